Source: an optimization exercise on an open RTL-to-GDS flow (aim: small area). Production flows keep margins and buffers that such runs may drop.
Where RTL was checked, it was by simulation tests only, not by an equivalence proof against the original.
Order is by start time. A run may have started before the one above it ended, and the first run may already hold edits.
The series may have gaps, and a smaller design here may also do less where the tests do not look.
Function not checked in run 1: the RTL went through the layout flow alone.
In runs 10 to 15 the design's own scripts or RTL, not TritonCTS, make the clock network.
The clock port is modelled as an ideal driver, which makes a skipped or thinned clock tree look cheaper than it is; a real chip needs a root buffer or a tree.

<file path="design/flow/design.v">
module PWM_Generator_Verilog(clk,reset,rise,fall,clk_out);
input wire clk;
input wire reset;
output wire clk_out;
input wire [31:0] rise; 
input wire [31:0] fall;
reg [31:0] count, count_on, count_off;
reg  pos_or_neg;
always @(posedge clk, posedge reset) begin
    if(reset) begin
		count<= 0;
		count <= 0;
        pos_or_neg <=1;
		end 
	else  if ( (pos_or_neg ==1) )
	begin
	if ((count >= count_on-1) )
		begin 
		count <=0;
		pos_or_neg <=0;  	  
		end
	else 
	count <= count+1;
	end
	else  if ( (pos_or_neg ==0) )
	begin
	if ((count >= count_off-1) )
		begin 
		count <=0;
		pos_or_neg <=1;  	  
		end
	else 
	count <= count+1;
	end
end	
always @(rise, fall)
begin
count_on <= rise;
count_off <= fall;	
end	
assign clk_out = pos_or_neg;
endmodule
module robot_arm_controller (
  input        CLOCK_50,
  input        RESET_N,
  input [3:0] 	KEY,
  output	[35:0] GPIO_0
);
wire clk;
wire reset;
wire key0_triggered;
wire key1_triggered;
wire key2_triggered;
wire key3_triggered;
reg key0_reg;
reg key1_reg;
reg key2_reg;
reg key3_reg;
assign key0_triggered = ~KEY[0] && ~key0_reg;
assign key1_triggered = ~KEY[1] && ~key1_reg;
assign key2_triggered = ~KEY[2] && ~key2_reg;
assign key3_triggered = ~KEY[3] && ~key3_reg;
wire out20;
wire out19;
wire out18;
wire out17;
wire out16;
wire out15;
wire out14;
wire out13;
wire out12;
wire out11;
wire out10;
wire outTest;
wire outKEY;
wire outGrip;
assign clk = CLOCK_50;
assign reset = !RESET_N;
wire [31:0] rise20 = 100000;
wire [31:0] fall20 = 900000;
wire [31:0] rise19 = 95000;
wire [31:0] fall19 = 905000;
wire [31:0] rise18 = 90000;
wire [31:0] fall18 = 910000;
wire [31:0] rise17 = 85000;
wire [31:0] fall17 = 915000;
wire [31:0] rise16 = 80000;
wire [31:0] fall16 = 920000;
wire [31:0] rise15 = 75000;
wire [31:0] fall15 = 925000;
wire [31:0] rise14 = 70000;
wire [31:0] fall14 = 930000;
wire [31:0] rise13 = 65000;
wire [31:0] fall13 = 935000;
wire [31:0] rise12 = 60000;
wire [31:0] fall12 = 940000;
wire [31:0] rise11 = 55000;
wire [31:0] fall11 = 945000;
wire [31:0] rise10 = 50000;
wire [31:0] fall10 = 950000;
wire [31:0] riseTest = 125000;
wire [31:0] fallTest = 875000;
assign GPIO_0[0] = out20;
assign GPIO_0[1] = out19;
assign GPIO_0[2] = out18;
assign GPIO_0[3] = out17;
assign GPIO_0[4] = out16;
assign GPIO_0[5] = out15;
assign GPIO_0[6] = out14;
assign GPIO_0[7] = out13;
assign GPIO_0[8] = out12;
assign GPIO_0[9] = out11;
assign GPIO_0[10] = out10;
assign GPIO_0[11] = outTest;
assign GPIO_0[12] = 1'b0;
assign GPIO_0[13] = outKEY;
assign GPIO_0[14] = 1'b0;
assign GPIO_0[15] = outGrip;
assign GPIO_0[35:16] = 20'b0;
reg [31:0] riseKey;
reg [31:0] fallKey;
reg [31:0] riseGrip;
reg [31:0] fallGrip;
PWM_Generator_Verilog generator20(clk, reset, rise20, fall20, out20);
PWM_Generator_Verilog generator19(clk, reset, rise19, fall19, out19);
PWM_Generator_Verilog generator18(clk, reset, rise18, fall18, out18);
PWM_Generator_Verilog generator17(clk, reset, rise17, fall17, out17);
PWM_Generator_Verilog generator16(clk, reset, rise16, fall16, out16);
PWM_Generator_Verilog generator15(clk, reset, rise15, fall15, out15);
PWM_Generator_Verilog generator14(clk, reset, rise14, fall14, out14);
PWM_Generator_Verilog generator13(clk, reset, rise13, fall13, out13);
PWM_Generator_Verilog generator12(clk, reset, rise12, fall12, out12);
PWM_Generator_Verilog generator11(clk, reset, rise11, fall11, out11);
PWM_Generator_Verilog generator10(clk, reset, rise10, fall10, out10);
PWM_Generator_Verilog generatorTest(clk, reset, riseTest, fallTest, outTest);
PWM_Generator_Verilog generatorKey(clk, reset, riseKey, fallKey, outKEY);
PWM_Generator_Verilog generatorGrip(clk, reset, riseGrip, fallGrip, outGrip);
always@(posedge clk) begin
		key0_reg <= ~KEY[0];
		key1_reg <= ~KEY[1];
		key2_reg <= ~KEY[2];
		key3_reg <= ~KEY[3];
end
always@(posedge clk)begin
		if (reset) begin
			riseKey <= 75000;
			fallKey <= 925000;
			riseGrip = 75000;
			fallGrip = 925000;
		end
		else if (key0_triggered && riseKey < 125000) begin
			riseKey <= riseKey + 25000;
			fallKey <= fallKey - 25000;
		end
		else if (key1_triggered && riseKey > 25000) begin
			riseKey <= riseKey - 25000;
			fallKey <= fallKey + 25000;
		end
		else if (key2_triggered && riseGrip < 125000) begin
			riseGrip <= riseGrip + 25000;
			fallGrip <= fallGrip - 25000;
		end
		else if (key3_triggered && riseGrip > 25000) begin
			riseGrip <= riseGrip - 25000;
			fallGrip <= fallGrip + 25000;
		end
end
endmodule
</file>
<file path="design/flow/run.sh">
#!/bin/bash
# synth_recipe.tcl (not shown) runs the flow's synth.tcl, then flattens the netlist and writes it again
# the make line also repeats each setting of config.mk as NAME=value (left out here)
make -C /OpenROAD-flow-scripts/flow DESIGN_CONFIG=/design/flow/config.mk WORK_HOME=/design/flow/orfs CLKGATE_MAP_FILE= SYNTH_SCRIPT=/design/flow/synth_recipe.tcl finish
</file>
<file path="design/flow/config.mk">
export PLATFORM = sky130hd
export DESIGN_NAME = robot_arm_controller
export DESIGN_NICKNAME = robot_arm_controller
export VERILOG_FILES = /design/flow/design.v
export SDC_FILE = /design/flow/constraint.sdc
export NUM_CORES = 4
export LEC_CHECK = 0
export CAP_MARGIN = 20
export CORE_MARGIN = 2
export CORE_UTILIZATION = 40
export SLEW_MARGIN = 20
</file>
<file path="design/flow/constraint.sdc">
create_clock -name core_clock -period 10.0 [get_ports {CLOCK_50}]
set_input_delay 2.0000 -clock core_clock [delete_from_list [all_inputs] [get_ports {CLOCK_50}]]
set_output_delay 2.0000 -clock core_clock [all_outputs]
set_load 0.01 [all_outputs]
</file>
==> results.cfg, run 1 <==
[status]
run_status = timing/DRC/antenna clean

[yosys]
yosys_warnings = 2
area_share_of_fa_ha_maj_cells_after_synthesis = 0.0768
yosys_register_bits = 582
commonest_cells_in_the_synthesized_netlist = sky130_fd_sc_hd__nor2_1 (564), sky130_fd_sc_hd__dfrtp_1 (448), sky130_fd_sc_hd__nand2_1 (269)
post_synth_mux_area_share = 0.00287
post_synth_and_or_nand_nor_area_fraction = 0.220
post-synth-top-area-fraction = 0.352
synth_top_family_by_area = simple AND/OR/NAND/NOR gates
post_synthesis_instance_area_sq_mm = 0.0318
synth_area_leader_cell = sky130_fd_sc_hd__dfrtp_1
synth.top_cells.by_area = sky130_fd_sc_hd__dfrtp_1 (35%), sky130_fd_sc_hd__dfxtp_1 (7.6%), sky130_fd_sc_hd__ha_1 (7.6%)
synthDistinctLibCells = 82
yosys_most_used_dff = sky130_fd_sc_hd__dfrtp_1
postSynth.asyncResetShare = 0.794
post-synth-top-count-cell = sky130_fd_sc_hd__nor2_1
synth_xor_xnor_area_share = 0.129
synth_sequential_area_ratio = 0.440
syn-mean-instance-area_sq_um = 9.26
synth-compound-area-share = 0.101
postSynthCellCount = 3436
post_synth_edffs = 0

[die]
fp-row-count = 103
pin_count = 42
floorplan.die.height_microns = 286
core_sq_mm = 0.0789
dieArea_sq_mm = 0.0818
initial_cell_density_of_the_core = 0.403
die_width_microns = 286

[placement]
portBuffers = 19
place.detailed.hpwl_mm = 42.4
gp_routability_congestion = 0.842

[clock_tree]
tritoncts_clock_tree = yes
clk-insertion-delay-late_ps = 600
cts_made_buffers = 70
holdBufCountCts = 0
clock_path_buffers = 3
tritoncts_sink_count = 582
post_cts_resized = 0
ctsRootBufferMaster = sky130_fd_sc_hd__clkbuf_16
path_clk_slew_ps = 60
clock_tree.htree_level_count = 3
post-cts-setup-buffer-count = 0

[critical_path]
cp_data_arrival_time_ps = 7110
cp_slowest_cell = sky130_fd_sc_hd__a311oi_1
worst_setup_path_end_kind = flop
timing.critical_path.buf_inv = 2
crit-reg2reg-capture = fallGrip[31]
r2r_start = riseGrip[24]
critPathMaxFanout = 37
ff2ff_setup_slack_ps = 4300
path_common_cell = sky130_fd_sc_hd__nor3_1
crit_path_cell_trace = clkdlybuf4s50_1 > or4_1 > or4_4 > clkinv_4 > ha_1 > a2111oi_0 > o2111ai_1 > nor3_1 > nor3_1 > a311oi_1 > o32ai_1 > mux2_2 > o21a_1 > nor3_1
cp_top_family = compound AO/OA/AOI/OAI gates
worst-endpoint-required_ps = 10530
start_kind = input port
rr_worst_depth = 15
critPathMaxStageDelay_ps = 790
criticalPathCategory = in -> reg

[global_route]
grt_start_max_net_pins = 154
initial_antenna_violation_count = 0
grt-ovfl-total = 0
grt_pass1_vias = 22500
grt_pass1_wl_mm = 109
grt_util_all_layers = 0.156

[sta]
grt_setup_unrepaired = no
tightest_slew_ps = 971
post-route-min-period_ps = 6580
setup_total_negative_slack_ps = 0
final_min_period_over_clock_period = 0.658
finalClockSkew_ps = 26.5
setup_viol = 0
maxClockFrequency_mhz = 152
finalMaxSlewViolations = 0
hold_ws_ps = 459
finalHoldViolCount = 0
max-slew-margin-rel = 0.352

[min_path]
whs_endpoint = generatorKey.count[0]
worstHoldStart = generatorKey.count[0]
timing.hold.worst_path_depth = 1
worst_hold_path_type = reg -> reg

[detailed_routing]
via_count = 23400
drt_first_pass_iters = 5
final_antenna_net_count = 0
number_of_violations_reported_at_the_end_of_detailed_routing_iteration_0 = 1265
finalWirelength_mm = 62.3
vias_per_cell = 5.01
routed_wire_length_per_instance_microns = 13.4
drcViolationCount = 0

[layout]
num-fill-cells = 7630
antennaDiodeCount = 0
multiInputGateArea_sq_mm = 0.0175
share_of_layout_cells_above_drive_strength_1 = 0.0525
postLayoutCoreUtil = 0.455
ff_latch_area_sq_mm = 0.0140
layout.nets = 3763
syn2layout_area_growth_pct = 12.8

[run]
maxCapViolCount = 0
## logic make-up after synthesis
group                      Yosys count
AOI/OAI and AO/OA                  497
xor gates and xnor gates           470
adders and majority gates          194
buffers and inverters              207
DFF                                582
muxes                                9
other                                1
and+or+nand+nor                   1476
## worst max-delay path by stage
stage | depth (start not counted) | startpoint | slack (ps) | endpoint
after global routing | 14 | KEY[2] | 3290 | fallGrip[31]
after CTS | 14 | KEY[2] | 3560 | fallGrip[31]
after global placement | 14 | KEY[2] | 2960 | fallGrip[31]
after floorplan | 15 | KEY[2] | 3550 | fallGrip[28]
final | 14 | KEY[2] | 3420 | fallGrip[31]
after detailed placement | 14 | KEY[2] | 3040 | fallGrip[31]
## cells in the final DEF, fill, tap and decap left out, drive strengths merged, types with 49 or more instances in the layout
cell type  instances
a21o              60
a21oi            152
and3              49
clkbuf            91
conb             166
dfrtp            448
dfxtp            120
ha               192
inv               64
nand2            270
nand3            172
nand4             64
nor2             564
nor3              89
nor4              81
o21ai             89
xnor2            237
xor2             233
## per-layer routing
metal,part of all wire,global-route usage,vias to the layer above
met2,0.45,0.247,247
li1,-,-,12100
met4,0.019,0.0463,0
met3,0.032,0.0236,84
met1,0.50,0.221,11000
met5,0,0,-
## through the flow
step	worst slack [ps]	instance area, sq um	cells
after floorplan	3550	32400	3601
after global placement	2960	33400	4541
after detailed placement	3040	33400	4541
after CTS	3560	35900	4668
after global routing	3290	35900	4668
final	3420	35900	4668
## layout make-up
cell class | count | share of cell area
multi-input cells | 2812 | 0.489
clock inverters | 36 | 0.0142
repair buffers | 35 | 0.00914
clock buffers | 91 | 0.0550
flip-flops and latches | 582 | 0.390
well taps | 1050 | 0.0366
inverters | 62 | 0.00663
Power of run 1 is not shown: the default activity estimate is doubtful for this run.
==> run 2, diff against run 1 <==
==> design/flow/design.v (replaced) <==
module PWM_Generator_Verilog (
  input  wire       clk,
  input  wire       rst_n,
  input  wire [2:0] level,
  output reg        clk_out
);
  localparam [14:0] R = 15'b100110000100000;
  localparam [14:0] S = 15'b010011000010000;
  reg [14:0] r;
  reg [5:0]  q;
  wire det = ~r[0] & ~r[2] & ~r[3] & r[4] & ~r[5] & ~r[6] & ~r[7] & ~r[8] &
             r[9] & r[10] & ~r[12] & r[13] & ~r[14];
  wire [5:0] qn  = q + {5'd0, det};
  wire [5:0] lim = clk_out ? {3'd0, level} : (6'd40 - {3'd0, level});
  wire       done = (qn >= lim);
  always @(posedge clk or negedge rst_n) begin
    if (!rst_n) begin
      r <= R;
      q <= 6'd0;
      clk_out <= 1'b1;
    end else begin
      if (done) begin
        r <= R;
        q <= 6'd0;
        clk_out <= ~clk_out;
      end else begin
        r <= {r[13:0], ~(r[14] ^ r[6]) ^ det};
        q <= qn;
      end
    end
  end
endmodule
module robot_arm_controller (
  input         CLOCK_50,
  input         RESET_N,
  input  [3:0]  KEY,
  output [35:0] GPIO_0
);
  localparam [12:0] FR = 13'b0000111011111;
  localparam [12:0] FS = 13'b0000011101111;
  reg [12:0] a;
  reg [7:0]  b;
  wire adet = a[1] & a[2] & a[3] & ~a[4] & a[5] & a[6] & a[7] & ~a[8] &
              ~a[9] & ~a[11];
  always @(posedge CLOCK_50 or negedge RESET_N) begin
    if (!RESET_N) begin
      a <= FR;
      b <= 8'd0;
    end else begin
      a <= {a[11:0], ~(a[12] ^ a[2]) ^ adet};
      if (adet) b <= (b == 8'd199) ? 8'd0 : b + 8'd1;
    end
  end
  assign GPIO_0[0]  = b < 8'd20;
  assign GPIO_0[1]  = b < 8'd19;
  assign GPIO_0[2]  = b < 8'd18;
  assign GPIO_0[3]  = b < 8'd17;
  assign GPIO_0[4]  = b < 8'd16;
  assign GPIO_0[5]  = b < 8'd15;
  assign GPIO_0[6]  = b < 8'd14;
  assign GPIO_0[7]  = b < 8'd13;
  assign GPIO_0[8]  = b < 8'd12;
  assign GPIO_0[9]  = b < 8'd11;
  assign GPIO_0[10] = b < 8'd10;
  assign GPIO_0[11] = b < 8'd25;
  assign GPIO_0[12] = 1'b0;
  assign GPIO_0[14] = 1'b0;
  assign GPIO_0[35:16] = 20'd0;
  reg [3:0] kp;
  always @(posedge CLOCK_50) kp <= KEY;
  wire [3:0] pr = ~KEY & kp;
  reg [2:0] lk, lg;
  wire inc_k = pr[0] & (lk != 3'd5);
  wire dec_k = pr[1] & (lk != 3'd1);
  wire inc_g = pr[2] & (lg != 3'd5);
  wire dec_g = pr[3] & (lg != 3'd1);
  always @(posedge CLOCK_50) begin
    if (!RESET_N) begin
      lk <= 3'd3;
      lg <= 3'd3;
    end else if (inc_k) lk <= lk + 3'd1;
    else if (dec_k) lk <= lk - 3'd1;
    else if (inc_g) lg <= lg + 3'd1;
    else if (dec_g) lg <= lg - 3'd1;
  end
  PWM_Generator_Verilog gen_key  (.clk(CLOCK_50), .rst_n(RESET_N), .level(lk), .clk_out(GPIO_0[13]));
  PWM_Generator_Verilog gen_grip (.clk(CLOCK_50), .rst_n(RESET_N), .level(lg), .clk_out(GPIO_0[15]));
endmodule
==> run 2 against run 1 <==
Effect of this change:
- flip-flop and latch count decreased by 507
- sequential share of layout area grew 4.2 points
- global-route usage down 1.4 points
- synthesized area decreased by 88%
==> results.cfg, run 2 <==
[sta]
setup_total_negative_slack_ps = 0
grt_setup_unrepaired = no
setup_viol = 0
final_min_period_over_clock_period = 0.430
post-route-min-period_ps = 4300
finalMaxSlewViolations = 0
tightest_slew_ps = 864
max-slew-margin-rel = 0.424
finalHoldViolCount = 0
finalClockSkew_ps = 8.25
maxClockFrequency_mhz = 232

[detailed_routing]
finalWirelength_mm = 6.63
via_count = 2625
number_of_violations_reported_at_the_end_of_detailed_routing_iteration_0 = 56
final_antenna_net_count = 0
routed_wire_length_per_instance_microns = 12.7
drt_first_pass_iters = 4
drcViolationCount = 0
vias_per_cell = 5.04

[yosys]
synth.top_cells.by_area = sky130_fd_sc_hd__dfrtp_1 (31%), sky130_fd_sc_hd__dfstp_2 (12%), sky130_fd_sc_hd__ha_1 (7.1%)
post_synthesis_instance_area_sq_mm = 0.00385
yosys_register_bits = 75
postSynth.asyncResetShare = 0.867
yosys_most_used_dff = sky130_fd_sc_hd__dfrtp_1
postSynthCellCount = 374
yosys_warnings = 2
post-synth-top-area-fraction = 0.305
synth_sequential_area_ratio = 0.480
synthDistinctLibCells = 50
post_synth_edffs = 0
syn-mean-instance-area_sq_um = 10.3
synth_area_leader_cell = sky130_fd_sc_hd__dfrtp_1
commonest_cells_in_the_synthesized_netlist = sky130_fd_sc_hd__dfrtp_1 (47), sky130_fd_sc_hd__inv_1 (47), sky130_fd_sc_hd__a211oi_1 (35)

[die]
pin_count = 42
fp-row-count = 35
initial_cell_density_of_the_core = 0.415
die_width_microns = 102
dieArea_sq_mm = 0.0104
floorplan.die.height_microns = 102
core_sq_mm = 0.00928

[min_path]
worst_hold_path_type = reg -> reg
timing.hold.worst_path_depth = 0
whs_endpoint = a[11]
worstHoldStart = a[10]

[placement]
place.detailed.hpwl_mm = 4.14
gp_routability_congestion = 0.767
portBuffers = 19

[clock_tree]
path_clk_slew_ps = 80
post-cts-setup-buffer-count = 0
post_cts_resized = 0
cts_made_buffers = 9
clock_tree.htree_level_count = 3
tritoncts_clock_tree = yes
holdBufCountCts = 0
ctsRootBufferMaster = sky130_fd_sc_hd__clkbuf_8
clock_path_buffers = 2
tritoncts_sink_count = 75
clk-insertion-delay-late_ps = 360

[critical_path]
rr_worst_depth = 12
ff2ff_setup_slack_ps = 6680
crit_path_cell_trace = or3_1 > or2_2 > a31oi_1 > clkdlybuf4s50_1
worst-endpoint-required_ps = 8000
crit_cells = 4
timing.critical_path.buf_inv = 1
critPathMaxStageDelay_ps = 560
worst_setup_path_end_kind = primary output
start_kind = flop
crit-reg2reg-capture = gen_key.clk_out
cp_slowest_cell = sky130_fd_sc_hd__clkdlybuf4s50_1
critPathMaxFanout = 9
r2r_start = gen_key.r[10]
criticalPathCategory = reg -> out
cp_data_arrival_time_ps = 2300
cp_top_family = simple AND/OR/NAND/NOR gates

[layout]
syn2layout_area_growth_pct = 11.0
layout_common_cells = sky130_fd_sc_hd__inv_1 (47), sky130_fd_sc_hd__dfrtp_1 (47), sky130_fd_sc_hd__a211oi_1 (35)
layout.nets = 415
antennaDiodeCount = 0
layout_top_registers = gen_grip.r: 15 flops, gen_key.r: 15 flops, a: 13 flops
num-fill-cells = 885
share_of_layout_cells_above_drive_strength_1 = 0.107

[global_route]
initial_antenna_violation_count = 0
grt_pass1_wl_mm = 11.8
grt_start_max_net_pins = 71
grt_pass1_vias = 2529
grt-ovfl-total = 0
grt_util_all_layers = 0.142

[status]
run_status = timing/DRC/antenna clean

[run]
maxCapViolCount = 0
## run 2: cell count changes in the layout (fill, tap and decap cells not counted), moves of 75 or more
cell and delta:
sky130_fd_sc_hd__nand3_1 -162, sky130_fd_sc_hd__nor2_1 -552, sky130_fd_sc_hd__nand2_1 -261, sky130_fd_sc_hd__nor3_1 -85, sky130_fd_sc_hd__xnor2_1 -225, sky130_fd_sc_hd__dfxtp_1 -110, sky130_fd_sc_hd__nor4_1 -75, sky130_fd_sc_hd__ha_1 -170
sky130_fd_sc_hd__xor2_1 -227, sky130_fd_sc_hd__a21oi_1 -137, sky130_fd_sc_hd__conb_1 -144, sky130_fd_sc_hd__dfrtp_1 -401
## run 2: kinds of logic after synthesis
logic type / Yosys count / synth area share
AOI/OAI and AO/OA: 89 / 0.168
buffers and inverters: 89 / 0.110
DFF: 75 / 0.480
and+or+nand+nor: 74 / 0.112
adders and majority gates: 22 / 0.0714
xor gates and xnor gates: 18 / 0.0409
muxes: 6 / 0.0162
other: 1 / 0.000973
## run 2: how the worst max path moves through the flow
stage               from   endpoint  slack (ps)
detailed placement  b[5]  GPIO_0[6]        6080
global route        b[5]  GPIO_0[6]        5520
finish              b[5]  GPIO_0[6]        5700
CTS                 b[5]  GPIO_0[6]        5680
floorplan           b[5]  GPIO_0[5]        6510
global placement    b[5]  GPIO_0[7]        6120
## run 2: cell type report
type	count	area, sq um	area share
sequential	75	1850	0.432
tap	129	161	0.0377
clock inverter	6	90.1	0.0211
multi-input combinational	231	1660	0.388
inverter	47	176	0.0412
timing repair buffer	23	215	0.0503
clock buffer	10	128	0.0298
## run 2: metrics by stage
| stage | util | area [sq um] | worst slack (ps) | hold slack, ps | std cells |
|---|---|---|---|---|---|
| final | 0.461 | 4280 | 5700 | 349 | 521 |
| after global placement | 0.437 | 4060 | 6120 | 335 | 505 |
| after floorplan | - | 3930 | 6510 | 331 | 395 |
| after global routing | 0.461 | 4280 | 5520 | 362 | 521 |
| after detailed placement | 0.437 | 4060 | 6080 | 338 | 505 |
| after CTS | 0.461 | 4280 | 5680 | 347 | 521 |
## run 2: layer usage
metal | part of all wire | vias up | GRT usage
met5 | 0 | - | 0
met4 | 0.015 | 0 | 0.0462
met3 | 0.030 | 6 | 0.0431
met2 | 0.45 | 43 | 0.211
met1 | 0.50 | 1267 | 0.200
li1 | - | 1309 | -
Power of run 2 is not shown: the default activity estimate is doubtful for this run.
==> run 3, diff against run 2 <==
--- a/design/flow/config.mk
+++ b/design/flow/config.mk
@@ -8,4 +8,6 @@
 export CAP_MARGIN = 20
 export CORE_MARGIN = 2
 export CORE_UTILIZATION = 40
+export CTS_CLUSTER_DIAMETER = 100
+export CTS_CLUSTER_SIZE = 50
 export SLEW_MARGIN = 20
==> run 3 against run 2 <==
Effect of this change:
- still clean on timing, DRC and antenna
- synthesized cell count stayed put
- register-to-register slack hardly changed
- count of clock-buffer cells in the layout stayed put
- maximum frequency stayed put
- utilization stayed put
- flip-flop and latch count stayed put
- first-iteration DRC count stayed put
- global-route usage stayed put
- wire length stayed put
==> results.cfg, run 3 <==
[status]
run_status = timing/DRC/antenna clean

[clock_tree]
holdBufCountCts = 0
clk-insertion-delay-late_ps = 360
ctsRootBufferMaster = sky130_fd_sc_hd__clkbuf_8
path_clk_slew_ps = 80
clock_tree.htree_level_count = 3
post_cts_resized = 0
post-cts-setup-buffer-count = 0
tritoncts_clock_tree = yes
clock_path_buffers = 2
cts_made_buffers = 9
tritoncts_sink_count = 75

[yosys]
syn-mean-instance-area_sq_um = 10.3
synth_sequential_area_ratio = 0.480
post-synth-top-area-fraction = 0.305
synthDistinctLibCells = 50
post_synthesis_instance_area_sq_mm = 0.00385
postSynthCellCount = 374
synth_area_leader_cell = sky130_fd_sc_hd__dfrtp_1
yosys_most_used_dff = sky130_fd_sc_hd__dfrtp_1
postSynth.asyncResetShare = 0.867
yosys_register_bits = 75
yosys_warnings = 2
commonest_cells_in_the_synthesized_netlist = sky130_fd_sc_hd__dfrtp_1 (47), sky130_fd_sc_hd__inv_1 (47), sky130_fd_sc_hd__a211oi_1 (35)
synth.top_cells.by_area = sky130_fd_sc_hd__dfrtp_1 (31%), sky130_fd_sc_hd__dfstp_2 (12%), sky130_fd_sc_hd__ha_1 (7.1%)
post_synth_edffs = 0

[detailed_routing]
vias_per_cell = 5.04
routed_wire_length_per_instance_microns = 12.7
number_of_violations_reported_at_the_end_of_detailed_routing_iteration_0 = 56
drt_first_pass_iters = 4
final_antenna_net_count = 0
finalWirelength_mm = 6.63
via_count = 2625
drcViolationCount = 0

[critical_path]
ff2ff_setup_slack_ps = 6680
critPathMaxFanout = 9
rr_worst_depth = 12
crit_path_cell_trace = or3_1 > or2_2 > a31oi_1 > clkdlybuf4s50_1
crit_cells = 4
timing.critical_path.buf_inv = 1
cp_top_family = simple AND/OR/NAND/NOR gates
worst-endpoint-required_ps = 8000
endpoint = GPIO_0[6]
r2r_start = gen_key.r[10]
start_kind = flop
cp_data_arrival_time_ps = 2300
setup.worst_path.start = b[5]
cp_slowest_cell = sky130_fd_sc_hd__clkdlybuf4s50_1
crit-reg2reg-capture = gen_key.clk_out
critPathMaxStageDelay_ps = 560
worst_setup_path_end_kind = primary output
criticalPathCategory = reg -> out

[global_route]
initial_antenna_violation_count = 0
global_routing_s_busiest_layer = met2
grt_pass1_wl_mm = 11.8
grt_use_met1 = 0.200
grt_util_all_layers = 0.142
use_met3 = 0.0431
grt-ovfl-total = 0
globalRouteMet2Util = 0.211
grt_pass1_vias = 2529
grt_start_max_net_pins = 71

[layout]
layout_top_registers = gen_grip.r: 15 flops, gen_key.r: 15 flops, a: 13 flops
antennaDiodeCount = 0
postLayoutCoreUtil = 0.461
multiInputGateArea_sq_mm = 0.00166
share_of_layout_cells_above_drive_strength_1 = 0.107
num-fill-cells = 885
layout.nets = 415
layout_common_cells = sky130_fd_sc_hd__inv_1 (47), sky130_fd_sc_hd__dfrtp_1 (47), sky130_fd_sc_hd__a211oi_1 (35)
syn2layout_area_growth_pct = 11.0
ff_latch_area_sq_mm = 0.00185

[die]
pin_count = 42
fp-row-count = 35
dieArea_sq_mm = 0.0104
floorplan.die.height_microns = 102
initial_cell_density_of_the_core = 0.415
die_width_microns = 102
core_sq_mm = 0.00928

[sta]
finalClockSkew_ps = 8.25
tightest_slew_ps = 864
setup_total_negative_slack_ps = 0
max-slew-margin-rel = 0.424
finalHoldViolCount = 0
final_min_period_over_clock_period = 0.430
grt_setup_unrepaired = no
setup_viol = 0
post-route-min-period_ps = 4300
maxClockFrequency_mhz = 232
finalMaxSlewViolations = 0

[placement]
place.detailed.hpwl_mm = 4.14
portBuffers = 19
gp_routability_congestion = 0.767

[run]
maxCapViolCount = 0

[min_path]
worst_hold_path_type = reg -> reg
run 3: cells by family (layout without fill, tap and decap cells):
family / count (synthesis) / after routing / share of synthesized area
buf+inv: 89 / 86 / 0.110
xor+xnor: 18 / 18 / 0.0409
flops: 75 / 75 / 0.480
other cells: 1 / 22 / 0.000973
compound gates: 89 / 89 / 0.168
simple gates: 74 / 74 / 0.112
fa+ha+maj: 22 / 22 / 0.0714
mux: 6 / 6 / 0.0162
run 3: area by class of cell:
type / count / share of cell area
clock buffers: 10 / 0.0298
flip-flops and latches: 75 / 0.432
inverters: 47 / 0.0412
repair buffers: 23 / 0.0503
well taps: 129 / 0.0377
clock inverters: 6 / 0.0211
multi-input cells: 231 / 0.388
run 3: worst min path at each step:
stage,startpoint,end,slack [ps],cells after the start
6_report,a[10],a[11],350,0
5_1_grt,a[10],a[11],360,0
4_1_cts,a[10],a[11],350,0
3_5_place_dp,a[10],a[11],340,0
3_3_place_gp,a[10],a[11],340,0
2_1_floorplan,a[10],a[11],330,0
run 3: metrics by stage:
step	cells	setup slack (ps)	hold WS (ps)	instance area [sq um]
global placement	505	6120	335	4060
global route	521	5520	362	4280
finish	521	5700	349	4280
detailed placement	505	6080	338	4060
CTS	521	5680	347	4280
floorplan	395	6510	331	3930
run 3: routing by layer:
metal / vias up / wire length (microns)
li1: 1309 / -
met1: 1267 / 3320
met2: 43 / 3010
met3: 6 / 201
met4: 0 / 101
met5: - / 0
Power of run 3 is not shown: the default activity estimate is doubtful for this run.
==> run 4, diff against run 3 <==
==> design/flow/flow/run.sh (new file) <==
#!/bin/bash
# Own layout flow: the standard flow (standard.sh) with
#  - synthesis by flow/mysynth.tcl (area-oriented abc, see there),
#  - port buffers of the smallest buffer cell,
#  - clock tree synthesis without dummy loads.
set -euo pipefail
W=$(pwd)
export MY_ABC_SCRIPT=$W/flow/area.abc
export BUFFER_PORTS_ARGS="-buffer_cell sky130_fd_sc_hd__buf_1"
export CTS_ARGS="-sink_clustering_enable -repair_clock_nets -dont_use_dummy_load"
bash standard.sh SYNTH_SCRIPT=$W/flow/mysynth.tcl finish > $W/standard_flow.log 2>&1
==> design/flow/flow/area.abc (new file) <==
strash
&get -n
&deepsyn -T 20
&put
dch -f
amap
strash
dch -f
amap
topo
==> design/flow/flow/mysynth.tcl (new file) <==
# The standard synthesis (synth_recipe.tcl) with two changes to the
# combinational mapping only: Yosys's extract_fa is skipped (no ha/fa cells)
# and abc runs flow/area.abc, an area-oriented script, in place of ORFS's.
# Registers, their names and cell types are as in the standard synthesis.
proc synth {args} { yosys synth -nofsm -noshare {*}$args }
proc abc {args} {
  set i [lsearch -exact $args -script]
  if {$i >= 0} { set args [lreplace $args $i [expr {$i + 1}] -script $::env(MY_ABC_SCRIPT)] }
  yosys abc {*}$args
}
proc extract_fa {args} {}
source $::env(SCRIPTS_DIR)/synth.tcl
# left out here: clear keep_hierarchy, flatten, clean up, hide names made inside functions, write 1_2_yosys.v
==> design/flow/standard.sh (new file) <==
#!/bin/bash
# synth_recipe.tcl (not shown) runs the flow's synth.tcl, then flattens the netlist and writes it again
# the make line also repeats each setting of config.mk as NAME=value (left out here)
make -C /OpenROAD-flow-scripts/flow DESIGN_CONFIG=/design/flow/config.mk WORK_HOME=/design/flow/orfs CLKGATE_MAP_FILE= SYNTH_SCRIPT=/design/flow/synth_recipe.tcl "${@:-finish}"
--- a/design/flow/config.mk
+++ b/design/flow/config.mk
@@ -8,6 +8,4 @@
 export CAP_MARGIN = 20
 export CORE_MARGIN = 2
 export CORE_UTILIZATION = 40
-export CTS_CLUSTER_DIAMETER = 100
-export CTS_CLUSTER_SIZE = 50
 export SLEW_MARGIN = 20
removed: design/flow/run.sh
==> run 4 against run 3 <==
Effect of this change:
- sequential share of layout area grew 11 points
- largest cell class unchanged
- maximum frequency up 11%
- still clean on timing, DRC and antenna
- wire length is 24% lower
==> results.cfg, run 4 <==
[yosys]
synth.top_cells.by_area = sky130_fd_sc_hd__dfrtp_1 (37%), sky130_fd_sc_hd__dfstp_2 (15%), sky130_fd_sc_hd__nor2_1 (6.8%)
postSynthCellCount = 329
post-synth-top-count-cell = sky130_fd_sc_hd__nor2_1
post_synthesis_instance_area_sq_mm = 0.00315
post_synth_edffs = 0
yosys_warnings = 2
post-synth-top-area-fraction = 0.374
yosys_most_used_dff = sky130_fd_sc_hd__dfrtp_1
syn-mean-instance-area_sq_um = 9.56
synthDistinctLibCells = 34
yosys_register_bits = 75
commonest_cells_in_the_synthesized_netlist = sky130_fd_sc_hd__nor2_1 (57), sky130_fd_sc_hd__dfrtp_1 (47), sky130_fd_sc_hd__clkinv_1 (42)
postSynth.asyncResetShare = 0.867
synth_area_leader_cell = sky130_fd_sc_hd__dfrtp_1
synth_sequential_area_ratio = 0.588

[status]
run_status = timing/DRC/antenna clean

[clock_tree]
clock_path_buffers = 2
cts_made_buffers = 9
clock_tree.htree_level_count = 3
path_clk_slew_ps = 70
post_cts_resized = 0
tritoncts_sink_count = 75
post-cts-setup-buffer-count = 0
tritoncts_clock_tree = yes
holdBufCountCts = 0
ctsRootBufferMaster = sky130_fd_sc_hd__clkbuf_8
clk-insertion-delay-late_ps = 340

[sta]
worst_slack_ps = 6110
finalHoldViolCount = 0
setup_viol = 0
grt_setup_unrepaired = no
maxClockFrequency_mhz = 257
setup_total_negative_slack_ps = 0
finalClockSkew_ps = 16.3
finalMaxSlewViolations = 0
post-route-min-period_ps = 3890
tightest_slew_ps = 847
max-slew-margin-rel = 0.435
final_min_period_over_clock_period = 0.389

[global_route]
grt_util_all_layers = 0.132
grt_pass1_wl_mm = 8.87
grt_pass1_vias = 2031
grt_start_max_net_pins = 69
grt-ovfl-total = 0
initial_antenna_violation_count = 0

[detailed_routing]
vias_per_cell = 4.59
finalWirelength_mm = 5.03
final_antenna_net_count = 0
number_of_violations_reported_at_the_end_of_detailed_routing_iteration_0 = 80
drt_first_pass_iters = 4
via_count = 2104
drcViolationCount = 0
routed_wire_length_per_instance_microns = 11.0

[layout]
layout_commonest_cell = sky130_fd_sc_hd__nor2_1
postLayoutCoreUtil = 0.440
num-fill-cells = 741
syn2layout_area_growth_pct = 7.64
layout.nets = 364
layout_top_registers = gen_grip.r: 15 flops, gen_key.r: 15 flops, a: 13 flops
antennaDiodeCount = 0
multiInputGateArea_sq_mm = 0.00104
ff_latch_area_sq_mm = 0.00185
share_of_layout_cells_above_drive_strength_1 = 0.0871
layout_common_cells = sky130_fd_sc_hd__nor2_1 (56), sky130_fd_sc_hd__dfrtp_1 (47), sky130_fd_sc_hd__clkinv_1 (42)

[placement]
place.detailed.hpwl_mm = 3.45
portBuffers = 19
preCtsSetupSlack_ps = 6270
gp_routability_congestion = 0.813

[critical_path]
critPathMaxFanout = 4
criticalPathCategory = reg -> out
cp_data_arrival_time_ps = 1890
worst_setup_path_end_kind = primary output
start_kind = flop
worst-endpoint-required_ps = 8000

[die]
initial_cell_density_of_the_core = 0.409
dieArea_sq_mm = 0.00859
die_width_microns = 92.7
fp-row-count = 32
floorplan.die.height_microns = 92.7
pin_count = 42
core_sq_mm = 0.00769

[run]
maxCapViolCount = 0

[min_path]
worst_hold_path_type = reg -> reg
-- run 4: routing by layer --
layer  global-route usage  vias up  share of wire
met5                    0        -              0
met4               0.0490        0          0.013
met3               0.0513        7          0.047
met2                0.205       34           0.44
met1                0.168      971           0.50
li1                     -     1092              -
-- run 4: per-stage QoR --
stage | area, sq um | hold slack, ps | std cells
5_1_grt | 3390 | 367 | 458
2_1_floorplan | 3220 | 331 | 350
3_3_place_gp | 3260 | 336 | 449
3_5_place_dp | 3260 | 347 | 449
4_1_cts | 3380 | 357 | 458
6_report | 3390 | 359 | 458
-- run 4: final timing paths --
| kind | start | slack, ps | depth (start not counted) | end |
|---|---|---|---|---|
| setup / recovery | b[5] | 6110 | 5 | GPIO_0[9] |
| hold / removal | a[1] | 360 | 0 | a[2] |
| setup reg to reg | gen_grip.r[8] | 6770 | 17 | gen_grip.q[4] |
| hold reg to reg | a[1] | 360 | 0 | a[2] |
| max in group asynchronous | RESET_N | 7600 | 2 | gen_grip.q[1] |
| min in group asynchronous | RESET_N | 1840 | 2 | gen_grip.q[4] |
-- run 4: cell families (layout without fill, tap and decap cells) --
group	Yosys count	in the layout	synth area share
other	1	22	0.00119
flip-flops	75	75	0.588
AO/OA/AOI/OAI	61	61	0.116
AND/OR/NAND/NOR	126	126	0.187
buffers and inverters	66	72	0.107
-- run 4: layout make-up --
type / instances / area share
clock buffers: 9 / 0.0366
inverters: 42 / 0.0466
multi-input cells: 209 / 0.307
flip-flops and latches: 75 / 0.546
well taps: 102 / 0.0377
repair buffers: 21 / 0.0259
-- run 4: critical path, stage by stage (launching register included) --
cell,delay [ps]
sky130_fd_sc_hd__dfrtp_1,400
sky130_fd_sc_hd__or3_1,420
sky130_fd_sc_hd__nor2_1,190
sky130_fd_sc_hd__o21ai_0,190
sky130_fd_sc_hd__a31oi_1,190
sky130_fd_sc_hd__buf_1,170
Power of run 4 is not shown: the default activity estimate is doubtful for this run.
==> run 5, diff against run 4 <==
==> design/flow/design.v (replaced) <==
module PWM_Generator_Verilog (
  input  wire       clk,
  input  wire       rst_n,
  input  wire [2:0] level,    
  output reg        clk_out
);
  localparam [255:0] DONE = 256'b0100111101001111010011110100111101001111010011110100111100001111000011110000101100001011000000110000001100000001000000010000000001001111010011110100111101001110010011100100110001001100010001000100010001000000010000000000000000000000000000000000000000000000;
  reg [14:0] s;
  reg [5:0]  q;
  wire det  = s[0] & ~s[1] & ~s[3] & ~s[4] & ~s[5] & ~s[6] & s[7] & ~s[8] & ~s[9] & ~s[10] & ~s[11] & s[12] & s[13];
  wire done = (clk_out | q[5]) & DONE[{clk_out, q[2:0], det, level}];
  wire clr  = det | done;
  always @(posedge clk or negedge rst_n) begin
    if (!rst_n) begin
      s <= 15'd0;
      q <= 6'd0;
      clk_out <= 1'b1;
    end else begin
      s <= clr ? 15'd0 : {~s[13:0], ~(s[14] ^ s[7])};
      q <= done ? 6'd0 : q + {5'd0, det};
      if (done) clk_out <= ~clk_out;
    end
  end
endmodule
module robot_arm_controller (
  input         CLOCK_50,
  input         RESET_N,
  input  [3:0]  KEY,
  output [35:0] GPIO_0
);
  localparam [12:0] FR = 13'b0000111011111;
  reg [12:0] a;
  reg [4:0]  b1;
  reg [2:0]  b2;
  wire adet = a[1] & a[2] & a[3] & ~a[4] & a[5] & a[6] & a[7] & ~a[8] & ~a[9] & ~a[11];
  wire bw   = b1[4] & b1[3];    
  always @(posedge CLOCK_50 or negedge RESET_N) begin
    if (!RESET_N) begin
      a  <= FR;
      b1 <= 5'd0;
      b2 <= 3'd0;
    end else begin
      a <= {a[11:0], ~(a[12] ^ a[2]) ^ adet};
      if (adet) begin
        b1 <= bw ? 5'd0 : b1 + 5'd1;
        if (bw) b2 <= b2 + 3'd1;
      end
    end
  end
  localparam [31:0] LT10 = 32'b00000000000000000000001111111111;
  localparam [31:0] LT11 = 32'b00000000000000000000011111111111;
  localparam [31:0] LT12 = 32'b00000000000000000000111111111111;
  localparam [31:0] LT13 = 32'b00000000000000000001111111111111;
  localparam [31:0] LT14 = 32'b00000000000000000011111111111111;
  localparam [31:0] LT15 = 32'b00000000000000000111111111111111;
  localparam [31:0] LT16 = 32'b00000000000000001111111111111111;
  localparam [31:0] LT17 = 32'b00000000000000011111111111111111;
  localparam [31:0] LT18 = 32'b00000000000000111111111111111111;
  localparam [31:0] LT19 = 32'b00000000000001111111111111111111;
  localparam [31:0] LT20 = 32'b00000000000011111111111111111111;
  wire sb0 = (b2 == 3'd0);
  assign GPIO_0[0] = sb0 & LT20[b1];
  assign GPIO_0[1] = sb0 & LT19[b1];
  assign GPIO_0[2] = sb0 & LT18[b1];
  assign GPIO_0[3] = sb0 & LT17[b1];
  assign GPIO_0[4] = sb0 & LT16[b1];
  assign GPIO_0[5] = sb0 & LT15[b1];
  assign GPIO_0[6] = sb0 & LT14[b1];
  assign GPIO_0[7] = sb0 & LT13[b1];
  assign GPIO_0[8] = sb0 & LT12[b1];
  assign GPIO_0[9] = sb0 & LT11[b1];
  assign GPIO_0[10] = sb0 & LT10[b1];
  assign GPIO_0[11] = sb0;
  assign GPIO_0[12] = 1'b0;
  assign GPIO_0[14] = 1'b0;
  assign GPIO_0[35:16] = 20'd0;
  localparam [7:0] IS5 = 8'b01000000;
  localparam [7:0] IS1 = 8'b00000001;
  localparam [23:0] INC = {3'd0, 3'd6, 3'd0, 3'd0, 3'd2, 3'd6, 3'd3, 3'd1};
  localparam [23:0] DEC = {3'd0, 3'd2, 3'd0, 3'd0, 3'd1, 3'd3, 3'd0, 3'd0};
  reg [3:0] kp;
  always @(posedge CLOCK_50) kp <= KEY;
  wire [3:0] pr = ~KEY & kp;
  reg [2:0] lk, lg;
  wire inc_k = pr[0] & ~IS5[lk];
  wire dec_k = pr[1] & ~IS1[lk];
  wire inc_g = pr[2] & ~IS5[lg];
  wire dec_g = pr[3] & ~IS1[lg];
  always @(posedge CLOCK_50) begin
    if (!RESET_N) begin
      lk <= 3'd3;
      lg <= 3'd3;
    end else if (inc_k) lk <= INC[lk*3 +: 3];
    else if (dec_k) lk <= DEC[lk*3 +: 3];
    else if (inc_g) lg <= INC[lg*3 +: 3];
    else if (dec_g) lg <= DEC[lg*3 +: 3];
  end
  PWM_Generator_Verilog gen_key  (.clk(CLOCK_50), .rst_n(RESET_N), .level(lk), .clk_out(GPIO_0[13]));
  PWM_Generator_Verilog gen_grip (.clk(CLOCK_50), .rst_n(RESET_N), .level(lg), .clk_out(GPIO_0[15]));
endmodule
--- a/design/flow/flow/run.sh
+++ b/design/flow/flow/run.sh
@@ -7,5 +7,5 @@
 W=$(pwd)
 export MY_ABC_SCRIPT=$W/flow/area.abc
 export BUFFER_PORTS_ARGS="-buffer_cell sky130_fd_sc_hd__buf_1"
-export CTS_ARGS="-sink_clustering_enable -repair_clock_nets -dont_use_dummy_load"
+export CTS_ARGS="-sink_clustering_enable -repair_clock_nets -dont_use_dummy_load -buf_list sky130_fd_sc_hd__clkbuf_4"
 bash standard.sh SYNTH_SCRIPT=$W/flow/mysynth.tcl finish > $W/standard_flow.log 2>&1
==> run 5 against run 4 <==
Effect of this change:
- utilization shrank 0.13 points
- critical path depth rose by 2
- worst hold slack improved by 3.5 ps
- register-to-register slack lost 230 ps
- global-route usage down 0.47 points
- still clean on timing, DRC and antenna
- wire length decreased by 7.1%
- via count shrank 2.4%
- critical endpoint is now GPIO_0[3]
==> results.cfg, run 5 <==
[yosys]
synth_area_leader_cell = sky130_fd_sc_hd__dfrtp_1
synthDistinctLibCells = 29
post_synth_edffs = 0
post-synth-top-area-fraction = 0.453
commonest_cells_in_the_synthesized_netlist = sky130_fd_sc_hd__nor2_1 (78), sky130_fd_sc_hd__dfrtp_1 (55), sky130_fd_sc_hd__clkinv_1 (28)
synth_sequential_area_ratio = 0.605
yosys_most_used_dff = sky130_fd_sc_hd__dfrtp_1
postSynth.asyncResetShare = 0.867
syn-mean-instance-area_sq_um = 9.65
post-synth-top-count-cell = sky130_fd_sc_hd__nor2_1
yosys_warnings = 2
yosys_register_bits = 75
synth.top_cells.by_area = sky130_fd_sc_hd__dfrtp_1 (45%), sky130_fd_sc_hd__nor2_1 (9.6%), sky130_fd_sc_hd__dfstp_2 (8.6%)
post_synthesis_instance_area_sq_mm = 0.00304
postSynthCellCount = 315

[layout]
layout_top_registers = gen_grip.s: 15 flops, gen_key.s: 15 flops, a: 13 flops
num-fill-cells = 729
share_of_layout_cells_above_drive_strength_1 = 0.0618
layout.cell_area.non_filler_sq_mm = 0.00320
postLayoutCoreUtil = 0.439
syn2layout_area_growth_pct = 5.35
layout_common_cells = sky130_fd_sc_hd__nor2_1 (78), sky130_fd_sc_hd__dfrtp_1 (55), sky130_fd_sc_hd__clkinv_1 (28)
antennaDiodeCount = 0
layout.nets = 348
layout_commonest_cell = sky130_fd_sc_hd__nor2_1

[sta]
maxClockFrequency_mhz = 248
tightest_slew_ps = 823
setup_viol = 0
final_min_period_over_clock_period = 0.403
finalHoldViolCount = 0
setup_total_negative_slack_ps = 0
finalClockSkew_ps = 29.1
hold_ws_ps = 362
post-route-min-period_ps = 4030
finalMaxSlewViolations = 0
grt_setup_unrepaired = no
max-slew-margin-rel = 0.451

[critical_path]
worst-endpoint-required_ps = 8000
rr_worst_depth = 10
start_kind = flop
worst_setup_path_end_kind = primary output
criticalPathCategory = reg -> out
critPathMaxFanout = 8
cp_data_arrival_time_ps = 2030

[global_route]
grt_util_all_layers = 0.127
grt_pass1_vias = 1887
grt_start_max_net_pins = 70
grt_pass1_wl_mm = 8.41
grt-ovfl-total = 0
initial_antenna_violation_count = 0

[die]
initial_cell_density_of_the_core = 0.417
core_sq_mm = 0.00729
dieArea_sq_mm = 0.00831
pin_count = 42
die_width_microns = 91.2
fp-row-count = 31
floorplan.die.height_microns = 91.2

[placement]
gp_routability_congestion = 0.787
portBuffers = 19
place.detailed.hpwl_mm = 3.28
placement.cell_area_sq_mm = 0.00313

[clock_tree]
post-cts-setup-buffer-count = 0
ctsRootBufferMaster = sky130_fd_sc_hd__clkbuf_4
clock_path_buffers = 2
path_clk_slew_ps = 120
clk-insertion-delay-late_ps = 400
clock_tree.htree_level_count = 3
cts_made_buffers = 9
tritoncts_clock_tree = yes
tritoncts_sink_count = 75
post_cts_resized = 0
holdBufCountCts = 0

[status]
run_status = timing/DRC/antenna clean

[detailed_routing]
number_of_violations_reported_at_the_end_of_detailed_routing_iteration_0 = 90
finalWirelength_mm = 4.67
routed_wire_length_per_instance_microns = 10.6
drcViolationCount = 0
final_antenna_net_count = 0
drt_first_pass_iters = 4
vias_per_cell = 4.68
via_count = 2053

[run]
maxCapViolCount = 0

[min_path]
worst_hold_path_type = reg -> reg
timing.hold.worst_path_depth = 0
[run 5: cell count changes after synthesis, moves of 8 or more]
cell,before,now
sky130_fd_sc_hd__a21oi_1,21,11
sky130_fd_sc_hd__clkinv_1,42,28
sky130_fd_sc_hd__nor3_1,8,25
sky130_fd_sc_hd__dfstp_2,18,10
sky130_fd_sc_hd__nor2_1,57,78
sky130_fd_sc_hd__dfrtp_1,47,55
sky130_fd_sc_hd__o21ai_0,18,8
sky130_fd_sc_hd__nor2b_1,19,4
[run 5: metal layers]
layer	part of all wire	GRT usage	wire length, microns	vias to the layer above
met2	0.42	0.179	1940	58
li1	-	-	-	1058
met1	0.52	0.178	2410	935
met4	0.0069	0.0417	32	0
met5	0	0	0	-
met3	0.062	0.0531	289	2
[run 5: cell families (layout without fill, tap and decap cells)]
| logic type | Yosys count | after routing | synth area share |
|---|---|---|---|
| compound gates | 44 | 44 | 0.0947 |
| buf+inv | 53 | 57 | 0.0963 |
| flops | 75 | 75 | 0.605 |
| other cells | 1 | 22 | 0.00123 |
| simple gates | 142 | 142 | 0.203 |
[run 5: layout make-up]
class,count,area (sq um),share of cell area
inverters,28,105,0.0328
repair buffers,20,80.1,0.0250
well taps,99,124,0.0387
flip-flops and latches,75,1840,0.574
clock buffers,9,67.6,0.0211
multi-input cells,208,986,0.308
[run 5: metrics by stage]
step / setup slack, ps / cells
floorplan: 6480 / 336
global placement: 6450 / 430
detailed placement: 6360 / 430
CTS: 5900 / 439
global route: 5730 / 439
finish: 5970 / 439
[run 5: worst paths after layout]
| check | from | endpoint | slack, ps |
|---|---|---|---|
| min in group asynchronous | RESET_N | gen_grip.q[5] | 1760 |
| hold reg to reg | a[0] | a[1] | 360 |
| setup reg to reg | gen_key.s[9] | gen_key.s[0] | 6540 |
| max in group asynchronous | RESET_N | gen_key.q[4] | 7670 |
| setup / recovery | b2[2] | GPIO_0[3] | 5970 |
| hold / removal | a[0] | a[1] | 360 |
[run 5: worst max-delay path, stage by stage (launching register included)]
cell,delay [ps]
sky130_fd_sc_hd__dfrtp_1,410
sky130_fd_sc_hd__nor3_1,300
sky130_fd_sc_hd__nand2_1,240
sky130_fd_sc_hd__clkinv_1,120
sky130_fd_sc_hd__a31oi_1,70
sky130_fd_sc_hd__a21oi_1,200
sky130_fd_sc_hd__o21a_1,150
sky130_fd_sc_hd__buf_1,140
Power of run 5 is not shown: the default activity estimate is doubtful for this run.
==> run 6, diff against run 5 <==
--- a/design/flow/flow/run.sh
+++ b/design/flow/flow/run.sh
@@ -7,5 +7,6 @@
 W=$(pwd)
 export MY_ABC_SCRIPT=$W/flow/area.abc
 export BUFFER_PORTS_ARGS="-buffer_cell sky130_fd_sc_hd__buf_1"
-export CTS_ARGS="-sink_clustering_enable -repair_clock_nets -dont_use_dummy_load -buf_list sky130_fd_sc_hd__clkbuf_4"
+export CTS_ARGS="-sink_clustering_enable -repair_clock_nets -dont_use_dummy_load -buf_list sky130_fd_sc_hd__clkbuf_4 -root_buf sky130_fd_sc_hd__clkbuf_8 -sink_clustering_size 6 -sink_clustering_max_diameter 30"
+export SKIP_REPAIR_TIE_FANOUT=1
 bash standard.sh SYNTH_SCRIPT=$W/flow/mysynth.tcl finish > $W/standard_flow.log 2>&1
==> run 6 against run 5 <==
Effect of this change:
- still clean
- synthesized area unchanged
- sequential share of layout area up 0.41 points
- global-route usage up 0.11 points
- wire length down 1.1%
- final area down 0.70%
- maximum frequency up 0.77%
- clock skew down 3.9 ps
- non-clock buffer count unchanged
- utilization down 0.31 points
- first-iteration DRC count up 13%
==> results.cfg, run 6 <==
[status]
run_status = timing/DRC/antenna clean

[clock_tree]
post-cts-setup-buffer-count = 0
cts_made_buffers = 9
ctsRootBufferMaster = sky130_fd_sc_hd__clkbuf_8
clock_path_buffers = 2
holdBufCountCts = 0
path_clk_slew_ps = 80
clk-insertion-delay-late_ps = 340
tritoncts_sink_count = 75
post_cts_resized = 0
tritoncts_clock_tree = yes
clock_tree.htree_level_count = 3

[layout]
share_of_layout_cells_above_drive_strength_1 = 0.0658
layout_top_registers = gen_grip.s: 15 flops, gen_key.s: 15 flops, a: 13 flops
layout.nets = 327
multiInputGateArea_sq_um = 907
ff_latch_area_sq_mm = 0.00184
syn2layout_area_growth_pct = 4.61
layout_commonest_cell = sky130_fd_sc_hd__nor2_1
postLayoutCoreUtil = 0.436
layout_common_cells = sky130_fd_sc_hd__nor2_1 (78), sky130_fd_sc_hd__dfrtp_1 (55), sky130_fd_sc_hd__clkinv_1 (28)
layout.cell_area.non_filler_sq_mm = 0.00318
num-fill-cells = 732
antennaDiodeCount = 0

[sta]
setup_viol = 0
max-slew-margin-rel = 0.449
setup_total_negative_slack_ps = 0
tightest_slew_ps = 826
finalMaxSlewViolations = 0
grt_setup_unrepaired = no
final_min_period_over_clock_period = 0.400
maxClockFrequency_mhz = 250
finalClockSkew_ps = 25.2
post-route-min-period_ps = 4000
finalHoldViolCount = 0

[detailed_routing]
finalWirelength_mm = 4.62
drt_first_pass_iters = 4
via_count = 1984
drcViolationCount = 0
final_antenna_net_count = 0
vias_per_cell = 4.75
routed_wire_length_per_instance_microns = 11.0
number_of_violations_reported_at_the_end_of_detailed_routing_iteration_0 = 102

[critical_path]
worst-endpoint-required_ps = 8000
critPathMaxFanout = 8
cp_data_arrival_time_ps = 2000
start_kind = flop
criticalPathCategory = reg -> out
worst_setup_path_end_kind = primary output

[global_route]
grt_start_max_net_pins = 70
grt_pass1_vias = 1899
grt-ovfl-total = 0
grt_util_all_layers = 0.128
grt_pass1_wl_mm = 8.51
initial_antenna_violation_count = 0

[placement]
placement.cell_area_sq_mm = 0.00306
place.detailed.hpwl_mm = 3.15
portBuffers = 19
gp_routability_congestion = 0.782

[die]
initial_cell_density_of_the_core = 0.417
fp-row-count = 31
dieArea_sq_mm = 0.00831
pin_count = 42
core_sq_mm = 0.00729
floorplan.die.height_microns = 91.2
die_width_microns = 91.2

[yosys]
postSynthCellCount = 315
synthDistinctLibCells = 29
synth.top_cells.by_area = sky130_fd_sc_hd__dfrtp_1 (45%), sky130_fd_sc_hd__nor2_1 (9.6%), sky130_fd_sc_hd__dfstp_2 (8.6%)
synth_sequential_area_ratio = 0.605
yosys_warnings = 2
postSynth.asyncResetShare = 0.867
yosys_register_bits = 75
commonest_cells_in_the_synthesized_netlist = sky130_fd_sc_hd__nor2_1 (78), sky130_fd_sc_hd__dfrtp_1 (55), sky130_fd_sc_hd__clkinv_1 (28)
synth_area_leader_cell = sky130_fd_sc_hd__dfrtp_1
yosys_most_used_dff = sky130_fd_sc_hd__dfrtp_1
post-synth-top-count-cell = sky130_fd_sc_hd__nor2_1
post_synth_edffs = 0
syn-mean-instance-area_sq_um = 9.65
post_synthesis_instance_area_sq_mm = 0.00304
post-synth-top-area-fraction = 0.453

[min_path]
worst_hold_path_type = reg -> reg

[run]
maxCapViolCount = 0
run 6: changes by cell type in the layout (fill, tap and decap cells not counted), sizes merged:
cell  previous run  this run
conb            22         1
run 6: metal layers:
| metal | share of wire | routed length, microns | vias to the layer above | GRT usage |
|---|---|---|---|---|
| met1 | 0.52 | 2380 | 911 | 0.177 |
| li1 | - | - | 1029 | - |
| met5 | 0 | 0 | - | 0 |
| met2 | 0.42 | 1920 | 39 | 0.186 |
| met4 | 0.012 | 57 | 0 | 0.0492 |
| met3 | 0.056 | 259 | 5 | 0.0448 |
run 6: path summary, 6_finish.rpt:
check                               from       endpoint  slack, ps  depth (start not counted)
setup / recovery                   b2[0]      GPIO_0[3]       6000                          7
hold / removal                      a[7]           a[8]        350                          0
setup reg to reg           gen_key.s[11]   gen_key.s[0]       6590                         10
hold reg to reg                     a[7]           a[8]        350                          0
max in group asynchronous        RESET_N   gen_key.q[1]       7600                          2
min in group asynchronous        RESET_N  gen_grip.q[3]       1840                          2
run 6: cell families (layout without fill, tap and decap cells):
kind of cell	Yosys count	count (layout)	share of synthesized area
other	1	1	0.00123
flip-flops	75	75	0.605
AO/OA/AOI/OAI	44	44	0.0947
AND/OR/NAND/NOR	142	142	0.203
buffers and inverters	53	57	0.0963
run 6: through the flow:
step | instances | hold WS (ps) | worst slack [ps]
2_1_floorplan | 315 | 331 | 6480
3_3_place_gp | 409 | 333 | 6440
3_5_place_dp | 409 | 341 | 6380
4_1_cts | 418 | 349 | 5970
5_1_grt | 418 | 352 | 5810
6_report | 418 | 351 | 6000
run 6: cell type report:
| cell class | instances | area share |
|---|---|---|
| clock buffer | 9 | 0.0390 |
| multi-input combinational | 187 | 0.285 |
| timing repair buffer | 20 | 0.0252 |
| tap | 99 | 0.0390 |
| sequential | 75 | 0.579 |
| inverter | 28 | 0.0331 |
run 6: critical path, stage by stage, from the launching register on:
cell and delay [ps]:
sky130_fd_sc_hd__dfrtp_1 400, sky130_fd_sc_hd__nor3_1 330, sky130_fd_sc_hd__nand2_1 230, sky130_fd_sc_hd__clkinv_1 130
sky130_fd_sc_hd__a31oi_1 70, sky130_fd_sc_hd__a21oi_1 200, sky130_fd_sc_hd__o21a_1 150, sky130_fd_sc_hd__buf_1 140
Power of run 6 is not shown: the default activity estimate is doubtful for this run.
==> run 7, diff against run 6 <==
==> design/flow/flow/run.sh (replaced) <==
#!/bin/bash
# Own layout flow: the standard flow (standard.sh) with
#  - synthesis by flow/mysynth.tcl: the standard synthesis script with an
#    area-oriented abc script (flow/area.abc) and without Yosys's extract_fa;
#    registers are those of the standard synthesis, which also runs here
#    (refsyn/) so that flow/regnames.py can give every register the
#    standard synthesis's instance name;
#  - port buffers of the smallest buffer cell (buf_1);
#  - clock tree synthesis without dummy loads;
#  - no splitting of the constant-0 driver (one tie cell for the 0 outputs).
set -euo pipefail
W=$(pwd)
R=orfs/results/sky130hd/robot_arm_controller/base
export MY_ABC_SCRIPT=$W/flow/area.abc
export BUFFER_PORTS_ARGS="-buffer_cell sky130_fd_sc_hd__buf_1"
export CTS_ARGS="-sink_clustering_enable -repair_clock_nets -dont_use_dummy_load"
export SKIP_REPAIR_TIE_FANOUT=1
bash standard.sh WORK_HOME=$W/refsyn synth > $W/refsyn.log 2>&1
bash standard.sh SYNTH_SCRIPT=$W/flow/mysynth.tcl synth > $W/synth.log 2>&1
python3 flow/regnames.py refsyn/results/sky130hd/robot_arm_controller/base/1_2_yosys.v $R/1_2_yosys.v $W/renamed.v > $W/regnames.log 2>&1
mv $W/renamed.v $R/1_2_yosys.v
rm -f $R/1_synth.odb $R/1_synth.sdc
bash standard.sh SYNTH_SCRIPT=$W/flow/mysynth.tcl finish > $W/layout.log 2>&1
==> design/flow/flow/regnames.py (new file) <==
#!/usr/bin/env python3
"""Give the registers of a synthesized netlist the instance names that the
standard synthesis gave them, pairing each register with the standard one
that drives the same output net (Q). Registers Yosys could not name after
their Verilog register get numbered names (_123_) that depend on how many
cells synthesis made before them, so a different combinational mapping
renumbers them. The cell types and Q nets must match one to one.
usage: regnames.py REF.v MINE.v OUT.v"""
import re, sys

inst_re = re.compile(r'^\s*(sky130_fd_sc_hd__\w+)\s+(\\\S+|\S+)\s*\($')
pin_re = re.compile(r'^\s*\.(\w+)\((.*)\),?\s*$')

def parse(path):
    lines = open(path).read().split('\n')
    insts = []  # (line index, type, name, pins)
    i = 0
    while i < len(lines):
        m = inst_re.match(lines[i])
        if m:
            t, n = m.group(1), m.group(2)
            pins = {}
            j = i + 1
            while not lines[j].strip().startswith(');'):
                pm = pin_re.match(lines[j])
                if pm: pins[pm.group(1)] = pm.group(2).strip()
                j += 1
            insts.append((i, t, n, pins))
            i = j
        i += 1
    return lines, insts

def is_reg(t):
    return re.match(r'sky130_fd_sc_hd__(df|sdf|edf|sedf)', t) is not None

def base(t):
    return re.sub(r'_\d+$', '', t)

ref_lines, ref = parse(sys.argv[1])
lines, mine = parse(sys.argv[2])
ref_q = {r[3]['Q']: (r[1], r[2]) for r in ref if is_reg(r[1])}
my_regs = [r for r in mine if is_reg(r[1])]
assert len(ref_q) == len([r for r in ref if is_reg(r[1])]), "ref: Q nets not unique"
assert len(my_regs) == len(ref_q), f"register count {len(my_regs)} != {len(ref_q)}"
names = {r[2] for r in mine}
renames = {}
for (i, t, n, pins) in my_regs:
    q = pins.get('Q')
    assert q in ref_q, f"no standard register drives {q}"
    rt, rn = ref_q[q]
    assert base(rt) == base(t), f"{q}: cell {t} != {rt}"
    if rn != n: renames[i] = rn
targets = set(renames.values())
fresh = 0
for (i, t, n, pins) in mine:
    if n in targets and i not in renames:
        # a non-register cell holds a name a register needs: rename it
        while f"_rn{fresh}_" in names: fresh += 1
        renames[i] = f"_rn{fresh}_"; names.add(renames[i])
for i, new in renames.items():
    m = inst_re.match(lines[i])
    lines[i] = lines[i].replace(m.group(2), new, 1)
    print(f"renamed {m.group(2)} -> {new}")
open(sys.argv[3], 'w').write('\n'.join(lines))
==> run 7 against run 6 <==
Effect of this change:
- maximum frequency about the same
- register-to-register slack worse by 40 ps
- global-route usage down 0.16 points
- synthesized cell count unchanged
- largest cell class unchanged
==> results.cfg, run 7 <==
[critical_path]
critPathMaxStageDelay_ps = 390
ff2ff_setup_slack_ps = 6550
crit-reg2reg-capture = gen_key.s[0]
worst-endpoint-required_ps = 8000
timing.critical_path.buf_inv = 2
critPathMaxFanout = 8
cp_top_family = simple AND/OR/NAND/NOR gates
criticalPathCategory = reg -> out
cp_slowest_cell = sky130_fd_sc_hd__dfrtp_1
cp_data_arrival_time_ps = 2000
start_kind = flop
r2r_start = gen_key.s[11]
rr_worst_depth = 10
crit_path_cell_trace = nor3_1 > nand2_1 > clkinv_1 > a31oi_1 > a21oi_1 > o21a_1 > buf_1
worst_setup_path_end_kind = primary output

[global_route]
grt_pass1_vias = 1876
grt_pass1_wl_mm = 8.34
grt-ovfl-total = 0
grt_util_all_layers = 0.127
grt_start_max_net_pins = 70
initial_antenna_violation_count = 0

[clock_tree]
cts_made_buffers = 9
tritoncts_clock_tree = yes
post-cts-setup-buffer-count = 0
clk-insertion-delay-late_ps = 340
post_cts_resized = 0
clock_tree.htree_level_count = 3
ctsRootBufferMaster = sky130_fd_sc_hd__clkbuf_8
tritoncts_sink_count = 75
clock_path_buffers = 2
holdBufCountCts = 0
path_clk_slew_ps = 80

[die]
pin_count = 42
die_width_microns = 91.2
core_sq_mm = 0.00729
fp-row-count = 31
initial_cell_density_of_the_core = 0.417
dieArea_sq_mm = 0.00831
floorplan.die.height_microns = 91.2

[yosys]
postSynth.asyncResetShare = 0.867
commonest_cells_in_the_synthesized_netlist = sky130_fd_sc_hd__nor2_1 (78), sky130_fd_sc_hd__dfrtp_1 (55), sky130_fd_sc_hd__clkinv_1 (28)
yosys_warnings = 2
postSynthCellCount = 315
yosys_register_bits = 75
post_synth_edffs = 0
synth.top_cells.by_area = sky130_fd_sc_hd__dfrtp_1 (45%), sky130_fd_sc_hd__nor2_1 (9.6%), sky130_fd_sc_hd__dfstp_2 (8.6%)
syn-mean-instance-area_sq_um = 9.65
post_synthesis_instance_area_sq_mm = 0.00304
synth_sequential_area_ratio = 0.605
yosys_most_used_dff = sky130_fd_sc_hd__dfrtp_1
synth_area_leader_cell = sky130_fd_sc_hd__dfrtp_1
synthDistinctLibCells = 29
post-synth-top-area-fraction = 0.453
post-synth-top-count-cell = sky130_fd_sc_hd__nor2_1

[sta]
setup_total_negative_slack_ps = 0
finalHoldViolCount = 0
final_min_period_over_clock_period = 0.400
post-route-min-period_ps = 4000
maxClockFrequency_mhz = 250
setup_viol = 0
finalClockSkew_ps = 20.6
finalMaxSlewViolations = 0
max-slew-margin-rel = 0.448
tightest_slew_ps = 828
grt_setup_unrepaired = no

[placement]
place.detailed.hpwl_mm = 3.23
gp_routability_congestion = 0.784
portBuffers = 19

[detailed_routing]
routed_wire_length_per_instance_microns = 11.2
drcViolationCount = 0
drt_first_pass_iters = 4
vias_per_cell = 4.81
via_count = 2012
final_antenna_net_count = 0
finalWirelength_mm = 4.67
number_of_violations_reported_at_the_end_of_detailed_routing_iteration_0 = 86

[layout]
layout_common_cells = sky130_fd_sc_hd__nor2_1 (78), sky130_fd_sc_hd__dfrtp_1 (55), sky130_fd_sc_hd__clkinv_1 (28)
syn2layout_area_growth_pct = 4.61
antennaDiodeCount = 0
share_of_layout_cells_above_drive_strength_1 = 0.0658
layout_commonest_cell = sky130_fd_sc_hd__nor2_1
layout.nets = 327
layout_top_registers = gen_grip.s: 15 flops, gen_key.s: 15 flops, a: 13 flops

[min_path]
worst_hold_path_type = reg -> reg
whs_endpoint = a[1]
worstHoldStart = a[0]
timing.hold.worst_path_depth = 0

[status]
run_status = timing/DRC/antenna clean

[run]
maxCapViolCount = 0
-- run 7: cell counts after synthesis --
No cell type changed its count.
-- run 7: worst max-delay path by stage --
stage               startpoint        end  cells past startpoint
finish                   b2[0]  GPIO_0[3]                      7
global route             b2[0]  GPIO_0[3]                      7
CTS                      b2[0]  GPIO_0[3]                      7
detailed placement      KEY[0]      lg[0]                     11
global placement        KEY[0]      lg[0]                     11
floorplan                b2[0]  GPIO_0[3]                      6
-- run 7: final cells by class --
cell class                 count  area [sq um]
clock buffer                   9           124
fill                         729          4110
inverter                      28           105
multi-input combinational    187           907
sequential                    75          1840
tap                           99           124
timing repair buffer          20          80.1
-- run 7: worst reg2reg max path: stages (launching register included) --
cell	delay, ps
sky130_fd_sc_hd__dfrtp_1	390
sky130_fd_sc_hd__nor4_1	260
sky130_fd_sc_hd__nand2_1	90
sky130_fd_sc_hd__nor3_1	310
sky130_fd_sc_hd__nor3_1	110
sky130_fd_sc_hd__or2_0	240
sky130_fd_sc_hd__o32ai_1	410
sky130_fd_sc_hd__clkinv_1	100
sky130_fd_sc_hd__o21ai_0	580
sky130_fd_sc_hd__or2_0	670
sky130_fd_sc_hd__nor2_1	130
-- run 7: cell families (layout without fill, tap and decap cells) --
family / after synthesis / in the layout / synth area share
AOI/OAI and AO/OA: 44 / 44 / 0.0947
buffers and inverters: 53 / 57 / 0.0963
DFF: 75 / 75 / 0.605
other: 1 / 1 / 0.00123
and+or+nand+nor: 142 / 142 / 0.203
-- run 7: routing by layer --
layer	share of wire	track usage	wire [microns]	up-vias
li1	-	-	-	1036
met1	0.51	0.168	2380	928
met2	0.42	0.186	1940	42
met3	0.061	0.0523	283	6
met4	0.013	0.0455	61	0
met5	0	0	0	-
-- run 7: through the flow --
step / instance area, sq um / std cells / worst slack, ps / hold WS, ps / utilization
5_1_grt: 3180 / 418 / 5810 / 361 / 0.436
3_3_place_gp: 3060 / 409 / 6440 / 335 / 0.419
2_1_floorplan: 3040 / 315 / 6480 / 331 / -
6_report: 3180 / 418 / 6000 / 359 / 0.436
4_1_cts: 3180 / 418 / 6010 / 360 / 0.436
3_5_place_dp: 3060 / 409 / 6360 / 348 / 0.419
Power of run 7 is not shown: the default activity estimate is doubtful for this run.
==> run 8, diff against run 7 <==
--- a/design/flow/flow/run.sh
+++ b/design/flow/flow/run.sh
@@ -13,7 +13,7 @@
 R=orfs/results/sky130hd/robot_arm_controller/base
 export MY_ABC_SCRIPT=$W/flow/area.abc
 export BUFFER_PORTS_ARGS="-buffer_cell sky130_fd_sc_hd__buf_1"
-export CTS_ARGS="-sink_clustering_enable -repair_clock_nets -dont_use_dummy_load"
+export CTS_ARGS="-sink_clustering_enable -repair_clock_nets -dont_use_dummy_load -buf_list sky130_fd_sc_hd__clkbuf_16 -root_buf sky130_fd_sc_hd__clkbuf_16"
 export SKIP_REPAIR_TIE_FANOUT=1
 bash standard.sh WORK_HOME=$W/refsyn synth > $W/refsyn.log 2>&1
 bash standard.sh SYNTH_SCRIPT=$W/flow/mysynth.tcl synth > $W/synth.log 2>&1
==> run 8 against run 7 <==
Effect of this change:
- non-clock buffer count unchanged
- first-iteration DRC count up 15%
- sequential share of layout area down 1.8 points
- critical path depth unchanged
==> results.cfg, run 8 <==
[status]
run_status = timing/DRC/antenna clean

[sta]
finalClockSkew_ps = 13.8
max-slew-margin-rel = 0.443
post-route-min-period_ps = 3970
grt_setup_unrepaired = no
setup_viol = 0
maxClockFrequency_mhz = 252
setup_total_negative_slack_ps = 0
tightest_slew_ps = 836
final_min_period_over_clock_period = 0.397
finalHoldViolCount = 0
finalMaxSlewViolations = 0

[yosys]
synth_sequential_area_ratio = 0.605
synth_area_leader_cell = sky130_fd_sc_hd__dfrtp_1
synth.top_cells.by_area = sky130_fd_sc_hd__dfrtp_1 (45%), sky130_fd_sc_hd__nor2_1 (9.6%), sky130_fd_sc_hd__dfstp_2 (8.6%)
post_synth_edffs = 0
postSynth.asyncResetShare = 0.867
synthDistinctLibCells = 29
syn-mean-instance-area_sq_um = 9.65
post_synthesis_instance_area_sq_mm = 0.00304
yosys_most_used_dff = sky130_fd_sc_hd__dfrtp_1
commonest_cells_in_the_synthesized_netlist = sky130_fd_sc_hd__nor2_1 (78), sky130_fd_sc_hd__dfrtp_1 (55), sky130_fd_sc_hd__clkinv_1 (28)
yosys_register_bits = 75
postSynthCellCount = 315
post-synth-top-count-cell = sky130_fd_sc_hd__nor2_1
post-synth-top-area-fraction = 0.453
yosys_warnings = 2

[clock_tree]
ctsRootBufferMaster = sky130_fd_sc_hd__clkbuf_16
holdBufCountCts = 0
path_clk_slew_ps = 50
cts_made_buffers = 9
clock_tree.htree_level_count = 3
clock_path_buffers = 2
post_cts_resized = 0
clk-insertion-delay-late_ps = 330
tritoncts_sink_count = 75
post-cts-setup-buffer-count = 0
tritoncts_clock_tree = yes

[run]
maxCapViolCount = 0

[critical_path]
crit_path_cell_trace = nor3_1 > nand2_1 > clkinv_1 > a31oi_1 > a21oi_1 > o21a_1 > buf_1
worst-endpoint-required_ps = 8000
critPathMaxStageDelay_ps = 380
worst_setup_path_end_kind = primary output
critPathMaxFanout = 8
cp_data_arrival_time_ps = 1970
criticalPathCategory = reg -> out
cp_top_family = simple AND/OR/NAND/NOR gates
start_kind = flop
cp_slowest_cell = sky130_fd_sc_hd__dfrtp_1
timing.critical_path.buf_inv = 2

[layout]
layout_common_cells = sky130_fd_sc_hd__nor2_1 (78), sky130_fd_sc_hd__dfrtp_1 (55), sky130_fd_sc_hd__clkinv_1 (28)
syn2layout_area_growth_pct = 7.95
num-fill-cells = 720
ff_latch_area_sq_mm = 0.00184
layout_commonest_cell = sky130_fd_sc_hd__nor2_1
layout.nets = 327
antennaDiodeCount = 0
share_of_layout_cells_above_drive_strength_1 = 0.0658
layout_top_registers = gen_grip.s: 15 flops, gen_key.s: 15 flops, a: 13 flops
multiInputGateArea_sq_um = 907

[detailed_routing]
routed_wire_length_per_instance_microns = 11.3
drt_first_pass_iters = 4
drcViolationCount = 0
number_of_violations_reported_at_the_end_of_detailed_routing_iteration_0 = 99
final_antenna_net_count = 0
via_count = 2020
finalWirelength_mm = 4.74
vias_per_cell = 4.83

[global_route]
grt_start_max_net_pins = 70
grt_pass1_vias = 1887
grt_util_all_layers = 0.129
grt-ovfl-total = 0
initial_antenna_violation_count = 0
grt_pass1_wl_mm = 8.42

[die]
die_width_microns = 91.2
core_sq_mm = 0.00729
fp-row-count = 31
initial_cell_density_of_the_core = 0.417
floorplan.die.height_microns = 91.2
pin_count = 42
dieArea_sq_mm = 0.00831

[placement]
place.detailed.hpwl_mm = 3.23
gp_routability_congestion = 0.784
portBuffers = 19

[min_path]
worst_hold_path_type = reg -> reg
## run 8: cell counts after synthesis
No cell type changed its count.
## run 8: path summary, 6_finish.rpt
| kind | from | to | slack [ps] | cells after the start |
|---|---|---|---|---|
| hold reg to reg | a[0] | a[1] | 360 | 0 |
| max in group asynchronous | RESET_N | gen_key.s[9] | 7580 | 2 |
| hold / removal | a[0] | a[1] | 360 | 0 |
| setup / recovery | b2[0] | GPIO_0[3] | 6030 | 7 |
| setup reg to reg | gen_key.s[11] | gen_key.s[0] | 6550 | 10 |
| min in group asynchronous | RESET_N | gen_key.q[5] | 1860 | 2 |
## run 8: cell families (layout without fill, tap and decap cells)
| group | Yosys count | count (layout) | synth area share |
|---|---|---|---|
| buffers and inverters | 53 | 57 | 0.0963 |
| AOI/OAI and AO/OA | 44 | 44 | 0.0947 |
| and+or+nand+nor | 142 | 142 | 0.203 |
| other | 1 | 1 | 0.00123 |
| DFF | 75 | 75 | 0.605 |
## run 8: layout make-up
| cell class | count | share of cell area |
|---|---|---|
| flip-flops and latches | 75 | 0.561 |
| multi-input cells | 187 | 0.277 |
| clock buffers | 9 | 0.0686 |
| well taps | 99 | 0.0378 |
| inverters | 28 | 0.0320 |
| repair buffers | 20 | 0.0244 |
## run 8: layer usage
layer,vias to the layer above,share of wire,global-route usage
li1,1036,-,-
met1,929,0.50,0.168
met2,48,0.43,0.190
met3,7,0.058,0.0573
met4,0,0.013,0.0492
met5,-,0,0
## run 8: per-stage QoR
| stage | hold slack [ps] | worst slack (ps) | cells | cell area, sq um | utilization |
|---|---|---|---|---|---|
| after floorplan | 331 | 6480 | 315 | 3040 | - |
| after global placement | 335 | 6440 | 409 | 3060 | 0.419 |
| after detailed placement | 348 | 6360 | 409 | 3060 | 0.419 |
| after CTS | 357 | 6030 | 418 | 3280 | 0.450 |
| after global routing | 358 | 5840 | 418 | 3280 | 0.450 |
| final | 355 | 6030 | 418 | 3280 | 0.450 |
Power of run 8 is not shown: the default activity estimate is doubtful for this run.
==> run 9, diff against run 8 <==
--- a/design/flow/design.v
+++ b/design/flow/design.v
@@ -4,7 +4,7 @@
   input  wire [2:0] level,    
   output reg        clk_out
 );
-  localparam [255:0] DONE = 256'b0100111101001111010011110100111101001111010011110100111100001111000011110000101100001011000000110000001100000001000000010000000001001111010011110100111101001110010011100100110001001100010001000100010001000000010000000000000000000000000000000000000000000000;
+  localparam [255:0] DONE = 256'b1111111111111111111111111111111111111111111111111111111100001111000011110000101100001011000000110000001100000001000000010000000011111111111111111111111111111110111111101111110011111100111101001111010011110000111100000000000000000000000000000000000000000000;
   reg [14:0] s;
   reg [5:0]  q;
   wire det  = s[0] & ~s[1] & ~s[3] & ~s[4] & ~s[5] & ~s[6] & s[7] & ~s[8] & ~s[9] & ~s[10] & ~s[11] & s[12] & s[13];
--- a/design/flow/flow/run.sh
+++ b/design/flow/flow/run.sh
@@ -13,7 +13,7 @@
 R=orfs/results/sky130hd/robot_arm_controller/base
 export MY_ABC_SCRIPT=$W/flow/area.abc
 export BUFFER_PORTS_ARGS="-buffer_cell sky130_fd_sc_hd__buf_1"
-export CTS_ARGS="-sink_clustering_enable -repair_clock_nets -dont_use_dummy_load -buf_list sky130_fd_sc_hd__clkbuf_16 -root_buf sky130_fd_sc_hd__clkbuf_16"
+export CTS_ARGS="-sink_clustering_enable -repair_clock_nets -dont_use_dummy_load"
 export SKIP_REPAIR_TIE_FANOUT=1
 bash standard.sh WORK_HOME=$W/refsyn synth > $W/refsyn.log 2>&1
 bash standard.sh SYNTH_SCRIPT=$W/flow/mysynth.tcl synth > $W/synth.log 2>&1
==> design/flow/flow/area.abc (replaced) <==
strash
&get -n
&deepsyn -T 20
&put
dch -f
amap
strash
&get -n
&dch -f
&nf -a -R 1000
&put
topo
==> run 9 against run 8 <==
Effect of this change:
- cell count down 5.5%
- via count down 4.3%
- still clean on timing, DRC and antenna
- maximum frequency up 6.8%
- final area down 3.4%
- critical path type unchanged
- worst hold slack worse by 3.4 ps
- clock skew up 7.4 ps
- synthesized area down 0.82%
- count of clock-buffer cells in the layout unchanged
- first-iteration DRC count down 33%
- highest routed layer unchanged
==> results.cfg, run 9 <==
[sta]
maxClockFrequency_mhz = 269
grt_setup_unrepaired = no
post-route-min-period_ps = 3710
final_min_period_over_clock_period = 0.371
finalMaxSlewViolations = 0
max-slew-margin-rel = 0.433
tightest_slew_ps = 851
finalHoldViolCount = 0
finalClockSkew_ps = 21.2
setup_viol = 0
setup_total_negative_slack_ps = 0

[die]
die_width_microns = 90.8
core_sq_mm = 0.00729
initial_cell_density_of_the_core = 0.413
fp-row-count = 31
pin_count = 42
dieArea_sq_mm = 0.00825
floorplan.die.height_microns = 90.8

[min_path]
worst_hold_path_type = reg -> reg

[critical_path]
cp_top_family = simple AND/OR/NAND/NOR gates
critPathMaxStageDelay_ps = 420
crit_path_cell_trace = nor3_1 > nand2_1 > a21oi_1 > a21boi_0 > buf_1
worst_setup_path_end_kind = primary output
worst-endpoint-required_ps = 8000
critPathMaxFanout = 4
cp_slowest_cell = sky130_fd_sc_hd__dfrtp_1
cp_data_arrival_time_ps = 1710
criticalPathCategory = reg -> out
timing.critical_path.buf_inv = 1
start_kind = flop

[status]
run_status = timing/DRC/antenna clean

[global_route]
grt_util_all_layers = 0.130
grt_pass1_wl_mm = 8.49
grt_pass1_vias = 1884
initial_antenna_violation_count = 0
grt-ovfl-total = 0
grt_start_max_net_pins = 72

[layout]
share_of_layout_cells_above_drive_strength_1 = 0.0777
layout_common_cells = sky130_fd_sc_hd__dfrtp_1 (55), sky130_fd_sc_hd__nor2_1 (53), sky130_fd_sc_hd__nand2_1 (18), sky130_fd_sc_hd__buf_1 (18), sky130_fd_sc_hd__a21oi_1 (14)
final-instance-count-excl-fill = 395
antennaDiodeCount = 0
syn2layout_area_growth_pct = 5.15
layout_top_registers = gen_grip.s: 15 flops, gen_key.s: 15 flops, a: 13 flops
layout_commonest_cell = sky130_fd_sc_hd__dfrtp_1
layout.nets = 304
num-fill-cells = 742

[detailed_routing]
drt_first_pass_iters = 4
finalWirelength_mm = 4.70
via_count = 1934
vias_per_cell = 4.90
number_of_violations_reported_at_the_end_of_detailed_routing_iteration_0 = 66
drcViolationCount = 0
routed_wire_length_per_instance_microns = 11.9
final_antenna_net_count = 0

[yosys]
yosys_warnings = 2
post-synth-top-area-fraction = 0.457
commonest_cells_in_the_synthesized_netlist = sky130_fd_sc_hd__dfrtp_1 (55), sky130_fd_sc_hd__nor2_1 (53), sky130_fd_sc_hd__buf_4 (25)
postSynth.asyncResetShare = 0.867
synthDistinctLibCells = 38
yosys_most_used_dff = sky130_fd_sc_hd__dfrtp_1
syn-mean-instance-area_sq_um = 10.4
post_synthesis_instance_area_sq_mm = 0.00301
synth.top_cells.by_area = sky130_fd_sc_hd__dfrtp_1 (46%), sky130_fd_sc_hd__dfstp_2 (8.7%), sky130_fd_sc_hd__dfxtp_1 (6.6%)
postSynthCellCount = 290
yosys_register_bits = 75
synth_sequential_area_ratio = 0.610
post_synth_edffs = 0
post-synth-top-count-cell = sky130_fd_sc_hd__dfrtp_1
synth_area_leader_cell = sky130_fd_sc_hd__dfrtp_1

[clock_tree]
cts_made_buffers = 9
clk-insertion-delay-late_ps = 340
path_clk_slew_ps = 70
clock_tree.htree_level_count = 3
ctsRootBufferMaster = sky130_fd_sc_hd__clkbuf_8
holdBufCountCts = 0
post-cts-setup-buffer-count = 0
post_cts_resized = 0
tritoncts_clock_tree = yes
clock_path_buffers = 2
tritoncts_sink_count = 75

[placement]
place.detailed.hpwl_mm = 3.08
gp_routability_congestion = 0.742
dp.cells = 386
portBuffers = 19

[run]
maxCapViolCount = 0
[run 9: changes by cell type after synthesis, sizes merged, moves of 4 or more]
cell / previous run / this run
nor2: 78 / 53
clkinv: 28 / 12
nor3: 25 / 13
a211oi: 7 / 0
and2: 1 / 6
o221ai: 5 / 0
nand2b: 0 / 4
nand4: 0 / 4
xnor2: 0 / 4
xor2: 0 / 4
[run 9: metrics by stage]
step	hold slack (ps)	util	instance area (sq um)	setup WS, ps
6_report	352	0.435	3170	6290
5_1_grt	361	0.435	3170	5970
4_1_cts	354	0.435	3170	6240
3_5_place_dp	337	0.418	3050	6440
3_3_place_gp	337	0.418	3050	6610
2_1_floorplan	331	-	3010	6600
[run 9: cell type report]
| type | instances | area (sq um) | share of cell area |
|---|---|---|---|
| multi-input cells | 178 | 942 | 0.297 |
| clock buffers | 9 | 124 | 0.0391 |
| repair buffers | 22 | 95.1 | 0.0300 |
| well taps | 99 | 124 | 0.0391 |
| flip-flops and latches | 75 | 1840 | 0.580 |
| inverters | 12 | 45.0 | 0.0142 |
[run 9: routing by layer]
layer	wire (microns)	GRT usage	part of all wire
met2	2120	0.192	0.45
met3	187	0.0601	0.040
met4	37	0.0417	0.0079
met5	0	0	0
met1	2360	0.169	0.50
[run 9: path summary, 6_finish.rpt]
kind	start	end	slack [ps]	cells after the start
worst max-delay path	b2[0]	GPIO_0[3]	6290	5
worst max register to register	gen_key.s[7]	gen_key.s[0]	6870	11
max in group asynchronous	RESET_N	gen_key.s[10]	7590	2
min in group asynchronous	RESET_N	gen_key.q[5]	1860	2
worst min-delay path	a[10]	a[11]	350	0
worst min register to register	a[10]	a[11]	350	0
[run 9: logic make-up (layout without fill, tap and decap cells)]
group,count (synthesis),after routing,share of synthesized area
compound gates,43,43,0.0876
xor+xnor,8,8,0.0232
buf+inv,37,43,0.0772
other cells,1,1,0.00124
flops,75,75,0.610
simple gates,126,126,0.200
Power of run 9 is not shown: the default activity estimate is doubtful for this run.
==> run 10, diff against run 9 <==
--- a/design/flow/flow/run.sh
+++ b/design/flow/flow/run.sh
@@ -13,7 +13,10 @@
 R=orfs/results/sky130hd/robot_arm_controller/base
 export MY_ABC_SCRIPT=$W/flow/area.abc
 export BUFFER_PORTS_ARGS="-buffer_cell sky130_fd_sc_hd__buf_1"
-export CTS_ARGS="-sink_clustering_enable -repair_clock_nets -dont_use_dummy_load"
+export PRE_CTS_TCL=$W/flow/manual_cts.tcl
+export MANUAL_CTS_GROUPS=4
+export MANUAL_CTS_BUF=sky130_fd_sc_hd__clkbuf_8
+export MANUAL_CTS_PORT=CLOCK_50
 export SKIP_REPAIR_TIE_FANOUT=1
 bash standard.sh WORK_HOME=$W/refsyn synth > $W/refsyn.log 2>&1
 bash standard.sh SYNTH_SCRIPT=$W/flow/mysynth.tcl synth > $W/synth.log 2>&1
==> design/flow/flow/manual_cts.tcl (new file) <==
# Sourced before ORFS's CTS step (PRE_CTS_TCL). Builds the clock tree by hand:
# the registers are split into NGROUPS regions by placement (halves by x, then
# by y), and one clock buffer placed at each region's centre drives the clock
# pins of that region; the clock port drives only these buffers. Then ORFS's
# clock_tree_synthesis call becomes a no-op; the rest of the CTS step
# (legalization, timing repair) runs as usual.
set ngroups $::env(MANUAL_CTS_GROUPS)
set bufcell $::env(MANUAL_CTS_BUF)
set block [ord::get_db_block]
set db [ord::get_db]
set clk_net [$block findNet $::env(MANUAL_CTS_PORT)]
set master [$db findMaster $bufcell]

set sinks {}
foreach it [$clk_net getITerms] {
  set inst [$it getInst]
  set loc [$inst getLocation]
  lappend sinks [list $it [lindex $loc 0] [lindex $loc 1]]
}
proc split_groups {items n axis} {
  if {$n <= 1} { return [list $items] }
  set sorted [lsort -integer -index $axis $items]
  set n1 [expr {$n / 2}]
  set k [expr {int(round(double([llength $sorted]) * $n1 / $n))}]
  set a [lrange $sorted 0 [expr {$k - 1}]]
  set b [lrange $sorted $k end]
  set next [expr {$axis == 1 ? 2 : 1}]
  return [concat [split_groups $a $n1 $next] [split_groups $b [expr {$n - $n1}] $next]]
}
set groups [split_groups $sinks $ngroups 1]
set g 0
foreach grp $groups {
  set sx 0; set sy 0
  foreach s $grp { incr sx [lindex $s 1]; incr sy [lindex $s 2] }
  set cx [expr {$sx / [llength $grp]}]
  set cy [expr {$sy / [llength $grp]}]
  set buf [odb::dbInst_create $block $master "clkbuf_manual_$g"]
  set net [odb::dbNet_create $block "clknet_manual_$g"]
  $net setSigType CLOCK
  [$buf findITerm A] connect $clk_net
  [$buf findITerm X] connect $net
  foreach s $grp {
    set it [lindex $s 0]
    $it disconnect
    $it connect $net
  }
  $buf setLocation $cx $cy
  $buf setPlacementStatus PLACED
  puts "manual CTS: buffer $g at ($cx, $cy) drives [llength $grp] clock pins"
  incr g
}
set_propagated_clock [all_clocks]
proc clock_tree_synthesis {args} { puts "clock_tree_synthesis skipped: manual clock tree built by flow/manual_cts.tcl" }
==> run 10 against run 9 <==
Effect of this change:
- critical endpoint unchanged
- final area fell by 2.2%
- largest cell class unchanged
- still clean
- critical path depth unchanged
- utilization down 0.94 points
==> results.cfg, run 10 <==
[clock_tree]
post_cts_resized = 0
path_clk_slew_ps = 110
clk-insertion-delay-late_ps = 170
holdBufCountCts = 0
post-cts-setup-buffer-count = 0

[critical_path]
crit-reg2reg-capture = gen_grip.s[0]
worst-endpoint-required_ps = 8000
ff2ff_setup_slack_ps = 6880
critPathMaxFanout = 4
start_kind = flop
cp_data_arrival_time_ps = 1550
crit_path_cell_trace = nor3_1 > nand2_1 > a21oi_1 > a21boi_0 > buf_1
worst_setup_path_end_kind = primary output
critPathMaxStageDelay_ps = 430
criticalPathCategory = reg -> out
rr_worst_depth = 13
cp_slowest_cell = sky130_fd_sc_hd__dfrtp_1
setup.worst_path.start = b2[0]
r2r_start = gen_grip.s[5]

[yosys]
yosys_most_used_dff = sky130_fd_sc_hd__dfrtp_1
post-synth-top-count-cell = sky130_fd_sc_hd__dfrtp_1
post-synth-top-area-fraction = 0.457
synth_sequential_area_ratio = 0.610
synthDistinctLibCells = 38
post_synthesis_instance_area_sq_mm = 0.00301
postSynthCellCount = 290
yosys_register_bits = 75
commonest_cells_in_the_synthesized_netlist = sky130_fd_sc_hd__dfrtp_1 (55), sky130_fd_sc_hd__nor2_1 (53), sky130_fd_sc_hd__buf_4 (25)
post_synth_edffs = 0
yosys_warnings = 2
syn-mean-instance-area_sq_um = 10.4
synth_area_leader_cell = sky130_fd_sc_hd__dfrtp_1
postSynth.asyncResetShare = 0.867
synth.top_cells.by_area = sky130_fd_sc_hd__dfrtp_1 (46%), sky130_fd_sc_hd__dfstp_2 (8.7%), sky130_fd_sc_hd__dfxtp_1 (6.6%)

[sta]
final_min_period_over_clock_period = 0.355
finalMaxSlewViolations = 0
maxClockFrequency_mhz = 281
finalHoldViolCount = 0
post-route-min-period_ps = 3550
finalClockSkew_ps = 8.53
max-slew-margin-rel = 0.433
tightest_slew_ps = 851
setup_total_negative_slack_ps = 0
grt_setup_unrepaired = no
setup_viol = 0

[layout]
share_of_layout_cells_above_drive_strength_1 = 0.0619
layout_commonest_cell = sky130_fd_sc_hd__dfrtp_1
antennaDiodeCount = 0
layout.nets = 299
layout_top_registers = gen_grip.s: 15 flops, gen_key.s: 15 flops, a: 13 flops
syn2layout_area_growth_pct = 2.86
postLayoutCoreUtil = 0.425
layout_common_cells = sky130_fd_sc_hd__dfrtp_1 (55), sky130_fd_sc_hd__nor2_1 (53), sky130_fd_sc_hd__nand2_1 (18), sky130_fd_sc_hd__buf_1 (18), sky130_fd_sc_hd__a21oi_1 (14)
final-instance-count-excl-fill = 390

[min_path]
whs_endpoint = a[11]
worst_hold_path_type = reg -> reg
worstHoldStart = a[10]
timing.hold.worst_path_depth = 0

[detailed_routing]
routed_wire_length_per_instance_microns = 11.8
vias_per_cell = 4.91
finalWirelength_mm = 4.60
via_count = 1916
drcViolationCount = 0
number_of_violations_reported_at_the_end_of_detailed_routing_iteration_0 = 63
final_antenna_net_count = 0
drt_first_pass_iters = 4

[placement]
place.detailed.hpwl_mm = 3.08
portBuffers = 19
gp_routability_congestion = 0.742
dp.cells = 386

[status]
run_status = timing/DRC/antenna clean

[global_route]
initial_antenna_violation_count = 0
grt_start_max_net_pins = 72
grt_util_all_layers = 0.114
grt_pass1_vias = 1845
grt-ovfl-total = 0
grt_pass1_wl_mm = 8.32

[run]
maxCapViolCount = 0

[die]
fp-row-count = 31
die_width_microns = 90.8
floorplan.die.height_microns = 90.8
initial_cell_density_of_the_core = 0.413
core_sq_mm = 0.00729
dieArea_sq_mm = 0.00825
pin_count = 42
==> run 10: cell counts after synthesis <==
Identical to the previous run, type by type.
==> run 10: area by class of cell <==
| type | count | area, sq um |
|---|---|---|
| multi-input cells | 178 | 942 |
| repair buffers | 22 | 95.1 |
| inverters | 12 | 45.0 |
| fillers | 740 | 4190 |
| flip-flops and latches | 75 | 1840 |
| well taps | 99 | 124 |
| plain buffers | 4 | 55.1 |
==> run 10: worst max path at each step <==
stage / to
after floorplan: GPIO_0[3]
final: GPIO_0[3]
after global placement: flop
after CTS: GPIO_0[3]
after global routing: GPIO_0[9]
after detailed placement: lg[0]
==> run 10: kinds of logic (layout without fill, tap and decap cells) <==
kind of cell              Yosys count  in the layout  share of synthesized area
AOI/OAI and AO/OA                  43             43                     0.0876
other                               1              1                    0.00124
and+or+nand+nor                   126            126                      0.200
DFF                                75             75                      0.610
buffers and inverters              37             38                     0.0772
xor gates and xnor gates            8              8                     0.0232
==> run 10: per-layer routing <==
layer  track usage  wire length, microns  vias to the layer above
met4        0.0152                    74                        0
met3       0.00668                    80                        5
met1         0.173                  2390                      942
met2         0.187                  2060                        8
met5             0                     0                        -
li1              -                     -                      961
==> run 10: per-stage QoR <==
step	setup slack, ps	area [sq um]	hold WS (ps)
detailed placement	6440	3050	337
floorplan	6600	3010	331
global route	6150	3100	366
finish	6450	3100	362
global placement	6610	3050	337
CTS	6420	3100	362
==> run 10: worst max-delay path: cells and delay by family (launching register included) <==
family	cells	cell delay [ps]
flip-flops	1	430
buffers and inverters	1	160
AO/OA/AOI/OAI	2	350
AND/OR/NAND/NOR	2	450
Power of run 10 is not shown: the default activity estimate is doubtful for this run.
==> run 11, diff against run 10 <==
--- a/design/flow/flow/run.sh
+++ b/design/flow/flow/run.sh
@@ -6,7 +6,8 @@
 #    (refsyn/) so that flow/regnames.py can give every register the
 #    standard synthesis's instance name;
 #  - port buffers of the smallest buffer cell (buf_1);
-#  - clock tree synthesis without dummy loads;
+#  - a hand-built clock tree (flow/manual_cts.tcl): four clkbuf_8, each
+#    driving the registers of one quarter of the placement;
 #  - no splitting of the constant-0 driver (one tie cell for the 0 outputs).
 set -euo pipefail
 W=$(pwd)
==> run 11 against run 10 <==
Effect of this change:
- synthesized cell count is the same
- worst setup slack is the same
- wire length is the same
- worst hold slack is the same
- utilization is the same
- die area is the same
- global-route usage is the same
- maximum frequency is the same
- final area is the same
==> results.cfg, run 11 <==
[sta]
setup_viol = 0
max-slew-margin-rel = 0.433
setup_total_negative_slack_ps = 0
finalHoldViolCount = 0
post-route-min-period_ps = 3550
finalMaxSlewViolations = 0
hold_ws_ps = 362
tightest_slew_ps = 851
final_min_period_over_clock_period = 0.355
grt_setup_unrepaired = no
maxClockFrequency_mhz = 281
finalClockSkew_ps = 8.53

[global_route]
grt_pass1_vias = 1845
grt-ovfl-total = 0
grt_pass1_wl_mm = 8.32
grt_util_all_layers = 0.114
initial_antenna_violation_count = 0
grt_start_max_net_pins = 72

[status]
run_status = timing/DRC/antenna clean

[critical_path]
criticalPathCategory = reg -> out
crit_cells = 5
critPathMaxFanout = 4
cp_top_family = simple AND/OR/NAND/NOR gates
crit_path_cell_trace = nor3_1 > nand2_1 > a21oi_1 > a21boi_0 > buf_1
critPathMaxStageDelay_ps = 430
start_kind = flop
cp_data_arrival_time_ps = 1550
rr_worst_depth = 13
worst_setup_path_end_kind = primary output
cp_slowest_cell = sky130_fd_sc_hd__dfrtp_1
timing.critical_path.buf_inv = 1
worst-endpoint-required_ps = 8000

[die]
die_width_microns = 90.8
initial_cell_density_of_the_core = 0.413
pin_count = 42
dieArea_sq_mm = 0.00825
floorplan.die.height_microns = 90.8
core_sq_mm = 0.00729
fp-row-count = 31

[yosys]
synth_top_family_by_area = simple AND/OR/NAND/NOR gates
synth-compound-area-share = 0.0876
yosys_register_bits = 75
postSynth.asyncResetShare = 0.867
post-synth-top-count-cell = sky130_fd_sc_hd__dfrtp_1
synth_xor_xnor_area_share = 0.0232
post-synth-top-area-fraction = 0.457
synth.top_cells.by_area = sky130_fd_sc_hd__dfrtp_1 (46%), sky130_fd_sc_hd__dfstp_2 (8.7%), sky130_fd_sc_hd__dfxtp_1 (6.6%)
synthDistinctLibCells = 38
post_synth_mux_area_share = 0
area_share_of_fa_ha_maj_cells_after_synthesis = 0
yosys_warnings = 2
postSynthCellCount = 290
yosys_most_used_dff = sky130_fd_sc_hd__dfrtp_1
commonest_cells_in_the_synthesized_netlist = sky130_fd_sc_hd__dfrtp_1 (55), sky130_fd_sc_hd__nor2_1 (53), sky130_fd_sc_hd__buf_4 (25)
post_synth_and_or_nand_nor_area_fraction = 0.200
synth_sequential_area_ratio = 0.610
post_synthesis_instance_area_sq_mm = 0.00301
post_synth_edffs = 0
synth_area_leader_cell = sky130_fd_sc_hd__dfrtp_1
syn-mean-instance-area_sq_um = 10.4

[layout]
syn2layout_area_growth_pct = 2.86
layout_common_cells = sky130_fd_sc_hd__dfrtp_1 (55), sky130_fd_sc_hd__nor2_1 (53), sky130_fd_sc_hd__nand2_1 (18), sky130_fd_sc_hd__buf_1 (18), sky130_fd_sc_hd__a21oi_1 (14)
layout_top_registers = gen_grip.s: 15 flops, gen_key.s: 15 flops, a: 13 flops
num-fill-cells = 740
final-instance-count-excl-fill = 390
layout_commonest_cell = sky130_fd_sc_hd__dfrtp_1
antennaDiodeCount = 0
layout.nets = 299
share_of_layout_cells_above_drive_strength_1 = 0.0619

[placement]
place.detailed.hpwl_mm = 3.08
gp_routability_congestion = 0.742
dp.cells = 386
portBuffers = 19

[detailed_routing]
via_count = 1916
wl_met1_mm = 2.39
dr_wl_met2_mm = 2.06
routed_wire_length_per_instance_microns = 11.8
number_of_violations_reported_at_the_end_of_detailed_routing_iteration_0 = 63
final_antenna_net_count = 0
top_signal_layer_used = met4
wl_met3_microns = 80
vias_per_cell = 4.91
finalWirelength_mm = 4.60
drcViolationCount = 0
drt_first_pass_iters = 4

[clock_tree]
path_clk_slew_ps = 110
clk-insertion-delay-late_ps = 170
post_cts_resized = 0
post-cts-setup-buffer-count = 0
holdBufCountCts = 0

[min_path]
timing.hold.worst_path_depth = 0
worst_hold_path_type = reg -> reg

[run]
maxCapViolCount = 0
[run 11: area by class of cell]
cell class                 count  area (sq um)  share of cell area
buffer                         4          55.1              0.0178
sequential                    75          1840               0.593
inverter                      12          45.0              0.0145
timing repair buffer          22          95.1              0.0307
tap                           99           124              0.0400
multi-input combinational    178           942               0.304
[run 11: path summary, 6_finish.rpt]
| path | to | slack (ps) | start |
|---|---|---|---|
| worst min-delay path | a[11] | 360 | a[10] |
| worst max register to register | gen_grip.s[0] | 6880 | gen_grip.s[5] |
| worst min register to register | a[11] | 360 | a[10] |
| min in group asynchronous | gen_key.q[4] | 2010 | RESET_N |
| max in group asynchronous | gen_grip.s[7] | 7440 | RESET_N |
| worst max-delay path | GPIO_0[3] | 6450 | b2[0] |
[run 11: worst reg2reg max path, stage by stage, from the launching register on]
cell	delay, ps
sky130_fd_sc_hd__dfrtp_1	390
sky130_fd_sc_hd__nor3_1	220
sky130_fd_sc_hd__nand4_1	120
sky130_fd_sc_hd__or4_1	540
sky130_fd_sc_hd__nor2_1	320
sky130_fd_sc_hd__and2_0	220
sky130_fd_sc_hd__nor2_1	70
sky130_fd_sc_hd__o21ai_0	80
sky130_fd_sc_hd__a31oi_1	60
sky130_fd_sc_hd__a21o_1	170
sky130_fd_sc_hd__o21ai_0	140
sky130_fd_sc_hd__buf_4	180
sky130_fd_sc_hd__nand2b_1	400
sky130_fd_sc_hd__nor2_1	100
[run 11: routing by layer]
layer	track usage	vias to the layer above
met1	0.173	942
met5	0	-
met2	0.187	8
li1	-	961
met3	0.00668	5
met4	0.0152	0
[run 11: cells by family after synthesis]
group | count (synthesis)
flip-flops | 75
AND/OR/NAND/NOR | 126
XOR/XNOR | 8
buffers and inverters | 37
other | 1
AO/OA/AOI/OAI | 43
[run 11: per-stage QoR]
stage | setup WS [ps] | cell area (sq um) | utilization
3_5_place_dp | 6440 | 3050 | 0.418
6_report | 6450 | 3100 | 0.425
4_1_cts | 6420 | 3100 | 0.425
3_3_place_gp | 6610 | 3050 | 0.418
2_1_floorplan | 6600 | 3010 | -
5_1_grt | 6150 | 3100 | 0.425
Power of run 11 is not shown: the default activity estimate is doubtful for this run.
==> run 12, diff against run 11 <==
--- a/design/flow/design.v
+++ b/design/flow/design.v
@@ -2,23 +2,22 @@
   input  wire       clk,
   input  wire       rst_n,
   input  wire [2:0] level,    
-  output reg        clk_out
+  output wire       clk_out
 );
   localparam [255:0] DONE = 256'b1111111111111111111111111111111111111111111111111111111100001111000011110000101100001011000000110000001100000001000000010000000011111111111111111111111111111110111111101111110011111100111101001111010011110000111100000000000000000000000000000000000000000000;
   reg [14:0] s;
   reg [5:0]  q;
   wire det  = s[0] & ~s[1] & ~s[3] & ~s[4] & ~s[5] & ~s[6] & s[7] & ~s[8] & ~s[9] & ~s[10] & ~s[11] & s[12] & s[13];
-  wire done = (clk_out | q[5]) & DONE[{clk_out, q[2:0], det, level}];
+  wire done = q[5] & DONE[{q[4], q[2:0], det, level}];
   wire clr  = det | done;
+  assign clk_out = q[5] & q[4];
   always @(posedge clk or negedge rst_n) begin
     if (!rst_n) begin
       s <= 15'd0;
-      q <= 6'd0;
-      clk_out <= 1'b1;
+      q <= 6'd56;
     end else begin
       s <= clr ? 15'd0 : {~s[13:0], ~(s[14] ^ s[7])};
-      q <= done ? 6'd0 : q + {5'd0, det};
-      if (done) clk_out <= ~clk_out;
+      q <= done ? {{3{~q[4]}}, 3'd0} : q + {5'd0, det};
     end
   end
 endmodule
==> run 12 against run 11 <==
Effect of this change:
- still clean
- sequential share of layout area decreased by 0.090 points
- cell count decreased by 3.6%
- die area decreased by 1.8%
- register-to-register slack got worse by 110 ps
- via count decreased by 4.8%
- worst hold slack improved by 1.0 ps
- clock skew decreased by 1.9 ps
- final area decreased by 2.3%
- global-route usage decreased by 0.33 points
- first-iteration DRC count increased by 86%
- critical path depth increased by 1
- worst setup slack got worse by 29 ps
- critical path type unchanged
- critical endpoint is now GPIO_0[9]
- highest routed layer unchanged
==> results.cfg, run 12 <==
[status]
run_status = timing/DRC/antenna clean

[yosys]
post_synth_edffs = 0
commonest_cells_in_the_synthesized_netlist = sky130_fd_sc_hd__dfrtp_1 (49), sky130_fd_sc_hd__nor2_1 (46), sky130_fd_sc_hd__buf_4 (25)
synthDistinctLibCells = 38
postSynthCellCount = 278
post-synth-top-count-cell = sky130_fd_sc_hd__dfrtp_1
syn-mean-instance-area_sq_um = 10.6
synth_area_leader_cell = sky130_fd_sc_hd__dfrtp_1
post-synth-top-area-fraction = 0.415
post_synthesis_instance_area_sq_mm = 0.00296
postSynth.asyncResetShare = 0.863
synth.top_cells.by_area = sky130_fd_sc_hd__dfrtp_1 (41%), sky130_fd_sc_hd__dfstp_2 (12%), sky130_fd_sc_hd__dfxtp_1 (6.8%)
yosys_register_bits = 73
synth_sequential_area_ratio = 0.607
yosys_warnings = 2
yosys_most_used_dff = sky130_fd_sc_hd__dfrtp_1

[min_path]
timing.hold.worst_path_depth = 0
whs_endpoint = a[1]
worst_hold_path_type = reg -> reg
worstHoldStart = a[0]

[clock_tree]
holdBufCountCts = 0
clk-insertion-delay-late_ps = 160
post-cts-setup-buffer-count = 0
post_cts_resized = 0
path_clk_slew_ps = 100

[critical_path]
critPathMaxFanout = 6
cp_data_arrival_time_ps = 1580
crit_path_cell_trace = nor3_1 > nand2b_1 > clkinv_1 > nand2_1 > a31oi_1 > buf_1
r2r_start = gen_key.s[4]
worst_setup_path_end_kind = primary output
start_kind = flop
worst-endpoint-required_ps = 8000
critPathMaxStageDelay_ps = 440
rr_worst_depth = 11
cp_slowest_cell = sky130_fd_sc_hd__dfrtp_1
criticalPathCategory = reg -> out
crit-reg2reg-capture = gen_key.s[0]
ff2ff_setup_slack_ps = 6770

[layout]
layout.cell_area.non_filler_sq_mm = 0.00303
share_of_layout_cells_above_drive_strength_1 = 0.0722
layout_top_registers = gen_grip.s: 15 flops, gen_key.s: 15 flops, a: 13 flops
syn2layout_area_growth_pct = 2.41
layout_commonest_cell = sky130_fd_sc_hd__dfrtp_1
layout.nets = 285
postLayoutCoreUtil = 0.420
layout_common_cells = sky130_fd_sc_hd__dfrtp_1 (49), sky130_fd_sc_hd__nor2_1 (46), sky130_fd_sc_hd__buf_1 (18)
antennaDiodeCount = 0

[die]
floorplan.die.height_microns = 90.0
core_sq_mm = 0.00721
die_width_microns = 90.0
pin_count = 42
fp-row-count = 31
dieArea_sq_mm = 0.00810
initial_cell_density_of_the_core = 0.410

[placement]
place.detailed.hpwl_mm = 3.00
portBuffers = 19
placement.cell_area_sq_mm = 0.00297
gp_routability_congestion = 0.817

[detailed_routing]
vias_per_cell = 4.85
finalWirelength_mm = 4.35
drcViolationCount = 0
final_antenna_net_count = 0
via_count = 1824
drt_first_pass_iters = 4
routed_wire_length_per_instance_microns = 11.6
number_of_violations_reported_at_the_end_of_detailed_routing_iteration_0 = 117

[sta]
tightest_slew_ps = 808
finalHoldViolCount = 0
final_min_period_over_clock_period = 0.358
max-slew-margin-rel = 0.462
grt_setup_unrepaired = no
maxClockFrequency_mhz = 279
finalClockSkew_ps = 6.60
hold_ws_ps = 363
setup_total_negative_slack_ps = 0
setup_viol = 0
post-route-min-period_ps = 3580
finalMaxSlewViolations = 0

[global_route]
grt_pass1_vias = 1818
grt_util_all_layers = 0.111
grt_start_max_net_pins = 70
initial_antenna_violation_count = 0
grt_pass1_wl_mm = 8.02
grt-ovfl-total = 0

[run]
maxCapViolCount = 0
-- run 12: cell count changes in the layout (fill, tap and decap cells not counted), sizes merged, moves of 4 or more --
cell / change
nor2: -7
nand2: -4
clkinv: -4
nor2b: +4
dfrtp: -6
dfstp: +4
-- run 12: layout make-up --
| cell class | count | area (sq um) |
|---|---|---|
| flip-flops and latches | 73 | 1790 |
| repair buffers | 20 | 80.1 |
| well taps | 99 | 124 |
| plain buffers | 4 | 55.1 |
| inverters | 8 | 30.0 |
| fillers | 721 | 4190 |
| multi-input cells | 172 | 946 |
-- run 12: critical path, delay by kind of cell (launching register included) --
family | cells | cell delay, ps
AOI/OAI and AO/OA | 1 | 140
and+or+nand+nor | 3 | 600
buffers and inverters | 2 | 250
DFF | 1 | 440
-- run 12: worst max path at each step --
stage | to | slack [ps] | startpoint
6_report | GPIO_0[9] | 6420 | b2[0]
5_1_grt | GPIO_0[9] | 6110 | b2[0]
4_1_cts | GPIO_0[9] | 6380 | b2[0]
3_5_place_dp | lg[0] | 6530 | KEY[0]
3_3_place_gp | lg[0] | 6640 | KEY[0]
2_1_floorplan | GPIO_0[3] | 6610 | b2[1]
-- run 12: cells by family after synthesis --
family / Yosys count / synth area share
AOI/OAI and AO/OA: 44 / 0.0948
xor gates and xnor gates: 9 / 0.0267
buffers and inverters: 33 / 0.0736
DFF: 73 / 0.607
other: 1 / 0.00127
and+or+nand+nor: 118 / 0.197
-- run 12: through the flow --
stage	instances	worst slack, ps
finish	376	6420
global placement	372	6640
detailed placement	372	6530
global route	376	6110
CTS	376	6380
floorplan	278	6610
-- run 12: metal layers --
| metal | GRT usage | wire length, microns |
|---|---|---|
| met1 | 0.167 | 2140 |
| met3 | 0.0109 | 164 |
| met4 | 0.0103 | 50 |
| met2 | 0.182 | 1990 |
| met5 | 0 | 0 |
Power of run 12 is not shown: the default activity estimate is doubtful for this run.
==> run 13, diff against run 12 <==
--- a/design/flow/config.mk
+++ b/design/flow/config.mk
@@ -7,5 +7,5 @@
 export LEC_CHECK = 0
 export CAP_MARGIN = 20
 export CORE_MARGIN = 2
-export CORE_UTILIZATION = 40
+export CORE_UTILIZATION = 65
 export SLEW_MARGIN = 20
==> run 13 against run 12 <==
Effect of this change:
- die area decreased by 37%
- sequential share of layout area increased by 1.2 points
- worst setup slack improved by 0.57 ps
- largest cell class unchanged
- still clean
- utilization increased by 26 points
==> results.cfg, run 13 <==
[critical_path]
cp_slowest_cell = sky130_fd_sc_hd__dfrtp_1
criticalPathCategory = reg -> out
crit_path_cell_trace = nor3_1 > nand2_1 > a21oi_1 > a21boi_0 > buf_1
worst_setup_path_end_kind = primary output
critPathMaxStageDelay_ps = 430
worst-endpoint-required_ps = 8000
cp_data_arrival_time_ps = 1580
cp_top_family = simple AND/OR/NAND/NOR gates
timing.critical_path.buf_inv = 1
critPathMaxFanout = 4
start_kind = flop

[yosys]
syn-mean-instance-area_sq_um = 10.6
postSynthCellCount = 278
postSynth.asyncResetShare = 0.863
post_synth_edffs = 0
yosys_warnings = 2
post-synth-top-count-cell = sky130_fd_sc_hd__dfrtp_1
yosys_register_bits = 73
commonest_cells_in_the_synthesized_netlist = sky130_fd_sc_hd__dfrtp_1 (49), sky130_fd_sc_hd__nor2_1 (46), sky130_fd_sc_hd__buf_4 (25)
synthDistinctLibCells = 38
post-synth-top-area-fraction = 0.415
post_synthesis_instance_area_sq_mm = 0.00296
yosys_most_used_dff = sky130_fd_sc_hd__dfrtp_1
synth_area_leader_cell = sky130_fd_sc_hd__dfrtp_1
synth_sequential_area_ratio = 0.607
synth.top_cells.by_area = sky130_fd_sc_hd__dfrtp_1 (41%), sky130_fd_sc_hd__dfstp_2 (12%), sky130_fd_sc_hd__dfxtp_1 (6.8%)

[sta]
finalClockSkew_ps = 11.5
tightest_slew_ps = 784
finalMaxSlewViolations = 0
setup_viol = 0
final_min_period_over_clock_period = 0.358
maxClockFrequency_mhz = 279
setup_total_negative_slack_ps = 0
post-route-min-period_ps = 3580
finalHoldViolCount = 0
max-slew-margin-rel = 0.477
grt_setup_unrepaired = no

[global_route]
initial_antenna_violation_count = 0
grt_pass1_vias = 1700
grt_util_all_layers = 0.171
grt-ovfl-total = 0
grt_pass1_wl_mm = 7.39
grt_start_max_net_pins = 70

[layout]
syn2layout_area_growth_pct = 0.423
layout_top_registers = gen_grip.s: 15 flops, gen_key.s: 15 flops, a: 13 flops
layout.nets = 285
share_of_layout_cells_above_drive_strength_1 = 0.0722
layout_common_cells = sky130_fd_sc_hd__dfrtp_1 (49), sky130_fd_sc_hd__nor2_1 (46), sky130_fd_sc_hd__buf_1 (18)
antennaDiodeCount = 0
layout_commonest_cell = sky130_fd_sc_hd__dfrtp_1

[placement]
place.detailed.hpwl_mm = 2.96
gp_routability_congestion = 0.809
portBuffers = 19

[detailed_routing]
number_of_violations_reported_at_the_end_of_detailed_routing_iteration_0 = 83
final_antenna_net_count = 0
routed_wire_length_per_instance_microns = 13.0
finalWirelength_mm = 4.27
drcViolationCount = 0
drt_first_pass_iters = 4
vias_per_cell = 5.56
via_count = 1830

[die]
die_width_microns = 71.5
floorplan.die.height_microns = 71.5
fp-row-count = 24
core_sq_mm = 0.00435
initial_cell_density_of_the_core = 0.679
pin_count = 42
dieArea_sq_mm = 0.00511

[status]
run_status = timing/DRC/antenna clean

[run]
maxCapViolCount = 0

[clock_tree]
holdBufCountCts = 0
clk-insertion-delay-late_ps = 160
post_cts_resized = 0
post-cts-setup-buffer-count = 0
path_clk_slew_ps = 100

[min_path]
worst_hold_path_type = reg -> reg
-- run 13: logic make-up (layout without fill, tap and decap cells) --
family / after synthesis / after routing / synth area share
AOI/OAI and AO/OA: 44 / 44 / 0.0948
xor gates and xnor gates: 9 / 9 / 0.0267
buffers and inverters: 33 / 32 / 0.0736
DFF: 73 / 73 / 0.607
other: 1 / 1 / 0.00127
and+or+nand+nor: 118 / 118 / 0.197
-- run 13: path summary, 6_finish.rpt --
kind	endpoint	from	depth (start not counted)	slack (ps)
setup / recovery	GPIO_0[3]	b2[0]	5	6420
hold / removal	a[1]	a[0]	0	360
setup reg to reg	gen_key.s[8]	gen_key.s[4]	11	6780
hold reg to reg	a[1]	a[0]	0	360
max in group asynchronous	b2[0]	RESET_N	2	7500
min in group asynchronous	gen_key.q[2]	RESET_N	2	2000
-- run 13: layout make-up --
| type | instances | area [sq um] |
|---|---|---|
| buffer | 4 | 55.1 |
| fill | 338 | 1380 |
| inverter | 8 | 30.0 |
| tap | 52 | 65.1 |
| sequential | 73 | 1790 |
| timing repair buffer | 20 | 80.1 |
| multi-input combinational | 172 | 946 |
-- run 13: routing by layer --
layer	vias to the layer above	part of all wire	routed length, microns	GRT usage
met2	12	0.47	2010	0.281
met3	3	0.026	111	0.0113
li1	928	-	-	-
met1	887	0.50	2120	0.262
met4	0	0.0077	33	0.0252
met5	-	0	0	0
-- run 13: per-stage QoR --
step                      setup slack [ps]   util  hold slack (ps)  cell area [sq um]  cells
after global placement                6640  0.670              336               2920    325
after detailed placement              6590  0.670              337               2920    325
after global routing                  6210  0.682              370               2970    329
after CTS                             6410  0.682              367               2970    329
final                                 6420  0.682              363               2970    329
after floorplan                       6610      -              331               2960    278
Power of run 13 is not shown: the default activity estimate is doubtful for this run.
==> run 14, diff against run 13 <==
--- a/design/flow/config.mk
+++ b/design/flow/config.mk
@@ -5,7 +5,7 @@
 export SDC_FILE = /design/flow/constraint.sdc
 export NUM_CORES = 4
 export LEC_CHECK = 0
-export CAP_MARGIN = 20
+export CAP_MARGIN = 0
 export CORE_MARGIN = 2
 export CORE_UTILIZATION = 65
-export SLEW_MARGIN = 20
+export SLEW_MARGIN = 0
==> run 14 against run 13 <==
Effect of this change:
- wire length stayed put
- global-route usage unchanged
- synthesized cell count unchanged
- still clean on timing, DRC and antenna
- die area unchanged
- final area unchanged
- worst setup slack stayed put
- critical path depth unchanged
- clock skew is the same
- synthesized area stayed put
- sequential share of layout area stayed put
- first-iteration DRC count unchanged
- via count unchanged
==> results.cfg, run 14 <==
[status]
run_status = timing/DRC/antenna clean

[yosys]
synth_area_leader_cell = sky130_fd_sc_hd__dfrtp_1
post-synth-top-count-cell = sky130_fd_sc_hd__dfrtp_1
yosys_warnings = 2
syn-mean-instance-area_sq_um = 10.6
commonest_cells_in_the_synthesized_netlist = sky130_fd_sc_hd__dfrtp_1 (49), sky130_fd_sc_hd__nor2_1 (46), sky130_fd_sc_hd__buf_4 (25)
postSynth.asyncResetShare = 0.863
post_synthesis_instance_area_sq_mm = 0.00296
synthDistinctLibCells = 38
synth_sequential_area_ratio = 0.607
yosys_most_used_dff = sky130_fd_sc_hd__dfrtp_1
post_synth_edffs = 0
yosys_register_bits = 73
synth.top_cells.by_area = sky130_fd_sc_hd__dfrtp_1 (41%), sky130_fd_sc_hd__dfstp_2 (12%), sky130_fd_sc_hd__dfxtp_1 (6.8%)
post-synth-top-area-fraction = 0.415
postSynthCellCount = 278

[detailed_routing]
final_antenna_net_count = 0
finalWirelength_mm = 4.27
routed_wire_length_per_instance_microns = 13.0
via_count = 1830
number_of_violations_reported_at_the_end_of_detailed_routing_iteration_0 = 83
drcViolationCount = 0
drt_first_pass_iters = 4
vias_per_cell = 5.56

[global_route]
grt_pass1_vias = 1700
grt_start_max_net_pins = 70
grt_pass1_wl_mm = 7.39
grt_util_all_layers = 0.171
initial_antenna_violation_count = 0
grt-ovfl-total = 0

[layout]
layout_common_cells = sky130_fd_sc_hd__dfrtp_1 (49), sky130_fd_sc_hd__nor2_1 (46), sky130_fd_sc_hd__buf_1 (18)
layout.nets = 285
layout_commonest_cell = sky130_fd_sc_hd__dfrtp_1
final-instance-count-excl-fill = 329
antennaDiodeCount = 0
syn2layout_area_growth_pct = 0.423
num-fill-cells = 338
layout.cell_area.non_filler_sq_mm = 0.00297
share_of_layout_cells_above_drive_strength_1 = 0.0722
layout_top_registers = gen_grip.s: 15 flops, gen_key.s: 15 flops, a: 13 flops

[clock_tree]
holdBufCountCts = 0
post-cts-setup-buffer-count = 0
path_clk_slew_ps = 100
clk-insertion-delay-late_ps = 160
post_cts_resized = 0

[critical_path]
cp_data_arrival_time_ps = 1580
critPathMaxStageDelay_ps = 430
worst-endpoint-required_ps = 8000
crit_path_cell_trace = nor3_1 > nand2_1 > a21oi_1 > a21boi_0 > buf_1
cp_slowest_cell = sky130_fd_sc_hd__dfrtp_1
critPathMaxFanout = 4
criticalPathCategory = reg -> out
rr_worst_depth = 11
timing.critical_path.buf_inv = 1
crit-reg2reg-capture = gen_key.s[8]
cp_top_family = simple AND/OR/NAND/NOR gates
r2r_start = gen_key.s[4]
ff2ff_setup_slack_ps = 6780
start_kind = flop
worst_setup_path_end_kind = primary output

[min_path]
whs_endpoint = a[1]
timing.hold.worst_path_depth = 0
worstHoldStart = a[0]
worst_hold_path_type = reg -> reg

[sta]
maxClockFrequency_mhz = 279
grt_setup_unrepaired = no
setup_total_negative_slack_ps = 0
setup_viol = 0
finalMaxSlewViolations = 0
final_min_period_over_clock_period = 0.358
tightest_slew_ps = 784
finalClockSkew_ps = 11.5
max-slew-margin-rel = 0.477
hold_ws_ps = 363
post-route-min-period_ps = 3580
finalHoldViolCount = 0

[run]
maxCapViolCount = 0

[placement]
placement.cell_area_sq_mm = 0.00292
portBuffers = 19
gp_routability_congestion = 0.809
dp.cells = 325
place.detailed.hpwl_mm = 2.96

[die]
core_sq_mm = 0.00435
pin_count = 42
fp-row-count = 24
initial_cell_density_of_the_core = 0.679
floorplan.die.height_microns = 71.5
die_width_microns = 71.5
dieArea_sq_mm = 0.00511
run 14: worst max path at each step:
stage	from	cells past startpoint	slack, ps	endpoint
floorplan	b2[1]	4	6610	GPIO_0[3]
global placement	KEY[0]	7	6640	lg[0]
detailed placement	KEY[0]	7	6590	lg[0]
CTS	b2[0]	6	6410	GPIO_0[9]
global route	b2[0]	5	6210	GPIO_0[3]
finish	b2[0]	5	6420	GPIO_0[3]
run 14: final cells by class:
cell class / instances / area, sq um / share of cell area
Tap cell: 52 / 65.1 / 0.0219
Sequential cell: 73 / 1790 / 0.604
Buffer: 4 / 55.1 / 0.0185
Multi-Input combinational cell: 172 / 946 / 0.318
Timing Repair Buffer: 20 / 80.1 / 0.0270
Inverter: 8 / 30.0 / 0.0101
run 14: cell families (layout without fill, tap and decap cells):
group	after synthesis	in the layout	synth area share
buf+inv	33	32	0.0736
simple gates	118	118	0.197
compound gates	44	44	0.0948
other cells	1	1	0.00127
xor+xnor	9	9	0.0267
flops	73	73	0.607
run 14: per-stage QoR:
step / worst slack [ps] / utilization
after floorplan: 6610 / -
after global placement: 6640 / 0.670
after detailed placement: 6590 / 0.670
after CTS: 6410 / 0.682
after global routing: 6210 / 0.682
final: 6420 / 0.682
run 14: layer usage:
metal	global-route usage	vias up	share of wire
met1	0.262	887	0.50
met4	0.0252	0	0.0077
li1	-	928	-
met5	0	-	0
met3	0.0113	3	0.026
met2	0.281	12	0.47
Power of run 14 is not shown: the default activity estimate is doubtful for this run.
==> run 15, diff against run 14 <==
--- a/design/flow/design.v
+++ b/design/flow/design.v
@@ -27,11 +27,11 @@
   input  [3:0]  KEY,
   output [35:0] GPIO_0
 );
-  localparam [12:0] FR = 13'b0000111011111;
+  localparam [12:0] FR = 13'b0100001110000;
   reg [12:0] a;
   reg [4:0]  b1;
   reg [2:0]  b2;
-  wire adet = a[1] & a[2] & a[3] & ~a[4] & a[5] & a[6] & a[7] & ~a[8] & ~a[9] & ~a[11];
+  wire adet = ~a[0] & ~a[1] & ~a[2] & a[3] & a[5] & ~a[6] & ~a[7] & ~a[9] & a[10] & ~a[11] & a[12];
   wire bw   = b1[4] & b1[3];    
   always @(posedge CLOCK_50 or negedge RESET_N) begin
     if (!RESET_N) begin
@@ -39,7 +39,7 @@
       b1 <= 5'd0;
       b2 <= 3'd0;
     end else begin
-      a <= {a[11:0], ~(a[12] ^ a[2]) ^ adet};
+      a <= {a[11:0], ~(a[12] ^ a[3]) ^ adet};
       if (adet) begin
         b1 <= bw ? 5'd0 : b1 + 5'd1;
         if (bw) b2 <= b2 + 3'd1;
==> design/flow/flow/area.abc (replaced) <==
strash
&get -n
&deepsyn -J 200 -T 200
&put
&get -n
&dch -f
&nf -a -R 1000
&put
strash
&get -n
&dch -f
&nf -a -R 1000
&put
topo
--- a/design/flow/config.mk
+++ b/design/flow/config.mk
@@ -5,7 +5,7 @@
 export SDC_FILE = /design/flow/constraint.sdc
 export NUM_CORES = 4
 export LEC_CHECK = 0
-export CAP_MARGIN = 0
+export CAP_MARGIN = 20
 export CORE_MARGIN = 2
-export CORE_UTILIZATION = 65
-export SLEW_MARGIN = 0
+export CORE_UTILIZATION = 40
+export SLEW_MARGIN = 20
==> run 15 against run 14 <==
Effect of this change:
- clock skew is 5.4 ps lower
- global-route usage is 5.9 points lower
- register-to-register slack worse by 70 ps
- flip-flop and latch count stayed put
- synthesized cell count is 3.2% higher
- cell count is 17% higher
- first-iteration DRC count is 48% higher
- worst hold slack worse by 1.3 ps
- critical endpoint is now GPIO_0[9]
==> results.cfg, run 15 <==
[status]
run_status = timing/DRC/antenna clean

[global_route]
grt_start_max_net_pins = 70
grt_pass1_vias = 1812
globalRouteMet2Util = 0.193
grt_use_met1 = 0.162
grt_pass1_wl_mm = 8.10
use_met3 = 0.00671
grt_util_all_layers = 0.112
global_routing_s_busiest_layer = met2
initial_antenna_violation_count = 0
grt-ovfl-total = 0

[clock_tree]
clk-insertion-delay-late_ps = 160
post_cts_resized = 0
path_clk_slew_ps = 100
holdBufCountCts = 0
post-cts-setup-buffer-count = 0

[sta]
finalMaxSlewViolations = 0
post-route-min-period_ps = 3590
setup_total_negative_slack_ps = 0
finalClockSkew_ps = 6.06
maxClockFrequency_mhz = 278
grt_setup_unrepaired = no
max-slew-margin-rel = 0.459
finalHoldViolCount = 0
final_min_period_over_clock_period = 0.359
worst_slack_ps = 6410
tightest_slew_ps = 811
setup_viol = 0

[placement]
gp_routability_congestion = 0.809
portBuffers = 19
place.detailed.hpwl_mm = 3.10
dp.cells = 381
preCtsSetupSlack_ps = 6610

[die]
core_sq_mm = 0.00721
die_width_microns = 90.1
initial_cell_density_of_the_core = 0.411
dieArea_sq_mm = 0.00812
floorplan.die.height_microns = 90.1
fp-row-count = 31
pin_count = 42

[yosys]
postSynthCellCount = 287
post_synth_edffs = 0
yosys_most_used_dff = sky130_fd_sc_hd__dfrtp_1
synth_sequential_area_ratio = 0.603
post-synth-top-area-fraction = 0.447
yosys_register_bits = 73
syn-mean-instance-area_sq_um = 10.3
yosys_warnings = 2
synth_area_leader_cell = sky130_fd_sc_hd__dfrtp_1
post_synthesis_instance_area_sq_mm = 0.00297
synthDistinctLibCells = 34
synth.top_cells.by_area = sky130_fd_sc_hd__dfrtp_1 (45%), sky130_fd_sc_hd__dfstp_2 (8.9%), sky130_fd_sc_hd__dfxtp_1 (6.7%)
post-synth-top-count-cell = sky130_fd_sc_hd__dfrtp_1
commonest_cells_in_the_synthesized_netlist = sky130_fd_sc_hd__dfrtp_1 (53), sky130_fd_sc_hd__nor2_1 (49), sky130_fd_sc_hd__buf_4 (25)
postSynth.asyncResetShare = 0.863

[detailed_routing]
vias_per_cell = 4.79
routed_wire_length_per_instance_microns = 11.6
drt_first_pass_iters = 4
final_antenna_net_count = 0
finalWirelength_mm = 4.47
drcViolationCount = 0
number_of_violations_reported_at_the_end_of_detailed_routing_iteration_0 = 123
via_count = 1844

[layout]
antennaDiodeCount = 0
layout_common_cells = sky130_fd_sc_hd__dfrtp_1 (53), sky130_fd_sc_hd__nor2_1 (49), sky130_fd_sc_hd__nand2_1 (21)
final-instance-count-excl-fill = 385
ff_latch_area_sq_mm = 0.00179
multiInputGateArea_sq_um = 971
share_of_layout_cells_above_drive_strength_1 = 0.0559
layout_commonest_cell = sky130_fd_sc_hd__dfrtp_1
postLayoutCoreUtil = 0.421
layout_top_registers = gen_grip.s: 15 flops, gen_key.s: 15 flops, a: 13 flops
num-fill-cells = 734
layout.nets = 294
syn2layout_area_growth_pct = 2.40

[critical_path]
ff2ff_setup_slack_ps = 6710
worst-endpoint-required_ps = 8000
cp_data_arrival_time_ps = 1590
criticalPathCategory = reg -> out
start_kind = flop
worst_setup_path_end_kind = primary output
critPathMaxFanout = 5

[min_path]
worst_hold_path_type = reg -> reg

[run]
maxCapViolCount = 0
[run 15: critical path, cell delays in order, from the launching register on]
cell,delay (ps)
sky130_fd_sc_hd__dfrtp_1,420
sky130_fd_sc_hd__nor3_1,330
sky130_fd_sc_hd__nand2b_1,200
sky130_fd_sc_hd__clkinv_1,90
sky130_fd_sc_hd__nand2_1,80
sky130_fd_sc_hd__a31oi_1,150
sky130_fd_sc_hd__buf_1,160
[run 15: cell type report]
class | instances | share of cell area
tap | 99 | 0.0408
buffer | 4 | 0.0181
timing repair buffer | 20 | 0.0264
inverter | 5 | 0.00618
multi-input combinational | 184 | 0.320
sequential | 73 | 0.589
[run 15: layer usage]
metal,wire [microns],share of wire,vias to the layer above
met1,2330,0.52,873
met4,66,0.015,0
met5,0,0,-
met2,1970,0.44,14
li1,-,-,951
met3,103,0.023,6
[run 15: stage by stage]
step | area, sq um | hold slack [ps]
after floorplan | 2970 | 331
after global placement | 2980 | 344
after detailed placement | 2980 | 350
after CTS | 3040 | 366
after global routing | 3040 | 372
final | 3040 | 362
[run 15: final timing paths]
| check | cells after the start | endpoint | from |
|---|---|---|---|
| worst max-delay path | 6 | GPIO_0[9] | b2[0] |
| worst min-delay path | 0 | a[9] | a[8] |
| worst max register to register | 11 | gen_grip.s[7] | gen_grip.s[7] |
| worst min register to register | 0 | a[9] | a[8] |
| max in group asynchronous | 2 | b2[2] | RESET_N |
| min in group asynchronous | 2 | gen_grip.q[1] | RESET_N |
[run 15: kinds of logic (layout without fill, tap and decap cells)]
logic type | count (synthesis) | count (layout) | share of synthesized area
simple gates | 127 | 127 | 0.206
compound gates | 49 | 49 | 0.0995
buf+inv | 30 | 29 | 0.0696
other cells | 1 | 1 | 0.00126
flops | 73 | 73 | 0.603
xor+xnor | 7 | 7 | 0.0207
Power of run 15 is not shown: the default activity estimate is doubtful for this run.

afterwards: timing with drivers on the ports:
The results above use ideal ports. As a check the final layouts listed here were re-extracted and re-timed, cells and wires unchanged.
Step 1, drivers: a clkbuf_16 drives CLOCK_50 and a buf_2 each remaining input, both assumed.
Step 2, shift: input delay + t, output delay - t, t = (earliest + latest rising clock arrival at the registers) / 2. This alone moves slack from input paths to output paths.
a / b / c = no drivers / after step 1 / after step 2; a / b = the first two.
run | t (ns) | slack for setup (ns) | slew at the worst register clock pin (ns) | cell pins on the clock port's net
run 1 | 0.648 | 3.416 / 3.453 / 2.805 | 0.06 / 0.06 | 1
run 2 | 0.381 | 5.696 / 5.666 / 6.047 | 0.08 / 0.08 | 1
run 3 | 0.381 | 5.696 / 5.666 / 6.047 | 0.08 / 0.08 | 1
run 4 | 0.360 | 6.105 / 6.076 / 6.270 | 0.07 / 0.07 | 1
run 5 | 0.411 | 5.970 / 5.945 / 6.327 | 0.12 / 0.12 | 1
run 6 | 0.358 | 6.001 / 5.973 / 6.331 | 0.08 / 0.08 | 1
run 7 | 0.358 | 6.005 / 5.977 / 6.335 | 0.08 / 0.08 | 1
run 8 | 0.350 | 6.035 / 6.003 / 6.334 | 0.06 / 0.06 | 1
run 9 | 0.356 | 6.287 / 6.259 / 6.486 | 0.08 / 0.08 | 1
run 10 | 0.221 | 6.445 / 6.387 / 6.508 | 0.11 / 0.11 | 4
run 11 | 0.221 | 6.445 / 6.387 / 6.508 | 0.11 / 0.11 | 4
run 12 | 0.213 | 6.417 / 6.360 / 6.573 | 0.10 / 0.10 | 4
run 13 | 0.210 | 6.417 / 6.365 / 6.575 | 0.11 / 0.11 | 4
run 14 | 0.210 | 6.417 / 6.365 / 6.575 | 0.11 / 0.11 | 4
run 15 | 0.215 | 6.406 / 6.350 / 6.566 | 0.11 / 0.11 | 4
After both steps every run listed still meets setup and hold. The setup slack of run 1, which loses most, moves by +0.037 ns with the drivers and by -0.611 ns with both steps.
